This is an optimization exercise on Yosys and OpenROAD, whose aim is small area, not a production implementation. RTL that was checked went through simulation tests only; none was proved equivalent to the original. Runs are listed by start time; runs that overlapped did not see each other's results, and the first one shown may already differ from the original design. Not every run is shown, and edits may drop behaviour that the tests do not exercise. No functional check of the RTL was part of run 4. Power and IR drop assume default switching activity.

--- design/flow/constraint.sdc ---
create_clock -name core_clock -period 10.0 [get_ports {CLK}]
set_input_delay 2.0000 -clock core_clock [delete_from_list [all_inputs] [get_ports {CLK}]]
set_output_delay 2.0000 -clock core_clock [all_outputs]
set_load 0.01 [all_outputs]
--- design/flow/run.sh ---
#!/bin/bash
# synth_recipe.tcl (not shown) runs the flow's synth.tcl, then flattens the netlist and writes it again
# the make line also repeats each setting of config.mk as NAME=value (left out here)
make -C /OpenROAD-flow-scripts/flow DESIGN_CONFIG=/design/flow/config.mk WORK_HOME=/design/flow/orfs CLKGATE_MAP_FILE= SYNTH_SCRIPT=/design/flow/synth_recipe.tcl finish
--- design/flow/config.mk ---
export PLATFORM = sky130hd
export DESIGN_NAME = all_modules
export DESIGN_NICKNAME = all_modules
export VERILOG_FILES = /design/flow/design.v
export SDC_FILE = /design/flow/constraint.sdc
export NUM_CORES = 4
export LEC_CHECK = 0
export CAP_MARGIN = 20
export CORE_MARGIN = 2
export CORE_UTILIZATION = 40
export SLEW_MARGIN = 20
--- design/flow/design.v ---
module kernel_control (
  input CLK,
  input RESET,
  input RESET_INsig,
  input DTMBsig,
  input [1:0] kernel_mode,
  input [1:0] KERNEL_MODEsig,
  output reg input_flag_kernel,
  output reg feedback_flag_kernel);
  reg [6:0] clk_counter;
  always @ (negedge CLK)
    begin
      if(RESET_INsig == 1)
        clk_counter <= 0;
      else if(RESET == 1 && DTMBsig == 0)
        clk_counter <= 0;
      else if(DTMBsig == 1)
        begin
          if(KERNEL_MODEsig == 2'b00 && clk_counter == 7'd8)
            clk_counter <= 0;
          else if(KERNEL_MODEsig == 2'b01 && clk_counter == 7'd32)
            clk_counter <= 0;
          else if(KERNEL_MODEsig == 2'b10 && clk_counter == 7'd127)
            clk_counter <= 0;
          else if(KERNEL_MODEsig == 2'b11)
            clk_counter <= 1;
          else 
            clk_counter <= clk_counter + 1;
        end
      else
        begin
          if(kernel_mode == 2'b00 && clk_counter == 7'd8)
            clk_counter <= 0;
          else if(kernel_mode == 2'b01 && clk_counter == 7'd32)
            clk_counter <= 0;
          else if(kernel_mode == 2'b10 && clk_counter == 7'd127)
            clk_counter <= 0;
          else if(kernel_mode == 2'b11)
            clk_counter <= 1;
          else 
            clk_counter <= clk_counter + 1;
        end
    end
  always @ (negedge CLK)
    begin
      if(RESET_INsig == 1)
        begin
          input_flag_kernel <= 1'b0;
          feedback_flag_kernel <= 1'b0;
        end
      else if(RESET == 1 && DTMBsig == 0)
        begin
          input_flag_kernel <= 1'b0;
          feedback_flag_kernel <= 1'b0;
        end
      else 
        begin
          if(clk_counter == 0)
            begin
              input_flag_kernel <= 1'b1;
              feedback_flag_kernel <= 1'b0;
            end
          else 
            begin
              input_flag_kernel <= 1'b0;
              feedback_flag_kernel <= 1'b1;  
            end
        end
    end
endmodule 
module frontmodule #(
  parameter COMPUTE=2'b10,  
  parameter WRITE = 2'b01,
  parameter READ = 2'b11,
  parameter SLEEP = 2'b00,
  parameter ENABLE = 2'b01,  
  parameter DISABLE = 2'b10  
)(
  input TMBsig,
  input DTMBsig,
  input [1:0] XBAR_ADDRsig,
  input [5:0] AXsig, 
  input [5:0] AYsig, 
  input CEBsig, 
  input RSTBsig, 
  input WEBsig, 
  input CMEBsig, 
  input DINsig,
  input [63:0] CM_WLsig, 
  input SIGM_INsig, 
  input ID_INsig, 
  input RESET_INsig,
  input CD_TRANSsig,
  input inputsig_CD_trans,
  input inputsig_flag_kernel,
  input feedbacksig_flag_kernel,
  input [1:0] inputsig_kernel_mode,
  input [1:0] KERNEL_MODEsig,
  input [1:0] inputsig_control,
  input [7:0] inputsig_id,
  input [11:0] inputsig_address, 
  input [63:0] inputsig_data_c,
  input [1:0] inputsig_xbar_address,
  input inputsig_data_w,
  input inputsig_flag,
  input feedbacksig_flag,
  input [63:0] feedbacksig_data,
  input [3:0] feedbacksig_row,
  input [3:0] inputsig_sigmoid_threshold,
  input CLK,
  input RESET,
  output reg [7:0] next_id,
  output reg [1:0] next_control,
  output reg next_data_w,
  output reg posxbar_data_w,
  output reg negxbar_data_w,
  output reg [3:0] next_row , 
  output reg [11:0] next_address, 
  output reg [11:0] posxbar_address, 
  output reg [11:0] negxbar_address,
  output reg [1:0] posxbar_enable,  
  output reg [1:0] negxbar_enable,
  output reg [1:0] next_xbar_address ,
  output reg [1:0] posxbar_control,  
  output reg [63:0] posxbar_data_c, 
  output reg [63:0] next_data_c,
  output reg [1:0] negxbar_control,
  output reg [63:0] negxbar_data_c,
  output reg [3:0] next_sigmoid_threshold,
  output reg next_CD_trans,
  output reg [1:0] next_kernel_mode
);
  reg compute_counter_bit;
  reg [6:0] clk_counter;
  reg [7:0] input_id;
  reg [1:0] input_control;
  reg [11:0] input_address;
  reg [63:0] input_data_c;
  reg input_data_w;
  reg [1:0] input_xbar_address;
  reg [3:0] input_sigmoid_threshold;
  reg input_flag;  
  reg input_CD_trans;
  reg input_flag_kernel;
  reg feedback_flag_kernel;
  reg [1:0]input_kernel_mode;
  reg feedback_flag;  
  reg [63:0] feedback_data;
  reg [3:0] feedback_row;
  wire FEEDBACK_FLAG;
  assign FEEDBACK_FLAG = (input_CD_trans == 1)?feedback_flag_kernel:feedback_flag;
  wire INPUT_FLAG;
  assign INPUT_FLAG = (input_CD_trans == 1)?input_flag_kernel:input_flag;
  always @ (negedge CLK)	 
    begin
      if (RESET_INsig == 1) 
        begin
          input_control <= SLEEP;
          input_address <= 0;
          input_data_c <= 0;
          input_xbar_address <= 0;
          input_data_w <= 0;
          input_flag <= 0;
          input_sigmoid_threshold <= 0;
          input_id <= 0;
          input_CD_trans <= 0;
          input_kernel_mode <= 0;
        end
      else if (clk_counter == 0)
        begin
          if (DTMBsig == 1)	
            begin
              input_control <= {WEBsig,CMEBsig};   
              input_address <= {AXsig[5:0],AYsig[5:0]};
              input_data_c <= CM_WLsig;
              input_xbar_address <= XBAR_ADDRsig;
              input_data_w <= DINsig;
              input_flag <= 1;	 
              if (SIGM_INsig ==1 )
                begin
                  input_sigmoid_threshold <= 4'b1111;	 
                end
              else
                begin
                  input_sigmoid_threshold <= 4'b0000;
                end
              input_id <= {7'b0,ID_INsig};
              input_CD_trans <=	CD_TRANSsig;
              input_kernel_mode <= KERNEL_MODEsig;
            end
          else 
            begin
              if(RESET == 1)
                begin
                  input_control <= SLEEP;
                  input_address <= 0;
                  input_data_c <= 0;
                  input_xbar_address <= 0;
                  input_data_w <= 0;
                  input_flag <= 0;
                  input_sigmoid_threshold <= 0;
                  input_id <= 0;
                  input_CD_trans <= 0;
                  input_kernel_mode <= 0;
                end
              else 
                begin
                  input_control <= inputsig_control;
                  input_address <= inputsig_address;
                  input_data_c <= inputsig_data_c;
                  input_xbar_address <= inputsig_xbar_address;
                  input_data_w <= inputsig_data_w;
                  input_flag <= inputsig_flag;
                  input_sigmoid_threshold <= inputsig_sigmoid_threshold;
                  input_id <= inputsig_id;
                  input_CD_trans <= inputsig_CD_trans;
                  input_kernel_mode <= inputsig_kernel_mode;
                end 
            end
        end
      else
        begin
          input_control <= input_control;
          input_address <= input_address;
          input_data_c <= input_data_c;
          input_xbar_address <= input_xbar_address;
          input_data_w <= input_data_w;
          input_flag <= input_flag;
          input_sigmoid_threshold <= input_sigmoid_threshold;
          input_id <= input_id;
          input_CD_trans <= input_CD_trans;
          input_kernel_mode <= input_kernel_mode;
        end
    end
  always @ (negedge CLK)	 
    begin
      if (RESET_INsig == 1) 
        begin
          clk_counter <= 0;
        end
      else 
        begin
          if(RESET == 1 && DTMBsig == 0)
            begin
              clk_counter <= 0 ;
            end
          else 
            begin 
              clk_counter <= clk_counter + 1;
            end  
        end
      end
  always @ (negedge CLK)	 
    begin
      if (RESET_INsig == 1) 
        begin
          feedback_flag <= 0;
          feedback_data <= 0;
          feedback_row <= 0;
          input_flag_kernel <= 0;
          feedback_flag_kernel <= 0; 
        end
      else
        begin
          if(RESET == 1 && DTMBsig == 0)
            begin
              feedback_flag <= 0;
              feedback_data <= 0;
              feedback_row <= 0;
              input_flag_kernel <= 0;
              feedback_flag_kernel <= 0; 
            end
          else 
            begin
              feedback_flag <= feedbacksig_flag;
              feedback_data <= feedbacksig_data;
              feedback_row <= feedbacksig_row;
              input_flag_kernel <= inputsig_flag_kernel;
              feedback_flag_kernel <= feedbacksig_flag_kernel; 
            end
        end
    end
  always @ (negedge CLK)
    begin
      if (RESET_INsig == 1) 
        begin
          compute_counter_bit <=0;
          posxbar_data_w <= 0;
          posxbar_address <= 0;
          negxbar_data_w <= 0;
          negxbar_address <= 0;
          next_id <= 0;
          posxbar_enable <= DISABLE;
          negxbar_enable <= DISABLE;
          next_control <= SLEEP;
          next_data_c <= 0;
          next_row <= 0;
          posxbar_control <= READ;
          posxbar_data_c <= 0;
          negxbar_control <= READ;
          negxbar_data_c <= 0;
        end
      else
        begin
          if (TMBsig ==1)	 
            begin
              compute_counter_bit <=0;
              next_id <=0;
              next_control <= SLEEP;
              next_data_c <= 0;
              next_row <= 0;
              if (XBAR_ADDRsig == 2'b00)
                begin
                  posxbar_data_w <= DINsig;
                  posxbar_address <= {AXsig[5:0],AYsig[5:0]};
                  posxbar_enable <= {CEBsig,RSTBsig};
                  posxbar_control <= {WEBsig,CMEBsig};
                  posxbar_data_c <= CM_WLsig;
                  negxbar_data_w <= 0;
                  negxbar_address <= 0;
                  negxbar_enable <= DISABLE;
                  negxbar_control <= READ;
                  negxbar_data_c <= 0;
                end
              else if (XBAR_ADDRsig == 2'b01)
                begin
                  posxbar_data_w <= 0;
                  posxbar_address <= 0;
                  posxbar_control <= READ;
                  posxbar_data_c <= 0;
                  posxbar_enable <= DISABLE;
                  negxbar_data_w <= DINsig;
                  negxbar_address <= {AXsig[5:0],AYsig[5:0]};
                  negxbar_enable <= {CEBsig,RSTBsig};
                  negxbar_control <= {WEBsig,CMEBsig};
                  negxbar_data_c <= CM_WLsig;
                end
              else
                begin
                  posxbar_data_w <= 0;
                  posxbar_address <= 0;
                  negxbar_data_w <= 0;
                  negxbar_address <= 0;
                  posxbar_enable <= DISABLE;
                  negxbar_enable <= DISABLE;
                  posxbar_control <= READ;
                  posxbar_data_c <= 0;
                  negxbar_control <= READ;
                  negxbar_data_c <= 0;
                end              
            end
          else
            begin
              if(RESET == 1 && DTMBsig == 0)
                begin
                  compute_counter_bit <=0;
                  posxbar_data_w <= 0;
                  posxbar_address <= 0;
                  negxbar_data_w <= 0;
                  negxbar_address <= 0;
                  next_id <= 0;
                  posxbar_enable <= DISABLE;
                  negxbar_enable <= DISABLE;
                  next_control <= SLEEP;
                  next_data_c <= 0;
                  next_row <= 0;
                  posxbar_control <= READ;
                  posxbar_data_c <= 0;
                  negxbar_control <= READ;
                  negxbar_data_c <= 0;
                end
              else
                begin
                  posxbar_data_w <= input_data_w;    
                  negxbar_data_w <= input_data_w;
                  if (FEEDBACK_FLAG == 1'b0)	 
                    begin
                      if (INPUT_FLAG == 1'b1)
                        begin
                          next_control <= input_control;
                          next_data_c <= input_data_c;
                          next_row <= 4'b0;
                          negxbar_data_c <= input_data_c;
                          posxbar_data_c <= input_data_c;
                          if (input_control == COMPUTE)
                            begin
                              posxbar_address[5:2] <= 4'b0;	
                              negxbar_address[5:2] <= 4'b0;
                              if (next_id != input_id && compute_counter_bit == 0) 
                                begin
                                  compute_counter_bit <= 1;
                                  next_id <= next_id;
                                  posxbar_enable <= DISABLE;
                                  negxbar_enable <= DISABLE;
                                  posxbar_control <= READ;
                                  negxbar_control <= READ;
                                end
                              else if (next_id != input_id && compute_counter_bit == 1)
                                begin
                                  compute_counter_bit <= 0;
                                  next_id <= input_id;
                                  posxbar_enable <= ENABLE;
                                  negxbar_enable <= ENABLE;
                                  posxbar_control <= input_control;
                                  negxbar_control <= input_control;    
                                end 
                              else
                                begin
                                  compute_counter_bit <= 0;
                                  next_id <= next_id;
                                  posxbar_enable <= posxbar_enable;
                                  negxbar_enable <= negxbar_enable;
                                  posxbar_control <= posxbar_control;
                                  negxbar_control <= negxbar_control;
                                end
                            end
                          else if (input_control == READ)
                            begin
                              posxbar_address <= input_address;
                              negxbar_address <= input_address;
                              next_id <= input_id;
                              posxbar_control <= READ;
                              negxbar_control <= READ;  
                              if (input_xbar_address == 2'b00)
                                begin
                                  posxbar_enable <= ENABLE;
                                  negxbar_enable <= DISABLE; 
                                end
                              else if (input_xbar_address == 2'b01)
                                begin
                                  posxbar_enable <= DISABLE;
                                  negxbar_enable <= ENABLE;            
                                end
                              else
                                begin
                                  posxbar_enable <= DISABLE;
                                  negxbar_enable <= DISABLE;            
                                end
                            end
                          else if (input_control == WRITE)
                            begin
                              next_id <= input_id;
                              posxbar_address <= input_address;
                              negxbar_address <= input_address;
                              if (input_xbar_address == 2'b00)
                                begin
                                  posxbar_control <= input_control; 
                                  negxbar_control <= READ; 
                                  posxbar_enable <= ENABLE;
                                  negxbar_enable <= DISABLE;
                                end
                              else if (input_xbar_address == 2'b01)
                                begin
                                  posxbar_control <= READ;
                                  negxbar_control <= input_control;  
                                  posxbar_enable <= DISABLE;
                                  negxbar_enable <= ENABLE;           
                                end
                              else
                                begin
                                  posxbar_control <= READ;
                                  negxbar_control <= READ; 
                                  posxbar_enable <= DISABLE;
                                  negxbar_enable <= DISABLE;             
                                end
                            end
                          else
                            begin
                              next_id <= next_id;
                              posxbar_control <= READ;
                              negxbar_control <= READ;
                              posxbar_enable <= DISABLE;
                              negxbar_enable <= DISABLE; 
                            end
                        end
                      else  
                        begin
                          posxbar_address <= input_address;
                          negxbar_address <= input_address;
                          next_id <= next_id;
                          next_control <= SLEEP; 
                          next_data_c <= next_data_c;
                          next_row <= 4'b0;
                          posxbar_enable <= DISABLE;
                          negxbar_enable <= DISABLE; 
                          posxbar_control <= READ;
                          posxbar_data_c <= input_data_c;
                          negxbar_control <= READ;
                          negxbar_data_c <= input_data_c;
                        end
                    end
                  else  
                    begin
                      next_id <= next_id;
                      next_control <= COMPUTE;
                      next_data_c <= feedback_data;
                      posxbar_control <= COMPUTE;
                      posxbar_address[5:2] <= feedback_row;
                      posxbar_data_c <= feedback_data;
                      negxbar_control <= COMPUTE;
                      negxbar_address[5:2] <= feedback_row;
                      negxbar_data_c <= feedback_data;
                      if (compute_counter_bit == 1)
                        begin
                          posxbar_enable <= ENABLE;
                          negxbar_enable <= ENABLE;              
                          next_row <= feedback_row;
                          compute_counter_bit <= 0;
                        end
                      else if (next_row != feedback_row) 
                        begin
                          posxbar_enable <= DISABLE;
                          negxbar_enable <= DISABLE;
                          next_row <= next_row;
                          compute_counter_bit <= 1;
                        end
                      else
                        begin
                          posxbar_enable <= ENABLE;
                          negxbar_enable <= ENABLE;
                          next_row <= next_row;
                          compute_counter_bit <= 0;
                        end                      
                    end
                end
            end
        end
    end
  always @ (negedge CLK)
    begin
      if (RESET_INsig == 1) 
        begin
          next_address <= 0;
          next_data_w <= 0;
          next_xbar_address <= 2'b00;
          next_sigmoid_threshold <= 4'b0000;
          next_CD_trans <= 0;
          next_kernel_mode <= 0;
        end
      else if (RESET == 1 && DTMBsig == 0)
        begin
          next_address <= 0;
          next_data_w <= 0;
          next_xbar_address <= 2'b00;
          next_sigmoid_threshold <= 4'b0000;
          next_CD_trans <= 0;
          next_kernel_mode <= 0;
        end
      else if (INPUT_FLAG == 1)
        begin
          next_address <= input_address;
          next_data_w <= input_data_w;
          next_xbar_address <= input_xbar_address;
          next_sigmoid_threshold <= input_sigmoid_threshold; 
          next_CD_trans <= input_CD_trans;
          next_kernel_mode <= input_kernel_mode;
        end
      else
        begin
          next_address <= next_address;
          next_data_w <= next_data_w;
          next_xbar_address <= next_xbar_address;
          next_sigmoid_threshold <= next_sigmoid_threshold;
          next_CD_trans <= next_CD_trans;
          next_kernel_mode <= next_kernel_mode;
        end
    end
endmodule
module frontmodule_second #(
  parameter COMPUTE=2'b10,  
  parameter WRITE = 2'b01,
  parameter READ = 2'b11,
  parameter SLEEP = 2'b00,
  parameter ENABLE = 2'b01,  
  parameter DISABLE = 2'b10  
)(
  input TMBsig,
  input DTMBsig,
  input [1:0] XBAR_ADDRsig,
  input [5:0] AXsig,
  input [5:0] AYsig,
  input CEBsig,
  input RSTBsig,
  input WEBsig,
  input CMEBsig,
  input DINsig,
  input [63:0] CM_WLsig,
  input SIGM_INsig,  
  input ID_INsig,
  input RESET_INsig,  
  input LAYERsig,  
  input DTWHOLEsig, 
  input [1:0] inputsig_control,
  input [11:0] inputsig_address,
  input [7:0] inputsig_id,
  input [63:0] inputsig_data_c,
  input [1:0] inputsig_xbar_address,
  input inputsig_data_w,
  input inputsig_data_r,
  input inputsig_flag, 
  input feedbacksig_flag,
  input [63:0] feedbacksig_data,
  input [3:0] feedbacksig_row,
  input [3:0] inputsig_sigmoid_threshold,
  input CLK,
  input RESET,
  output reg next_data_r,
  output reg [1:0] next_control,
  output reg next_data_w,
  output reg posxbar_data_w,
  output reg negxbar_data_w,
  output reg [3:0] next_row ,
  output reg [11:0] next_address, 
  output reg [7:0] next_id,
  output reg [11:0] posxbar_address, 
  output reg [11:0] negxbar_address,
  output reg [1:0] next_xbar_address ,
  output reg [1:0] posxbar_control,
  output reg [1:0] posxbar_enable,   
  output reg [63:0] posxbar_data_c, 
  output reg [63:0] next_data_c,
  output reg [1:0] negxbar_control,   
  output reg [1:0] negxbar_enable,
  output reg [63:0] negxbar_data_c,
  output reg [3:0] next_sigmoid_threshold
);
  reg compute_counter_bit;
  reg [6:0] clk_counter;
  reg input_data_r;
  reg [1:0] input_control;
  reg [11:0] input_address;
  reg [7:0] input_id;
  reg [63:0] input_data_c;
  reg input_data_w;
  reg [1:0] input_xbar_address;
  reg [3:0] input_sigmoid_threshold;
  reg input_flag;  
  reg feedback_flag;  
  reg [63:0] feedback_data;
  reg [3:0] feedback_row;
  always @ (negedge CLK)
    begin
      if (RESET_INsig == 1) 
        begin
          input_id <= 0;
          input_data_r <= 0;
          input_control <= SLEEP;
          input_address <= 0;
          input_data_c <= 0;
          input_xbar_address <= 0;
          input_data_w <= 0;
          input_flag <= 0;
          input_sigmoid_threshold <= 0;
        end
      else if(RESET == 1 && DTMBsig == 0)
        begin
          input_id <= 0;
          input_data_r <= 0;
          input_control <= SLEEP;
          input_address <= 0;
          input_data_c <= 0;
          input_xbar_address <= 0;
          input_data_w <= 0;
          input_flag <= 0;
          input_sigmoid_threshold <= 0;
        end
      else if (clk_counter == 0)
        begin
          if (DTMBsig == 1 && DTWHOLEsig ==0 && LAYERsig == 1)
            begin
              input_control <= {WEBsig,CMEBsig};
              input_address <= {AXsig[5:0],AYsig[5:0]};
              input_data_c <= CM_WLsig;
              input_data_r <= input_data_r;
              input_xbar_address <= XBAR_ADDRsig;
              input_data_w <= DINsig;
              input_flag <= 1;
              if (SIGM_INsig ==1 )
                input_sigmoid_threshold <= 4'b1111;
              else
                input_sigmoid_threshold <= 4'b0000;
              input_id <= {7'b0,ID_INsig};
            end
          else
            begin
              input_control <= inputsig_control;
              input_address <= inputsig_address;
              input_data_c <= inputsig_data_c;
              input_data_r <= inputsig_data_r;
              input_xbar_address <= inputsig_xbar_address;
              input_data_w <= inputsig_data_w;
              input_flag <= inputsig_flag;
              input_sigmoid_threshold <= inputsig_sigmoid_threshold;
              input_id <= inputsig_id;
            end
        end
      else
        begin
          input_id <= input_id;
          input_data_r <= input_data_r;
          input_control <= input_control;
          input_address <= input_address;
          input_data_c <= input_data_c;
          input_xbar_address <= input_xbar_address;
          input_data_w <= input_data_w;
          input_flag <= input_flag;
          input_sigmoid_threshold <= input_sigmoid_threshold;
        end
    end
    always @ (negedge CLK)
    begin
      if (RESET_INsig == 1) 
        begin
          clk_counter <= 0;
        end
      else 
        begin
          if(RESET == 1 && DTMBsig == 0)
            begin
              clk_counter <= 0;
            end
          else
            begin
              clk_counter <= clk_counter + 1;
            end
        end
      end
  always @ (negedge CLK)
    begin
      if (RESET_INsig == 1) 
        begin
          feedback_flag <= 0;
          feedback_data <= 0;
          feedback_row <= 0;
        end
      else
        begin
          if(RESET == 1 && DTMBsig == 0)
            begin
              feedback_flag <= 0;
              feedback_data <= 0;
              feedback_row <= 0;
            end
          else 
            begin
              feedback_flag <= feedbacksig_flag;
              feedback_data <= feedbacksig_data;
              feedback_row <= feedbacksig_row;
            end
        end
    end
  always @ (negedge CLK)
    begin
      if(RESET_INsig == 1) 
        begin
          compute_counter_bit <=0;
          next_id <=0;
          posxbar_data_w <= 0;
          posxbar_address <= 0;
          negxbar_data_w <= 0;
          negxbar_address <= 0;
          posxbar_enable <= DISABLE;
          negxbar_enable <= DISABLE;
          next_control <= SLEEP;
          next_data_c <= 0;
          next_row <= 0;
          posxbar_control <= READ;
          posxbar_data_c <= 0;
          negxbar_control <= READ;
          negxbar_data_c <= 0;
        end
      else
        begin
          if (TMBsig ==1)
            begin
              compute_counter_bit <=0;
              next_id <=0;
              next_control <= SLEEP;
              next_data_c <= 0;
              next_row <= 0;
              if (XBAR_ADDRsig == 2'b10)
                begin
                  posxbar_data_w <= DINsig;
                  posxbar_address <= {AXsig[5:0],AYsig[5:0]};
                  posxbar_enable <= {CEBsig,RSTBsig};
                  posxbar_control <= {WEBsig,CMEBsig};
                  posxbar_data_c <= CM_WLsig;
                  negxbar_data_w <= 0;
                  negxbar_address <= 0;
                  negxbar_enable <= DISABLE;
                  negxbar_control <= READ;
                  negxbar_data_c <= 0;
                end
              else if (XBAR_ADDRsig == 2'b11)
                begin
                  posxbar_data_w <= 0;
                  posxbar_address <= 0;
                  posxbar_control <= READ;
                  posxbar_data_c <= 0;
                  posxbar_enable <= DISABLE;
                  negxbar_data_w <= DINsig;
                  negxbar_address <= {AXsig[5:0],AYsig[5:0]};
                  negxbar_enable <= {CEBsig,RSTBsig};
                  negxbar_control <= {WEBsig,CMEBsig};
                  negxbar_data_c <= CM_WLsig;
                end
              else
                begin
                  posxbar_data_w <= 0;
                  posxbar_address <= 0;
                  negxbar_data_w <= 0;
                  negxbar_address <= 0;
                  posxbar_enable <= DISABLE;
                  negxbar_enable <= DISABLE;
                  posxbar_control <= READ;
                  posxbar_data_c <= 0;
                  negxbar_control <= READ;
                  negxbar_data_c <= 0;
                end              
            end
          else
            if(RESET == 1 && DTMBsig == 0)
              begin
                compute_counter_bit <=0;
                next_id <=0;
                posxbar_data_w <= 0;
                posxbar_address <= 0;
                negxbar_data_w <= 0;
                negxbar_address <= 0;
                posxbar_enable <= DISABLE;
                negxbar_enable <= DISABLE;
                next_control <= SLEEP;
                next_data_c <= 0;
                next_row <= 0;
                posxbar_control <= READ;
                posxbar_data_c <= 0;
                negxbar_control <= READ;
                negxbar_data_c <= 0;
              end
            else
              begin
                posxbar_data_w <= input_data_w;
                negxbar_data_w <= input_data_w;
                if (feedback_flag == 1'b0)
                  begin
                    if (input_flag == 1'b1)
                      begin
                        next_control <= input_control;
                        next_data_c <= input_data_c;
                        next_row <= 4'b0;
                        negxbar_data_c <= input_data_c;
                        posxbar_data_c <= input_data_c;
                        if (input_control == COMPUTE)
                          begin
                            negxbar_address[5:2] <= 4'b0;
                            posxbar_address[5:2] <= 4'b0;
                            if (next_id != input_id && compute_counter_bit == 0)
                              begin
                                compute_counter_bit <= 1;
                                next_id <= next_id;
                                posxbar_enable <= DISABLE;
                                negxbar_enable <= DISABLE;
                                posxbar_control <= READ;
                                negxbar_control <= READ;
                              end
                            else if (next_id != input_id && compute_counter_bit == 1)
                              begin
                                compute_counter_bit <= 0;
                                next_id <= input_id;
                                posxbar_enable <= ENABLE;
                                negxbar_enable <= ENABLE;
                                posxbar_control <= input_control;
                                negxbar_control <= input_control;    
                              end 
                            else
                              begin
                                compute_counter_bit <= 0;
                                next_id <= next_id;
                                posxbar_enable <= posxbar_enable;
                                negxbar_enable <= negxbar_enable;
                                posxbar_control <= posxbar_control;
                                negxbar_control <= negxbar_control;
                              end
                          end
                        else if (input_control == READ)
                          begin
                            posxbar_address <= input_address;
                            negxbar_address <= input_address;
                            next_id <= input_id;
                            posxbar_control <= READ;
                            negxbar_control <= READ;  
                            if (input_xbar_address == 2'b10)
                              begin
                                posxbar_enable <= ENABLE;
                                negxbar_enable <= DISABLE; 
                              end
                            else if (input_xbar_address == 2'b11)
                              begin
                                posxbar_enable <= DISABLE;
                                negxbar_enable <= ENABLE;            
                              end
                            else
                              begin
                                posxbar_enable <= DISABLE;
                                negxbar_enable <= DISABLE;            
                              end    
                          end
                        else if (input_control == WRITE)
                          begin
                            next_id <= input_id;
                            posxbar_address <= input_address;
                            negxbar_address <= input_address;
                            if (input_xbar_address == 2'b10)
                              begin
                                posxbar_control <= input_control; 
                                negxbar_control <= READ; 
                                posxbar_enable <= ENABLE;
                                negxbar_enable <= DISABLE;
                              end
                            else if (input_xbar_address == 2'b11)
                              begin
                                posxbar_control <= READ;
                                negxbar_control <= input_control;  
                                posxbar_enable <= DISABLE;
                                negxbar_enable <= ENABLE;           
                              end
                            else
                              begin
                                posxbar_control <= READ;
                                negxbar_control <= READ; 
                                posxbar_enable <= DISABLE;
                                negxbar_enable <= DISABLE;             
                              end
                          end
                        else
                          begin
                            next_id <= next_id;
                            posxbar_control <= READ;
                            negxbar_control <= READ;
                            posxbar_enable <= DISABLE;
                            negxbar_enable <= DISABLE;
                          end
                      end
                    else  
                      begin
                        posxbar_address <= input_address;
                        negxbar_address <= input_address;
                        next_id <= next_id;
                        next_control <= SLEEP; 
                        next_data_c <= next_data_c;
                        next_row <= 4'b0;
                        posxbar_enable <= DISABLE;
                        negxbar_enable <= DISABLE;
                        posxbar_control <= READ;
                        posxbar_data_c <= input_data_c;
                        negxbar_control <= READ;
                        negxbar_data_c <= input_data_c;
                      end
                  end
                else 
                  begin
                    next_id <= next_id;
                    next_control <= COMPUTE;
                    next_data_c <= feedback_data;
                    posxbar_control <= COMPUTE;
                    posxbar_address[5:2] <= feedback_row;
                    posxbar_data_c <= feedback_data;
                    negxbar_control <= COMPUTE;
                    negxbar_address[5:2] <= feedback_row;
                    negxbar_data_c <= feedback_data;
                    if (compute_counter_bit == 1)
                      begin
                        posxbar_enable <= ENABLE;
                        negxbar_enable <= ENABLE;              
                        next_row <= feedback_row;
                        compute_counter_bit <= 0;
                      end
                    else if (next_row != feedback_row) 
                      begin
                        posxbar_enable <= DISABLE;
                        negxbar_enable <= DISABLE;
                        next_row <= next_row;
                        compute_counter_bit <= 1;
                      end
                    else
                      begin
                        posxbar_enable <= ENABLE;
                        negxbar_enable <= ENABLE;
                        next_row <= next_row;
                        compute_counter_bit <= 0;
                      end
                  end 
            end 
        end 
    end 
always @ (negedge CLK)
  begin
    if (RESET_INsig == 1) 
      begin
        next_address <= 0;
        next_data_w <= 0;
        next_xbar_address <= 0;
        next_sigmoid_threshold <= 0;
        next_data_r <= 0;
      end
    else if(RESET == 1 && DTMBsig == 0)
      begin
        next_address <= 0;
        next_data_w <= 0;
        next_xbar_address <= 0;
        next_sigmoid_threshold <= 0;
        next_data_r <= 0;
      end  
    else if (input_flag ==1)
      begin
        next_address <= input_address;
        next_data_w <= input_data_w;
        next_xbar_address <= input_xbar_address;
        next_sigmoid_threshold <= input_sigmoid_threshold;
        next_data_r <= input_data_r;
      end  
    else
      begin
        next_address <= next_address;
        next_data_w <= next_data_w;
        next_xbar_address <= next_xbar_address;
        next_sigmoid_threshold <= next_sigmoid_threshold;
        next_data_r <= next_data_r;
      end
  end
endmodule
module aftermodule #(
  parameter COMPUTE=2'b10,  
  parameter WRITE = 2'b01,
  parameter READ = 2'b11,
  parameter SLEEP = 2'b00,
  parameter ENABLE = 2'b01,  
  parameter DISABLE = 2'b10  
)(
  input RESET_INsig,
  input DTMBsig,
  input [1:0] fwdsig_control,
  input [7:0] fwdsig_id,
  input [11:0] fwdsig_address,
  input [63:0] fwdsig_data_c,
  input [1:0] fwdsig_xbar_address,
  input fwdsig_data_w,
  input [3:0] posxbarsig_result_c,negxbarsig_result_c,
  input posxbarsig_result_r, negxbarsig_result_r,
  input [3:0] fwdsig_row,
  input [3:0] fwdsig_sigmoid_threshold,
  input CLK,
  input RESET,
  input fwdsig_CD_trans,
  input [1:0] fwdsig_kernel_mode,
  output reg [7:0] output_id,
  output reg [63:0] pre_data_c, output_data_c,
  output reg [3:0] pre_row,
  output reg [1:0] output_control,
  output reg [11:0] output_address,
  output reg [1:0] output_xbar_address,
  output reg output_data_w,
  output reg output_data_r,
  output reg output_flag, 
  output reg pre_flag,
  output reg [3:0] output_sigmoid_threshold
);
  reg [3:0] now_row;
  reg [3:0] sigmoid_threshold; 
  reg [1:0] fwd_control;
  reg [11:0] fwd_address;
  reg [7:0] fwd_id;
  reg [63:0] fwd_data_c;
  reg [1:0] fwd_xbar_address;
  reg fwd_data_w;
  reg [11:0] posxbar_result_c, negxbar_result_c;
  reg posxbar_result_r, negxbar_result_r;
  reg [3:0] fwd_row;
  reg fwd_CD_trans; 
  reg [7:0] reg_file_index;
  reg [255:0] reg_file;
  reg [1:0] input_count;
  reg [1:0] fwd_kernel_mode;
  integer x;
  reg input_full_flag;
  wire [3:0] subtraction_result0;
  wire [3:0] subtraction_result1;
  wire [3:0] subtraction_result2;
  wire [3:0] subtraction_result3;
  assign subtraction_result0 = {1'b0,posxbar_result_c[2:0]} - {1'b0,negxbar_result_c[2:0]};
  assign subtraction_result1 = {1'b0,posxbar_result_c[5:3]} - {1'b0,negxbar_result_c[5:3]};
  assign subtraction_result2 = {1'b0,posxbar_result_c[8:6]} - {1'b0,negxbar_result_c[8:6]};
  assign subtraction_result3 = {1'b0,posxbar_result_c[11:9]} - {1'b0,negxbar_result_c[11:9]};
  always @ (negedge CLK ) 
    begin
      if (RESET_INsig == 1) 
        begin
          fwd_control <= SLEEP;
          fwd_address <= 0;
          fwd_data_c <= 0;
          fwd_xbar_address <= 0;
          fwd_data_w <= 0;
          fwd_row <= 0;
          posxbar_result_r <= 0;
          negxbar_result_r <= 0;
          sigmoid_threshold <= 0;
          fwd_id <=0;
          fwd_CD_trans <= 0;
          fwd_kernel_mode <= 0;
        end
      else
        begin
          if(RESET == 1 && DTMBsig == 0)
            begin
              fwd_control <= SLEEP;
              fwd_address <= 0;
              fwd_data_c <= 0;
              fwd_xbar_address <= 0;
              fwd_data_w <= 0;
              fwd_row <= 0;
              posxbar_result_r <= 0;
              negxbar_result_r <= 0;
              sigmoid_threshold <= 0;
              fwd_id <=0;
              fwd_CD_trans <= 0;
              fwd_kernel_mode <= 0;
            end
          else 
            begin
              fwd_id <=fwdsig_id;
              fwd_control <= fwdsig_control;
              fwd_address <= fwdsig_address;
              fwd_data_c <= fwdsig_data_c;
              fwd_xbar_address <= fwdsig_xbar_address;
              fwd_data_w <= fwdsig_data_w;
              fwd_row <= fwdsig_row;
              fwd_CD_trans <= fwdsig_CD_trans;
              fwd_kernel_mode <= fwdsig_kernel_mode;
              posxbar_result_r <= posxbarsig_result_r;
              negxbar_result_r <= negxbarsig_result_r;
              sigmoid_threshold <= fwdsig_sigmoid_threshold;
            end  
        end
    end
  always @ (negedge CLK)
    begin
      if(RESET_INsig == 1)
        begin
          input_count <= 0;
          posxbar_result_c <= 0;
          negxbar_result_c <= 0;
        end
      else if(RESET == 1 && DTMBsig == 0)
        begin
          input_count <= 0;
          posxbar_result_c <= 0;
          negxbar_result_c <= 0;
        end
      else 
        begin
          case(input_count)
            2'b00:
              begin
                posxbar_result_c[0] <= posxbarsig_result_c[0];
                posxbar_result_c[3] <= posxbarsig_result_c[1];
                posxbar_result_c[6] <= posxbarsig_result_c[2];
                posxbar_result_c[9] <= posxbarsig_result_c[3];
                negxbar_result_c[0] <= negxbarsig_result_c[0];
                negxbar_result_c[3] <= negxbarsig_result_c[1];
                negxbar_result_c[6] <= negxbarsig_result_c[2];
                negxbar_result_c[9] <= negxbarsig_result_c[3];
                input_count <= 2'b01;
              end
            2'b01:
              begin
                posxbar_result_c[1] <= posxbarsig_result_c[0];
                posxbar_result_c[4] <= posxbarsig_result_c[1];
                posxbar_result_c[7] <= posxbarsig_result_c[2];
                posxbar_result_c[10] <= posxbarsig_result_c[3];
                negxbar_result_c[1] <= negxbarsig_result_c[0];
                negxbar_result_c[4] <= negxbarsig_result_c[1];
                negxbar_result_c[7] <= negxbarsig_result_c[2];
                negxbar_result_c[10] <= negxbarsig_result_c[3];
                input_count <= 2'b10;
              end
            2'b10:
              begin
                posxbar_result_c[2] <= posxbarsig_result_c[0];
                posxbar_result_c[5] <= posxbarsig_result_c[1];
                posxbar_result_c[8] <= posxbarsig_result_c[2];
                posxbar_result_c[11] <= posxbarsig_result_c[3];
                negxbar_result_c[2] <= negxbarsig_result_c[0];
                negxbar_result_c[5] <= negxbarsig_result_c[1];
                negxbar_result_c[8] <= negxbarsig_result_c[2];
                negxbar_result_c[11] <= negxbarsig_result_c[3];
                input_count <= 2'b00;
              end
            2'b11:
              begin
                posxbar_result_c <= posxbar_result_c;
                negxbar_result_c <= negxbar_result_c;
                input_count <= 2'b00;
              end
          endcase
        end
    end
  always @ (negedge CLK)  
    begin
      if (RESET_INsig == 1) 
        begin
          now_row <= 0;
          pre_flag <=0;
          pre_row <= 0;
          output_flag <=0;
        end
      else if(RESET == 1 && DTMBsig == 0)
        begin 
          now_row <= 0;
          pre_flag <=0;
          pre_row <= 0;
          output_flag <=0;
        end  
      else if (fwd_control == COMPUTE)
        begin
          if (output_id == fwd_id && fwd_row == 0 && output_flag == 1)  
            begin
              now_row <= 0;
              pre_flag <= 0;
              pre_row <= 0;
              output_flag <= 1'b1;
            end
          else if ((fwd_row != now_row && now_row !=4'b1111)|| output_id != fwd_id)  
            begin
              now_row <= fwd_row;
              pre_row<= fwd_row;
              pre_flag <= 1;
              output_flag <= 0;
            end
          else if (input_count == 2'b00) 
            begin
              output_flag <= 0;
              pre_flag <= 1;
              now_row <= fwd_row;
              pre_row <= fwd_row;
            end
          else if (input_count == 2'b01) 
            begin
              output_flag <= output_flag;
              pre_flag <= pre_flag;
              now_row <= now_row;
              pre_row <= pre_row;
            end
          else if (fwd_row == 4'b1111 && input_count == 2'b10)
            begin
              now_row <= fwd_row;
              output_flag <= 1'b1;
              pre_flag <= 1'b0;
              pre_row <= 4'b0;
            end
          else if (fwd_row != 4'b1111 && input_count == 2'b10)
            begin
              now_row <= fwd_row;
              output_flag <= 1'b0;
              pre_flag <= 1'b1;
              pre_row <= fwd_row+1;
            end
        end
      else
        begin 
          pre_flag <=0;
          pre_row <= 4'b0;
          if (fwd_control == READ || fwd_control == WRITE)
            begin
              output_flag <=1;
            end
          else
            begin          
              output_flag <=output_flag;
            end
        end
    end
  always @ (negedge CLK)
    begin
      if (RESET_INsig == 1)
        begin
          reg_file <= 0;
          reg_file_index <= 0;
        end
      else if (RESET == 1 && DTMBsig == 0)
        begin
          reg_file <= 0;
          reg_file_index <= 0;
        end
      else if (input_count == 2'b10)
        begin
          case ({subtraction_result0[3],sigmoid_threshold[3]})
            2'b00:
                reg_file[reg_file_index] <= (subtraction_result0[2:0]>=sigmoid_threshold[2:0]);
            2'b01:
                reg_file[reg_file_index] <= 1;
            2'b11:
                reg_file[reg_file_index] <= (subtraction_result0[2:0]<sigmoid_threshold[2:0]);
            2'b10:
                reg_file[reg_file_index] <= 0;
          endcase
          case ({subtraction_result1[3],sigmoid_threshold[3]})
            2'b00:
                reg_file[reg_file_index+1] <= (subtraction_result1[2:0]>=sigmoid_threshold[2:0]);
            2'b01:
                reg_file[reg_file_index+1] <= 1;
            2'b11:
                reg_file[reg_file_index+1] <= (subtraction_result1[2:0]<sigmoid_threshold[2:0]);
            2'b10:
                reg_file[reg_file_index+1] <= 0;
          endcase                                                                
          case ({subtraction_result2[3],sigmoid_threshold[3]})
            2'b00:
                reg_file[reg_file_index+2] <= (subtraction_result2[2:0]>=sigmoid_threshold[2:0]);
            2'b01:
                reg_file[reg_file_index+2] <= 1;
            2'b11:
                reg_file[reg_file_index+2] <= (subtraction_result2[2:0]<sigmoid_threshold[2:0]);
            2'b10:
                reg_file[reg_file_index+2] <= 0;
          endcase
          case ({subtraction_result3[3],sigmoid_threshold[3]})
            2'b00:
                reg_file[reg_file_index+3] <= (subtraction_result3[2:0]>=sigmoid_threshold[2:0]);
            2'b01:
                reg_file[reg_file_index+3] <= 1;
            2'b11:
                reg_file[reg_file_index+3] <= (subtraction_result3[2:0]<sigmoid_threshold[2:0]);
            2'b10:
                reg_file[reg_file_index+3] <= 0;
          endcase
          reg_file_index <= reg_file_index + 4;
        end
      else 
        begin
          reg_file_index <= reg_file_index;
          reg_file <= reg_file;
        end
    end
  always @ (negedge CLK)
    begin
      if (RESET_INsig == 1) 
        begin
          output_id <=0;
          output_address <= 0;
          output_data_w <= 0;
          output_xbar_address <= 0;
          output_control <= SLEEP;
          output_sigmoid_threshold <= 0;
          pre_data_c <= 0;  
          output_data_c <= 0;          
          output_data_r <= 0;
        end
      else
        begin
          if(RESET == 1 && DTMBsig == 0)
            begin
              output_id <=0;
              output_address <= 0;
              output_data_w <= 0;
              output_xbar_address <= 0;
              output_control <= SLEEP;
              output_sigmoid_threshold <= 0;
              pre_data_c <= 0;  
              output_data_c <= 0;          
              output_data_r <= 0;
            end
          else 
            begin 
              output_id <= fwd_id;
              output_address <= fwd_address;
              output_data_w <= fwd_data_w;
              output_xbar_address <= fwd_xbar_address;
              output_control <= fwd_control;
              output_sigmoid_threshold <= sigmoid_threshold;
              pre_data_c <= fwd_data_c;  
              if (fwd_control == COMPUTE)
                begin
                  if (output_id == fwd_id && fwd_row == 0 && output_flag == 1)  
                    begin
                      output_data_r <= output_data_r;
                      output_data_c <= output_data_c;             
                    end
                  else
                    begin
                      output_data_r <= output_data_r;
                      if (((fwd_row != now_row && now_row !=4'b1111) || output_id != fwd_id) && input_count == 2'b10)  
                        begin
                          if(fwd_CD_trans == 0)  
                            begin 
                              case ({subtraction_result0[3],sigmoid_threshold[3]})
                                2'b00:
                                    output_data_c[fwd_row*4] <= (subtraction_result0[2:0]>=sigmoid_threshold[2:0]);
                                2'b01:
                                    output_data_c[fwd_row*4] <= 1;
                                2'b11:
                                    output_data_c[fwd_row*4] <= (subtraction_result0[2:0]<sigmoid_threshold[2:0]);
                                2'b10:
                                    output_data_c[fwd_row*4] <= 0;
                              endcase
                              case ({subtraction_result1[3],sigmoid_threshold[3]})
                                2'b00:
                                    output_data_c[fwd_row*4+1] <= (subtraction_result1[2:0]>=sigmoid_threshold[2:0]);
                                2'b01:
                                    output_data_c[fwd_row*4+1] <= 1;
                                2'b11:
                                    output_data_c[fwd_row*4+1] <= (subtraction_result1[2:0]<sigmoid_threshold[2:0]);
                                2'b10:
                                    output_data_c[fwd_row*4+1] <= 0;
                              endcase                                                                
                              case ({subtraction_result2[3],sigmoid_threshold[3]})
                                2'b00:
                                    output_data_c[fwd_row*4+2] <= (subtraction_result2[2:0]>=sigmoid_threshold[2:0]);
                                2'b01:
                                    output_data_c[fwd_row*4+2] <= 1;
                                2'b11:
                                    output_data_c[fwd_row*4+2] <= (subtraction_result2[2:0]<sigmoid_threshold[2:0]);
                                2'b10:
                                    output_data_c[fwd_row*4+2] <= 0;
                              endcase
                              case ({subtraction_result3[3],sigmoid_threshold[3]})
                                2'b00:
                                    output_data_c[fwd_row*4+3] <= (subtraction_result3[2:0]>=sigmoid_threshold[2:0]);
                                2'b01:
                                    output_data_c[fwd_row*4+3] <= 1;
                                2'b11:
                                    output_data_c[fwd_row*4+3] <= (subtraction_result3[2:0]<sigmoid_threshold[2:0]);
                                2'b10:
                                    output_data_c[fwd_row*4+3] <= 0;
                              endcase
                            end
                          else  
                            begin
                              for(x = 0; x<=63; x = x+1)
                                begin
                                  case(fwd_kernel_mode)
                                    2'b00:
                                      begin
                                        output_data_c[x] <= (reg_file[x] || reg_file[x+4] || reg_file[x+32] || reg_file[x+36]);
                                      end
                                    2'b01:
                                      begin
                                        output_data_c[x] <= (reg_file[x] || reg_file[x+16] || reg_file[x+64] || reg_file[x+80]);  
                                      end
                                    2'b10:
                                      begin
                                        output_data_c[x] <= (reg_file[x] || reg_file[x+64] || reg_file[x+128] || reg_file[x+192]);  
                                      end
                                    2'b11:
                                      begin
                                        output_data_c[x] <= output_data_c[x];    
                                      end    
                                  endcase
                                end
                            end
                        end
                      else
                        begin
                          output_data_c <= output_data_c;       
                        end
                    end
                end              
              else if (fwd_control == WRITE)
                begin
                  output_data_r <= output_data_r;
                  output_data_c <= output_data_c;
                end
              else if (fwd_control == READ)
                begin
                  output_data_c <= output_data_c;
                  if (fwd_xbar_address == 2'b00)
                    begin
                      output_data_r <= posxbar_result_r;
                    end
                  else if (fwd_xbar_address == 2'b01)
                    begin
                      output_data_r <= negxbar_result_r;             
                    end
                  else
                    begin
                      output_data_r <= output_data_r;
                    end
                end
              else  
                begin
                  output_data_c <= output_data_c;
                  output_data_r <= output_data_r;
                end
            end    
        end
    end
endmodule
module aftermodule_second #(
  parameter COMPUTE=2'b10,  
  parameter WRITE = 2'b01,
  parameter READ = 2'b11,
  parameter SLEEP = 2'b00,
  parameter ENABLE = 2'b01,  
  parameter DISABLE = 2'b10  
)(
  input RESET_INsig,
  input DTMBsig,
  input [1:0] fwdsig_control,
  input [11:0] fwdsig_address,
  input [7:0] fwdsig_id,
  input [63:0] fwdsig_data_c,
  input [1:0] fwdsig_xbar_address,
  input fwdsig_data_w,
  input fwdsig_data_r,
  input [3:0] posxbarsig_result_c, negxbarsig_result_c,
  input posxbarsig_result_r, negxbarsig_result_r,
  input [3:0] fwdsig_row,
  input [3:0]fwdsig_sigmoid_threshold,
  input CLK,
  input RESET,
  output reg [63:0] pre_data_c, output_data_c,
  output reg [3:0] pre_row,
  output reg [1:0] output_control,
  output reg [11:0] output_address,
  output reg [7:0] output_id,
  output reg [1:0] output_xbar_address,
  output reg output_data_w,
  output reg output_data_r,
  output reg output_flag, 
  output reg pre_flag,
  output reg [3:0] output_sigmoid_threshold
);
  reg [3:0] now_row;
  reg [3:0] sigmoid_threshold;
  reg [1:0] fwd_control;
  reg [11:0] fwd_address;
  reg [7:0] fwd_id;
  reg [63:0] fwd_data_c;
  reg [1:0] fwd_xbar_address;
  reg fwd_data_w;
  reg fwd_data_r;
  reg [11:0] posxbar_result_c, negxbar_result_c;
  reg posxbar_result_r, negxbar_result_r;
  reg [3:0] fwd_row;
  reg [1:0] input_count;
  wire [3:0] subtraction_result0;
  wire [3:0] subtraction_result1;
  wire [3:0] subtraction_result2;
  wire [3:0] subtraction_result3;
  assign subtraction_result0 = {1'b0,posxbar_result_c[2:0]} - {1'b0,negxbar_result_c[2:0]};
  assign subtraction_result1 = {1'b0,posxbar_result_c[5:3]} - {1'b0,negxbar_result_c[5:3]};
  assign subtraction_result2 = {1'b0,posxbar_result_c[8:6]} - {1'b0,negxbar_result_c[8:6]};
  assign subtraction_result3 = {1'b0,posxbar_result_c[11:9]} - {1'b0,negxbar_result_c[11:9]};
  always @ (negedge CLK ) 
    begin
      if (RESET_INsig == 1) 
        begin
          fwd_id <= 0;
          fwd_control <= SLEEP;
          fwd_address <= 0;
          fwd_data_c <= 0;
          fwd_xbar_address <= 0;
          fwd_data_w <= 0;
          fwd_data_r <= 0;
          fwd_row <= 0;
          posxbar_result_r <= 0;
          negxbar_result_r <= 0;
          sigmoid_threshold <= 0;
        end
      else
        begin
          if(RESET == 1 && DTMBsig == 0)
            begin
              fwd_id <= 0;
              fwd_control <= SLEEP;
              fwd_address <= 0;
              fwd_data_c <= 0;
              fwd_xbar_address <= 0;
              fwd_data_w <= 0;
              fwd_data_r <= 0;
              fwd_row <= 0;
              posxbar_result_r <= 0;
              negxbar_result_r <= 0;
              sigmoid_threshold <= 0;
            end
          else 
            begin
              fwd_id <= fwdsig_id;
              fwd_control <= fwdsig_control;
              fwd_address <= fwdsig_address;
              fwd_data_c <= fwdsig_data_c;
              fwd_xbar_address <= fwdsig_xbar_address;
              fwd_data_w <= fwdsig_data_w;
              fwd_data_r <= fwdsig_data_r;
              fwd_row <= fwdsig_row;
              posxbar_result_r <= posxbarsig_result_r;
              negxbar_result_r <= negxbarsig_result_r;
              sigmoid_threshold <= fwdsig_sigmoid_threshold;
            end
        end
    end
  always @ (negedge CLK)
    begin
      if(RESET_INsig == 1)
        begin
          input_count <= 0;
          posxbar_result_c <= 0;
          negxbar_result_c <= 0;
        end
      else if(RESET == 1 && DTMBsig == 0)
        begin
          input_count <= 0;
          posxbar_result_c <= 0;
          negxbar_result_c <= 0;
        end
      else 
        begin
          input_count <= input_count + 1;
          case(input_count)
            2'b00:
              begin
                posxbar_result_c[0] <= posxbarsig_result_c[0];
                posxbar_result_c[3] <= posxbarsig_result_c[1];
                posxbar_result_c[6] <= posxbarsig_result_c[2];
                posxbar_result_c[9] <= posxbarsig_result_c[3];
                negxbar_result_c[0] <= negxbarsig_result_c[0];
                negxbar_result_c[3] <= negxbarsig_result_c[1];
                negxbar_result_c[6] <= negxbarsig_result_c[2];
                negxbar_result_c[9] <= negxbarsig_result_c[3];
                input_count <= 2'b01;
              end
            2'b01:
              begin
                posxbar_result_c[1] <= posxbarsig_result_c[0];
                posxbar_result_c[4] <= posxbarsig_result_c[1];
                posxbar_result_c[7] <= posxbarsig_result_c[2];
                posxbar_result_c[10] <= posxbarsig_result_c[3];
                negxbar_result_c[1] <= negxbarsig_result_c[0];
                negxbar_result_c[4] <= negxbarsig_result_c[1];
                negxbar_result_c[7] <= negxbarsig_result_c[2];
                negxbar_result_c[10] <= negxbarsig_result_c[3];
                input_count <= 2'b10;
              end
            2'b10:
              begin
                posxbar_result_c[2] <= posxbarsig_result_c[0];
                posxbar_result_c[5] <= posxbarsig_result_c[1];
                posxbar_result_c[8] <= posxbarsig_result_c[2];
                posxbar_result_c[11] <= posxbarsig_result_c[3];
                negxbar_result_c[2] <= negxbarsig_result_c[0];
                negxbar_result_c[5] <= negxbarsig_result_c[1];
                negxbar_result_c[8] <= negxbarsig_result_c[2];
                negxbar_result_c[11] <= negxbarsig_result_c[3];
                input_count <= 2'b00;
              end
            2'b11:
              begin
                posxbar_result_c <= posxbar_result_c;
                negxbar_result_c <= negxbar_result_c;
                input_count <= 2'b00;
              end
          endcase
        end
    end  
  always @ (negedge CLK)  
    begin
      if (RESET_INsig == 1) 
        begin
          now_row <= 0;
          pre_flag <=0;
          pre_row <= 4'b0;
          output_flag <=0;
        end
      else if (RESET == 1 && DTMBsig == 0)
        begin
          now_row <= 0;
          pre_flag <=0;
          pre_row <= 4'b0;
          output_flag <=0;
        end
      else if (fwd_control == COMPUTE)
        begin
          if (output_id == fwd_id && fwd_row == 0 && output_flag == 1)  
            begin
              now_row <= 0;
              pre_flag <= 1'b0;
              pre_row <= 4'b0;
              output_flag <= 1'b1;
            end
          else if ((fwd_row != now_row && now_row !=4'b1111)|| output_id != fwd_id)  
            begin
              now_row <= fwd_row;
              pre_row<= fwd_row;
              pre_flag <= 1;
              output_flag <= 0;
            end
          else if (input_count == 2'b00)
            begin
              output_flag <= 0;
              pre_flag <= 1;
              now_row <= fwd_row;
              pre_row <= fwd_row;
            end
          else if (input_count == 2'b01)
            begin
              output_flag <= output_flag;
              pre_flag <= pre_flag;
              now_row <= now_row;
              pre_row <= pre_row;
            end
          else if (fwd_row == 4'b1111 && input_count == 2'b10)
            begin
              now_row <= fwd_row;
              output_flag <= 1'b1;
              pre_flag <= 1'b0;
              pre_row <= 4'b0;
            end
          else if (fwd_row != 4'b1111 && input_count == 2'b10)
            begin
              now_row <= fwd_row;
              output_flag <= 1'b0;
              pre_flag <= 1'b1;
              pre_row <= fwd_row+1;
            end
        end
      else
        begin 
          pre_flag <=0;
          pre_row <= 4'b0;
          if (fwd_control == READ || fwd_control == WRITE)
            begin
              output_flag <=1;
            end
          else
            begin          
              output_flag <=output_flag;
            end
        end
    end
  always @ (negedge CLK)
    begin
      if (RESET_INsig == 1) 
        begin
          output_id <=0;
          output_address <= 0;
          output_data_w <= 0;
          output_xbar_address <= 0;
          output_control <= SLEEP;
          output_sigmoid_threshold <= 0;
          pre_data_c <= 0;  
          output_data_c <= 0;          
          output_data_r <= 0;
        end
      else if(RESET == 1 && DTMBsig == 0)
        begin
          output_id <=0;
          output_address <= 0;
          output_data_w <= 0;
          output_xbar_address <= 0;
          output_control <= SLEEP;
          output_sigmoid_threshold <= 0;
          pre_data_c <= 0;  
          output_data_c <= 0;          
          output_data_r <= 0;
        end
      else
        begin
          output_id <= fwd_id;
          output_address <= fwd_address;
          output_data_w <= fwd_data_w;
          output_xbar_address <= fwd_xbar_address;
          output_control <= fwd_control;
          output_sigmoid_threshold <= sigmoid_threshold;
          pre_data_c <= fwd_data_c;  
          if (fwd_control == COMPUTE)
            begin
              if (output_id == fwd_id && fwd_row == 0 && output_flag == 1)  
                begin
                  output_data_r <= output_data_r;
                  output_data_c <= output_data_c;             
                end
              else
                begin
                  output_data_r <= output_data_r;
                  if (((fwd_row != now_row && now_row !=4'b1111) || output_id != fwd_id) && input_count == 2'b10)  
                    begin
                      case ({subtraction_result0[3],sigmoid_threshold[3]})
                            2'b00:
                                output_data_c[fwd_row*4] <= (subtraction_result0[2:0]>=sigmoid_threshold[2:0]);
                            2'b01:
                                output_data_c[fwd_row*4] <= 1;
                            2'b11:
                                output_data_c[fwd_row*4] <= (subtraction_result0[2:0]<sigmoid_threshold[2:0]);
                            2'b10:
                                output_data_c[fwd_row*4] <= 0;
                          endcase
                          case ({subtraction_result1[3],sigmoid_threshold[3]})
                            2'b00:
                                output_data_c[fwd_row*4+1] <= (subtraction_result1[2:0]>=sigmoid_threshold[2:0]);
                            2'b01:
                                output_data_c[fwd_row*4+1] <= 1;
                            2'b11:
                                output_data_c[fwd_row*4+1] <= (subtraction_result1[2:0]<sigmoid_threshold[2:0]);
                            2'b10:
                                output_data_c[fwd_row*4+1] <= 0;
                          endcase                                                                
                          case ({subtraction_result2[3],sigmoid_threshold[3]})
                            2'b00:
                                output_data_c[fwd_row*4+2] <= (subtraction_result2[2:0]>=sigmoid_threshold[2:0]);
                            2'b01:
                                output_data_c[fwd_row*4+2] <= 1;
                            2'b11:
                                output_data_c[fwd_row*4+2] <= (subtraction_result2[2:0]<sigmoid_threshold[2:0]);
                            2'b10:
                                output_data_c[fwd_row*4+2] <= 0;
                          endcase
                          case ({subtraction_result3[3],sigmoid_threshold[3]})
                            2'b00:
                                output_data_c[fwd_row*4+3] <= (subtraction_result3[2:0]>=sigmoid_threshold[2:0]);
                            2'b01:
                                output_data_c[fwd_row*4+3] <= 1;
                            2'b11:
                                output_data_c[fwd_row*4+3] <= (subtraction_result3[2:0]<sigmoid_threshold[2:0]);
                            2'b10:
                                output_data_c[fwd_row*4+3] <= 0;
                          endcase
                    end
                  else
                    begin
                      output_data_c <= output_data_c; 
                    end
                  end
              end              
          else if (fwd_control == WRITE)
            begin
              output_data_r <= output_data_r;
              output_data_c <= output_data_c;
            end
          else if (fwd_control == READ)
            begin
              output_data_c <= output_data_c;
              if (fwd_xbar_address == 2'b10)
                begin
                  output_data_r <= posxbar_result_r;
                end
              else if (fwd_xbar_address == 2'b11)
                begin
                  output_data_r <= negxbar_result_r;             
                end
              else
                begin
                  output_data_r <= fwd_data_r;
                end
            end
          else  
            begin
              output_data_c <= output_data_c;
              output_data_r <= output_data_r;
            end
        end
    end
endmodule
module all_modules
  (
  input TMBsig,
  input DTMBsig,
  input LAYERsig,
  input DTWHOLEsig,
  input RESET_INsig,
  input SIGM_INsig,
  input ID_INsig,
  input [1:0] XBAR_ADDRsig,
  input [5:0] AXsig,
  input [5:0] AYsig,
  input CEBsig,
  input RSTBsig,
  input WEBsig,
  input CMEBsig,
  input DINsig,
  input [63:0] CM_WLsig,
  input CD_TRANSsig,
  input [1:0] KERNEL_MODEsig,
  input [1:0] inputsig_control,
  input [11:0] inputsig_address,
  input [7:0] inputsig_id,
  input [63:0] inputsig_data_c,
  input [1:0] inputsig_xbar_address,
  input inputsig_data_w,
  input inputsig_flag,
  input [3:0] inputsig_sigmoid_threshold,
  input [1:0] inputsig_kernel_mode, 
  input inputsig_CD_trans,
  input CLK,
  input RESET,
  input [11:0] xb0_DO_CM, xb1_DO_CM, xb2_DO_CM, xb3_DO_CM,
  input xb0_DO_R, xb1_DO_R, xb2_DO_R, xb3_DO_R,
  output xb0_DIN, xb1_DIN, xb2_DIN, xb3_DIN,
  output [5:0] xb0_AX, xb1_AX, xb2_AX, xb3_AX,
  output [5:0] xb0_AY, xb1_AY, xb2_AY, xb3_AY,
  output xb0_WEB, xb1_WEB, xb2_WEB, xb3_WEB,
  output xb0_CMEB, xb1_CMEB, xb2_CMEB, xb3_CMEB,
  output [63:0] xb0_WL_CM, xb1_WL_CM, xb2_WL_CM, xb3_WL_CM,
  output xb0_CEB, xb1_CEB, xb2_CEB, xb3_CEB,
  output xb0_RSTB, xb1_RSTB, xb2_RSTB, xb3_RSTB,
  output reg [11:0] DO_CMpo,
  output reg DO_Rpo,
  output [7:0] output_id_2,
  output [63:0] output_data_c_2,
  output [1:0] output_control_2,
  output [11:0] output_address_2,
  output [1:0] output_xbar_address_2,
  output output_data_w_2,
  output output_data_r_2,
  output output_flag_2, 
  output [3:0] output_sigmoid_threshold_2
);
  wire inputsig_flag_kernel;
  wire feedbacksig_flag_kernel;
  wire [1:0] next_control_1;
  wire next_data_w_1,posxbar_data_w_1,negxbar_data_w_1;
  wire [3:0] next_row_1 ;
  wire [11:0] next_address_1, posxbar_address_1, negxbar_address_1;
  wire [7:0] next_id_1;
  wire [1:0] next_xbar_address_1 ;
  wire [1:0] posxbar_control_1;
  wire [63:0] posxbar_data_c_1, next_data_c_1;
  wire [1:0] negxbar_control_1;
  wire [63:0] negxbar_data_c_1;
  wire [3:0] next_sigmoid_threshold_1;
  wire [1:0] posxbar_enable_1;
  wire [1:0] negxbar_enable_1;
  wire next_CD_trans_1;
  wire [1:0] next_kernel_mode_1;
  wire [11:0] xbar_result_c_pos_1;
  wire xbar_result_r_pos_1;
  wire [11:0] xbar_result_c_neg_1;
  wire xbar_result_r_neg_1;
  wire [63:0] pre_data_c_1; 
  wire [3:0] pre_row_1;
  wire pre_flag_1;
  wire [63:0] output_data_c_1;
  wire [1:0] output_control_1;
  wire [11:0] output_address_1;
  wire [7:0] output_id_1;
  wire [1:0] output_xbar_address_1;
  wire output_data_w_1;
  wire output_data_r_1;
  wire output_flag_1;  
  wire [3:0] output_sigmoid_threshold_1;
  wire next_data_r_2;
  wire [1:0] next_control_2;
  wire next_data_w_2;
  wire posxbar_data_w_2;
  wire negxbar_data_w_2;
  wire [3:0] next_row_2 ;
  wire [11:0] next_address_2;
  wire [7:0] next_id_2;
  wire [11:0] posxbar_address_2;
  wire [11:0] negxbar_address_2;
  wire [1:0] next_xbar_address_2;
  wire [1:0] posxbar_control_2;
  wire [63:0] posxbar_data_c_2;
  wire [63:0] next_data_c_2;
  wire [1:0] negxbar_control_2;
  wire [63:0] negxbar_data_c_2;
  wire [3:0] next_sigmoid_threshold_2;
  wire [1:0] posxbar_enable_2;
  wire [1:0] negxbar_enable_2;
  wire [11:0] xbar_result_c_pos_2;
  wire xbar_result_r_pos_2;
  wire [11:0] xbar_result_c_neg_2;
  wire xbar_result_r_neg_2;
  wire pre_flag_2;
  wire [3:0] pre_row_2;
  wire [63:0] pre_data_c_2;
  kernel_control
    ker_con(
      .CLK (CLK),
      .RESET (RESET),
      .RESET_INsig (RESET_INsig),
      .DTMBsig (DTMBsig),
      .kernel_mode(inputsig_kernel_mode),
      .KERNEL_MODEsig(KERNEL_MODEsig),
      .input_flag_kernel(inputsig_flag_kernel),
      .feedback_flag_kernel(feedbacksig_flag_kernel)
      );
   frontmodule 
    front1(
    .CLK        (CLK),
    .RESET      (RESET),
    .RESET_INsig (RESET_INsig),
    .SIGM_INsig (SIGM_INsig),
    .ID_INsig (ID_INsig),
    .TMBsig (TMBsig),
    .DTMBsig (DTMBsig),
    .XBAR_ADDRsig (XBAR_ADDRsig),
    .AXsig (AXsig),
    .AYsig (AYsig),
    .CEBsig (CEBsig),
    .RSTBsig (RSTBsig),
    .WEBsig (WEBsig),
    .CMEBsig (CMEBsig),
    .DINsig (DINsig),
    .CM_WLsig (CM_WLsig),
    .CD_TRANSsig(CD_TRANSsig),
    .inputsig_CD_trans(inputsig_CD_trans),
    .inputsig_flag_kernel(inputsig_flag_kernel),
    .feedbacksig_flag_kernel(feedbacksig_flag_kernel),
    .inputsig_kernel_mode(inputsig_kernel_mode),
    .KERNEL_MODEsig(KERNEL_MODEsig),
    .inputsig_id(inputsig_id),
    .inputsig_control(inputsig_control),
    .inputsig_address(inputsig_address),
    .inputsig_data_c(inputsig_data_c),
    .inputsig_xbar_address(inputsig_xbar_address),
    .inputsig_data_w(inputsig_data_w),
    .inputsig_flag(inputsig_flag),
    .inputsig_sigmoid_threshold(inputsig_sigmoid_threshold),
    .feedbacksig_flag(pre_flag_1),
    .feedbacksig_data(pre_data_c_1),
    .feedbacksig_row(pre_row_1),
    .next_control(next_control_1),
    .next_data_w(next_data_w_1),
    .posxbar_data_w(posxbar_data_w_1),
    .negxbar_data_w(negxbar_data_w_1),
    .next_row (next_row_1),
    .next_address(next_address_1), 
    .posxbar_address(posxbar_address_1), 
    .negxbar_address(negxbar_address_1),
    .next_xbar_address(next_xbar_address_1) ,
    .posxbar_control(posxbar_control_1),
    .posxbar_data_c(posxbar_data_c_1), 
    .next_data_c(next_data_c_1),
    .posxbar_enable(posxbar_enable_1),
    .negxbar_control(negxbar_control_1),
    .negxbar_data_c(negxbar_data_c_1),
    .negxbar_enable(negxbar_enable_1),
    .next_sigmoid_threshold (next_sigmoid_threshold_1),
    .next_id (next_id_1),
    .next_CD_trans (next_CD_trans_1),
    .next_kernel_mode(next_kernel_mode_1)
    );
  assign xb0_DIN = posxbar_data_w_1;
  assign xb0_AX = posxbar_address_1[11:6];
  assign xb0_AY = posxbar_address_1[5:0];
  assign xb0_WEB = posxbar_control_1[1];
  assign xb0_CMEB = posxbar_control_1[0];
  assign xb0_WL_CM = posxbar_data_c_1;
  assign xb0_CEB = posxbar_enable_1[1];
  assign xb0_RSTB = posxbar_enable_1[0];
  assign xbar_result_c_pos_1 = xb0_DO_CM;
  assign xbar_result_r_pos_1 = xb0_DO_R;
  assign xb1_DIN = negxbar_data_w_1;
  assign xb1_AX = negxbar_address_1[11:6];
  assign xb1_AY = negxbar_address_1[5:0];
  assign xb1_WEB = negxbar_control_1[1];
  assign xb1_CMEB = negxbar_control_1[0];
  assign xb1_WL_CM = negxbar_data_c_1;
  assign xb1_CEB = negxbar_enable_1[1];
  assign xb1_RSTB = negxbar_enable_1[0];
  assign xbar_result_c_neg_1 = xb1_DO_CM;
  assign xbar_result_r_neg_1 = xb1_DO_R;
    aftermodule 
    after1(
    .CLK        (CLK),
    .DTMBsig    (DTMBsig),
    .RESET      (RESET),
    .RESET_INsig (RESET_INsig),
    .fwdsig_control   (next_control_1),
    .fwdsig_address   (next_address_1),
    .fwdsig_data_c    (next_data_c_1),
    .fwdsig_xbar_address    (next_xbar_address_1),
    .fwdsig_data_w    (next_data_w_1),
    .posxbarsig_result_c    (xbar_result_c_pos_1),
    .negxbarsig_result_c    (xbar_result_c_neg_1),
    .posxbarsig_result_r    (xbar_result_r_pos_1),
    .negxbarsig_result_r    (xbar_result_r_neg_1),
    .fwdsig_row   (next_row_1),
    .fwdsig_sigmoid_threshold (next_sigmoid_threshold_1),
    .fwdsig_id (next_id_1),
    .fwdsig_CD_trans (next_CD_trans_1),
    .fwdsig_kernel_mode (next_kernel_mode_1),
    .output_id (output_id_1),
    .pre_data_c   (pre_data_c_1),
    .output_data_c    (output_data_c_1),
    .pre_row    (pre_row_1),
    .output_control   (output_control_1),
    .output_address   (output_address_1),
    .output_xbar_address    (output_xbar_address_1),
    .output_data_w    (output_data_w_1),
    .output_data_r    (output_data_r_1),
    .output_flag      (output_flag_1),
    .output_sigmoid_threshold (output_sigmoid_threshold_1),
    .pre_flag     (pre_flag_1)
    );
    frontmodule_second 
    front2nd1(
    .CLK        (CLK),
    .RESET      (RESET),
    .RESET_INsig (RESET_INsig),
    .SIGM_INsig (SIGM_INsig),
    .ID_INsig (ID_INsig),
    .TMBsig (TMBsig),
    .DTMBsig (DTMBsig),
    .XBAR_ADDRsig (XBAR_ADDRsig),
    .AXsig (AXsig),
    .AYsig (AYsig),
    .CEBsig (CEBsig),
    .RSTBsig (RSTBsig),
    .WEBsig (WEBsig),
    .CMEBsig (CMEBsig),
    .DINsig (DINsig),
    .CM_WLsig (CM_WLsig),
    .LAYERsig (LAYERsig),
    .DTWHOLEsig (DTWHOLEsig),
    .inputsig_id (output_id_1),
    .inputsig_control(output_control_1),
    .inputsig_address(output_address_1),
    .inputsig_data_c(output_data_c_1),
    .inputsig_xbar_address(output_xbar_address_1),
    .inputsig_data_w(output_data_w_1),
    .inputsig_flag(output_flag_1),
    .inputsig_sigmoid_threshold(output_sigmoid_threshold_1),
    .feedbacksig_flag(pre_flag_2),
    .feedbacksig_data(pre_data_c_2),
    .feedbacksig_row(pre_row_2),
    .inputsig_data_r(output_data_r_1),
    .next_id (next_id_2),
    .next_data_r (next_data_r_2),
    .next_control(next_control_2),
    .next_data_w(next_data_w_2),
    .posxbar_data_w(posxbar_data_w_2),
    .negxbar_data_w(negxbar_data_w_2),
    .next_row (next_row_2),
    .next_address(next_address_2), 
    .posxbar_address(posxbar_address_2), 
    .negxbar_address(negxbar_address_2),
    .next_xbar_address(next_xbar_address_2) ,
    .posxbar_control(posxbar_control_2),
    .posxbar_enable (posxbar_enable_2),
    .posxbar_data_c(posxbar_data_c_2), 
    .next_data_c(next_data_c_2),
    .negxbar_control(negxbar_control_2),
    .negxbar_enable(negxbar_enable_2),
    .negxbar_data_c(negxbar_data_c_2),
    .next_sigmoid_threshold (next_sigmoid_threshold_2)
    );
  assign xb2_DIN = posxbar_data_w_2;
  assign xb2_AX = posxbar_address_2[11:6];
  assign xb2_AY = posxbar_address_2[5:0];
  assign xb2_WEB = posxbar_control_2[1];
  assign xb2_CMEB = posxbar_control_2[0];
  assign xb2_WL_CM = posxbar_data_c_2;
  assign xb2_CEB = posxbar_enable_2[1];
  assign xb2_RSTB = posxbar_enable_2[0];
  assign xbar_result_c_pos_2 = xb2_DO_CM;
  assign xbar_result_r_pos_2 = xb2_DO_R;
  assign xb3_DIN = negxbar_data_w_2;
  assign xb3_AX = negxbar_address_2[11:6];
  assign xb3_AY = negxbar_address_2[5:0];
  assign xb3_WEB = negxbar_control_2[1];
  assign xb3_CMEB = negxbar_control_2[0];
  assign xb3_WL_CM = negxbar_data_c_2;
  assign xb3_CEB = negxbar_enable_2[1];
  assign xb3_RSTB = negxbar_enable_2[0];
  assign xbar_result_c_neg_2 = xb3_DO_CM;
  assign xbar_result_r_neg_2 = xb3_DO_R;
    aftermodule_second
    after2nd1(
    .CLK        (CLK),
    .DTMBsig    (DTMBsig),
    .RESET      (RESET),
    .RESET_INsig (RESET_INsig),
    .fwdsig_id (next_id_2),
    .fwdsig_control   (next_control_2),
    .fwdsig_address   (next_address_2),
    .fwdsig_data_c    (next_data_c_2),
    .fwdsig_xbar_address    (next_xbar_address_2),
    .fwdsig_data_w    (next_data_w_2),
    .posxbarsig_result_c    (xbar_result_c_pos_2),
    .negxbarsig_result_c    (xbar_result_c_neg_2),
    .posxbarsig_result_r    (xbar_result_r_pos_2),
    .negxbarsig_result_r    (xbar_result_r_neg_2),
    .fwdsig_row   (next_row_2),
    .fwdsig_sigmoid_threshold (next_sigmoid_threshold_2),
    .fwdsig_data_r (next_data_r_2),
    .output_id (output_id_2),
    .pre_data_c   (pre_data_c_2),
    .output_data_c    (output_data_c_2),
    .pre_row    (pre_row_2),
    .output_control   (output_control_2),
    .output_address   (output_address_2),
    .output_xbar_address    (output_xbar_address_2),
    .output_data_w    (output_data_w_2),
    .output_data_r    (output_data_r_2),
    .output_flag      (output_flag_2),
    .output_sigmoid_threshold (output_sigmoid_threshold_2),
    .pre_flag     (pre_flag_2)
    );
    always @ (negedge CLK)
  begin
    if (TMBsig == 1 )
      begin
        if (XBAR_ADDRsig == 2'b00)
          begin
            DO_Rpo <= xbar_result_r_pos_1;
            DO_CMpo <= xbar_result_c_pos_1;
          end
        else if (XBAR_ADDRsig == 2'b01)
          begin
            DO_Rpo <= xbar_result_r_neg_1;
            DO_CMpo <= xbar_result_c_neg_1;
          end
        else if (XBAR_ADDRsig == 2'b10)
          begin
            DO_Rpo <= xbar_result_r_pos_2;
            DO_CMpo <= xbar_result_c_pos_2;
          end
        else if (XBAR_ADDRsig == 2'b11)
          begin
            DO_Rpo <= xbar_result_r_neg_2;
            DO_CMpo <= xbar_result_c_neg_2;
          end
      end
    else if(DTMBsig ==1 && LAYERsig == 0 && DTWHOLEsig == 0)
      begin
        DO_Rpo <= output_data_r_1;
        DO_CMpo <= {output_id_1[0],output_data_c_1[10:0]};
      end      
    else if(DTMBsig ==1 && DTWHOLEsig == 1)
      begin
        DO_Rpo <= output_data_r_2;
        DO_CMpo <= {output_id_2[0],output_data_c_2[10:0]};
      end  
    else if(DTMBsig ==1 && LAYERsig == 1 && DTWHOLEsig == 0)
      begin
        DO_Rpo <= output_data_r_2;
        DO_CMpo <= {output_id_2[0],output_data_c_2[10:0]};
      end     
  end
endmodule
==> results of run 1 <==
## logic make-up (layout without fill, tap and decap cells)
group           count (synthesis)  count (layout)  synth area share [%]
xor+xnor                       77              77                 0.938
other cells                     0              26                     0
simple gates                 3437            3437                  22.0
buf+inv                       749            3068                  3.98
flops                        1744            1744                  48.8
compound gates               2116            2116                  19.7
mux                           194             194                  2.82
fa+ha+maj                      96              96                  1.76
## cell type report
| cell class | instances | area (um2) |
|---|---|---|
| inverters | 111 | 417 |
| clock buffers | 198 | 4950 |
| repair buffers | 850 | 8400 |
| clock inverters | 1909 | 8420 |
| diodes | 26 | 65.1 |
| well taps | 2355 | 2950 |
| flip-flops and latches | 1744 | 35000 |
| multi-input cells | 5920 | 34200 |
| fillers | 16900 | 84000 |
## worst min path at each step
| stage | start | end | depth (start not counted) |
|---|---|---|---|
| global route | front2nd1.next_control[1]$_SDFF_NP0_ | after2nd1.fwd_control[1]$_SDFF_NP0_ | 1 |
| detailed placement | after2nd1.pre_data_c[15]$_SDFF_NP0_ | front2nd1.feedback_data[15]$_SDFF_NP0_ | 1 |
| CTS | after2nd1.pre_data_c[60]$_SDFF_NP0_ | front2nd1.feedback_data[60]$_SDFF_NP0_ | 1 |
| finish | after2nd1.pre_data_c[60]$_SDFF_NP0_ | front2nd1.feedback_data[60]$_SDFF_NP0_ | 1 |
| floorplan | front1.next_control[0]$_SDFF_NP0_ | after1.fwd_control[0]$_SDFF_NP0_ | 1 |
| global placement | after1.pre_data_c[19]$_SDFF_NP0_ | front1.feedback_data[19]$_SDFF_NP0_ | 1 |
## flip-flops by register name, summed over array words and instances (netlist names), 64 cells and up
name	flops
after1.fwd_data_c	64
after1.output_data_c	64
after1.pre_data_c	64
after1.reg_file	256
after2nd1.fwd_data_c	64
after2nd1.output_data_c	64
after2nd1.pre_data_c	64
front1.feedback_data	64
front1.input_data_c	64
front1.negxbar_data_c	64
front1.next_data_c	64
front1.posxbar_data_c	64
front2nd1.feedback_data	64
front2nd1.input_data_c	64
front2nd1.negxbar_data_c	64
front2nd1.next_data_c	64
front2nd1.posxbar_data_c	64
## worst reg2reg max path: stages, from the launching register on
cell and delay [ns]:
dfxtp_1 0.33, inv_1 0.05, ha_1 0.21, fa_1 0.44, xnor2_1 0.14, ha_1 0.31
a21oi_1 0.18, o21a_1 0.23, nand3_1 0.64, a21oi_1 1.08, nor2_1 0.35, a211oi_1 0.32
## power by group through the flow
stage          logic (mW)  registers, mW  clock network [mW]
3_5_place_dp         1.67           7.40                1.05
6_report             1.72           7.31                10.5
3_3_place_gp         1.65           7.39                1.05
5_1_grt              1.80           7.31                11.5
4_1_cts              1.68           7.31                10.7
2_1_floorplan       0.832           7.38                1.05
## cell usage after synthesis, types with 12 or more instances
| cell type | number | area share (%) |
|---|---|---|
| ha_1 | 88 | 1.5 |
| nor4_1 | 27 | 0.24 |
| a211oi_1 | 187 | 2.0 |
| and2_1 | 560 | 4.9 |
| xor2_1 | 38 | 0.46 |
| buf_2 | 29 | 0.20 |
| nor2b_1 | 52 | 0.45 |
| a221oi_1 | 190 | 2.3 |
| a32o_1 | 20 | 0.28 |
| a31oi_1 | 72 | 0.63 |
| a221o_1 | 19 | 0.26 |
| o211ai_1 | 53 | 0.55 |
| nand2_1 | 1454 | 7.6 |
| a21oi_1 | 746 | 5.2 |
| nand3_1 | 177 | 1.2 |
| o31ai_1 | 34 | 0.36 |
| o221ai_1 | 36 | 0.44 |
| dfxtp_1 | 1731 | 48 |
| nor3b_1 | 23 | 0.24 |
| or3_1 | 30 | 0.26 |
| or4_1 | 66 | 0.69 |
| nand4_1 | 28 | 0.24 |
| edfxtp_1 | 13 | 0.54 |
| nand2b_1 | 44 | 0.38 |
| o41ai_1 | 72 | 0.88 |
| mux2i_1 | 125 | 1.7 |
| o32ai_1 | 22 | 0.27 |
| and3_1 | 18 | 0.16 |
| inv_1 | 109 | 0.57 |
| nor3_1 | 169 | 1.2 |
| clkbuf_1 | 543 | 2.8 |
| o21ai_0 | 293 | 2.0 |
| mux2_2 | 69 | 1.1 |
| a311oi_1 | 218 | 2.7 |
| nand3b_1 | 16 | 0.17 |
| o211a_1 | 12 | 0.17 |
| nor2_1 | 729 | 3.8 |
| buf_1 | 62 | 0.32 |
| xnor2_1 | 39 | 0.48 |
## cell usage in the layout (no fill, tap or decap), types with 51 or more instances in the layout
| cell | count |
|---|---|
| nor2b_1 | 51 |
| a221oi_1 | 190 |
| clkdlybuf4s50_1 | 672 |
| a21oi_1 | 745 |
| nor3_1 | 167 |
| and2_1 | 557 |
| a31oi_1 | 70 |
| or4_1 | 66 |
| o211ai_1 | 53 |
| nand2_1 | 1453 |
| inv_1 | 1888 |
| ha_1 | 86 |
| o21ai_0 | 291 |
| nand3_1 | 177 |
| buf_4 | 147 |
| a311oi_1 | 218 |
| a211oi_1 | 186 |
| mux2_2 | 67 |
| clkbuf_16 | 198 |
| mux2i_1 | 122 |
| nor2_1 | 717 |
| o41ai_1 | 72 |
| dfxtp_1 | 1728 |
## routing by layer
layer | part of all wire, % | global-route usage (%)
met1 | 40 | 40.1
met2 | 45 | 50.2
met3 | 8.6 | 9.36
met4 | 6.3 | 23.4
met5 | 0.032 | 0
==> results.sh, run 1 <==
export IMPL_status="finished clean"
export IMPL_grt_usage_pct=33.0
export IMPL_crit_reg2reg_launch="after1.posxbar_result_c[9]$_SDFFE_NP0P_"
export IMPL_portBuffers=675
export IMPL_avgSynthCellArea_um2=8.54
export IMPL_placeableCoreArea_um2=178000
export IMPL_design_die_area_um2=183000
export IMPL_synth_warnings=10
export IMPL_start_kind="flip-flop"
export IMPL_wirelength_um=314000
export IMPL_h_tree_depth=4
export IMPL_clkTransAtPathRegs_ns=0.04
export IMPL_r2r_end="after1.reg_file[15]$_SDFFE_NP0N_"
export IMPL_finalSetupViolCount=0
export IMPL_max_slew_margin_pct=20.3
export IMPL_dp_slack_ns=0.293
export IMPL_dpl_cell_area_um2=81000
export IMPL_cts_hold_buf=0
export IMPL_worst_pin_slew_ns=1.19
export IMPL_rr_worst_depth=11
export IMPL_min_path_type="reg -> reg"
export IMPL_synthFlopType="dfxtp_1"
export IMPL_cts_tree="yes"
export IMPL_timing_hold_violations_final=0
export IMPL_pwr_density_cell_nw_per_um2=206
export IMPL_power_internal_mw=13.2
export IMPL_route_antenna_remaining_nets=0
export IMPL_netlist_instances=8413
export IMPL_rsz0062_at_grt="no"
export IMPL_grt_max_degree=217
export IMPL_critPathRequiredTime_ns=8.00
export IMPL_finClkSkew_ns=0.0351
export IMPL_crit_path_max_fanout=1
export IMPL_dr_total_vias=75000
export IMPL_swShare_pct=32.4
export IMPL_cts_setup_buffers=0
export IMPL_cp_slowest_stage_delay_ns=0.96
export IMPL_cts_resized=0
export IMPL_finalMaxSlewViolations=0
export IMPL_arrival_ns=7.06
export IMPL_grt_pass1_vias=74100
export IMPL_critical_path_class="reg -> out"
export IMPL_slowest_stage="clkdlybuf4s50_1"
export IMPL_cp_end_kind="output port"
export IMPL_areaGrowthSynthToFinish_pct=31.5
export IMPL_clockPowerShare_pct=53.7
export IMPL_netlist_area_um2=71900
export IMPL_ff2ff_setup_slack_ns=5.63
export IMPL_crit_start="after2nd1.output_control[0]$_SDFF_NP0_"
export IMPL_cts_inserted_buffers=195
export IMPL_clk_path_buf_depth=3
export IMPL_dieHeight_um=428
export IMPL_drtPass1Iterations=7
export IMPL_fin_ws_ns=0.943
export IMPL_path_delay_family="buffers and inverters"
export IMPL_fin_hold_ws_ns=0.402
export IMPL_drt_iter0_drc=7726
export IMPL_path_cells="clkdlybuf4s50_1"
export IMPL_drc=0
export IMPL_vdd_drop_max_mv=0.173
export IMPL_drv_cap=0
export IMPL_tns_ns=0
export IMPL_antenna_found_initial=33
export IMPL_start_util_pct=40.3
export IMPL_ys_async_sr_fraction_pct=0
export IMPL_cts_sinks=1744
export IMPL_critPathBufInv=1
export IMPL_dieWidth_um=428
export IMPL_dp_hpwl_um=216000
export IMPL_endpoint="output_control_2[0]"
export IMPL_wire_per_inst_um=24.0
export IMPL_p_comb_share_pct=8.8
export IMPL_synth_edf_count=13
export IMPL_overflow=0
export IMPL_fin_util_pct=52.9
export IMPL_gp_congestion=1.00
export IMPL_synth_seq_cells=1744
export IMPL_drive_gt1_share_pct=6.15
export IMPL_std_cell_rows=155
export IMPL_synthDistinctLibCells=93
export IMPL_leakagePower_nw=41.1
export IMPL_dp_cells=11000
export IMPL_pwr_share_seq_pct=37.5
export IMPL_switchingPower_mw=6.31
export IMPL_final_area_um2=94500
export IMPL_clk_latency_ns=0.81
export IMPL_ios=676
export IMPL_cp_num_cells=1
export IMPL_nets=10900
export IMPL_viasPerCell=5.72
export IMPL_cts_root_buf="clkbuf_16"
export IMPL_final_cells=13100
export IMPL_synth_seq_area_share_pct=48.8
export IMPL_synth_nets=8753
export IMPL_grt_pass1_wl_um=460000
export IMPL_fin_total_pwr_mw=19.5
==> run 2: changes to the inputs <==
==> design/flow/design.v (replaced) <==
module all_modules
  (
  input TMBsig,
  input DTMBsig,
  input LAYERsig,
  input DTWHOLEsig,
  input RESET_INsig,
  input SIGM_INsig,
  input ID_INsig,
  input [1:0] XBAR_ADDRsig,
  input [5:0] AXsig,
  input [5:0] AYsig,
  input CEBsig,
  input RSTBsig,
  input WEBsig,
  input CMEBsig,
  input DINsig,
  input [63:0] CM_WLsig,
  input CD_TRANSsig,
  input [1:0] KERNEL_MODEsig,
  input [1:0] inputsig_control,
  input [11:0] inputsig_address,
  input [7:0] inputsig_id,
  input [63:0] inputsig_data_c,
  input [1:0] inputsig_xbar_address,
  input inputsig_data_w,
  input inputsig_flag,
  input [3:0] inputsig_sigmoid_threshold,
  input [1:0] inputsig_kernel_mode, 
  input inputsig_CD_trans,
  input CLK,
  input RESET,
  input [11:0] xb0_DO_CM, xb1_DO_CM, xb2_DO_CM, xb3_DO_CM,
  input xb0_DO_R, xb1_DO_R, xb2_DO_R, xb3_DO_R,
  output xb0_DIN, xb1_DIN, xb2_DIN, xb3_DIN,
  output [5:0] xb0_AX, xb1_AX, xb2_AX, xb3_AX,
  output [5:0] xb0_AY, xb1_AY, xb2_AY, xb3_AY,
  output xb0_WEB, xb1_WEB, xb2_WEB, xb3_WEB,
  output xb0_CMEB, xb1_CMEB, xb2_CMEB, xb3_CMEB,
  output [63:0] xb0_WL_CM, xb1_WL_CM, xb2_WL_CM, xb3_WL_CM,
  output xb0_CEB, xb1_CEB, xb2_CEB, xb3_CEB,
  output xb0_RSTB, xb1_RSTB, xb2_RSTB, xb3_RSTB,
  output reg [11:0] DO_CMpo,
  output reg DO_Rpo,
  output [7:0] output_id_2,
  output [63:0] output_data_c_2,
  output [1:0] output_control_2,
  output [11:0] output_address_2,
  output [1:0] output_xbar_address_2,
  output output_data_w_2,
  output output_data_r_2,
  output output_flag_2, 
  output [3:0] output_sigmoid_threshold_2
);
  localparam [1:0] COMPUTE = 2'b10, WRITE = 2'b01, READ = 2'b11, SLEEP = 2'b00;
  localparam [1:0] ENABLE = 2'b01, DISABLE = 2'b10;
  wire crst = RESET & ~DTMBsig;         
  wire rst  = RESET_INsig | crst;
  reg [6:0] cc;
  always @(negedge CLK)
    if (rst) cc <= 7'd0;
    else     cc <= cc + 7'd1;
  wire cc0 = (cc == 7'd0);
  reg [1:0] ic;
  always @(negedge CLK)
    if (rst) ic <= 2'd0;
    else     ic <= {ic[0], ~(ic[1] | ic[0])};
  wire ic0 = ~(ic[1] | ic[0]);
  wire ic1 = ic[0];
  wire ic2 = ic[1];
  reg [6:0] kc;
  reg kif, kff;
  wire [1:0] kms = DTMBsig ? KERNEL_MODEsig : inputsig_kernel_mode;
  always @(negedge CLK)
    if (rst) kc <= 7'd0;
    else if (kms == 2'b11) kc <= 7'd1;
    else if ((kms == 2'b00 && kc == 7'd8) || (kms == 2'b01 && kc == 7'd32) ||
             (kms == 2'b10 && kc == 7'd127)) kc <= 7'd0;
    else kc <= kc + 7'd1;
  always @(negedge CLK)
    if (rst) begin kif <= 1'b0; kff <= 1'b0; end
    else begin kif <= (kc == 7'd0); kff <= (kc != 7'd0); end
  reg [1:0]  i1_ctl;  reg [11:0] i1_addr; reg [63:0] i1_dat; reg i1_w;
  reg [1:0]  i1_xb;   reg [3:0]  i1_sig;  reg i1_flag; reg [7:0] i1_id;
  reg        i1_cd;   reg [1:0]  i1_km;
  always @(negedge CLK)
    if (RESET_INsig || (cc0 && crst)) begin
      i1_ctl <= SLEEP; i1_addr <= 12'd0; i1_dat <= 64'd0; i1_w <= 1'b0; i1_xb <= 2'd0;
      i1_sig <= 4'd0; i1_flag <= 1'b0; i1_id <= 8'd0; i1_cd <= 1'b0; i1_km <= 2'd0;
    end else if (cc0) begin
      if (DTMBsig) begin
        i1_ctl <= {WEBsig, CMEBsig}; i1_addr <= {AXsig, AYsig}; i1_dat <= CM_WLsig;
        i1_w <= DINsig; i1_xb <= XBAR_ADDRsig; i1_sig <= {4{SIGM_INsig}}; i1_flag <= 1'b1;
        i1_id <= {7'b0, ID_INsig}; i1_cd <= CD_TRANSsig; i1_km <= KERNEL_MODEsig;
      end else begin
        i1_ctl <= inputsig_control; i1_addr <= inputsig_address; i1_dat <= inputsig_data_c;
        i1_w <= inputsig_data_w; i1_xb <= inputsig_xbar_address; i1_sig <= inputsig_sigmoid_threshold;
        i1_flag <= inputsig_flag; i1_id <= inputsig_id; i1_cd <= inputsig_CD_trans;
        i1_km <= inputsig_kernel_mode;
      end
    end
  reg f1_fbf, f1_ifk, f1_ffk;
  reg [63:0] f1_B;
  reg [3:0]  f1_brow;
  wire       a1_pflag;
  wire [63:0] a1_P;
  wire [3:0] a1_prow;
  always @(negedge CLK)
    if (rst) begin f1_fbf <= 1'b0; f1_ifk <= 1'b0; f1_ffk <= 1'b0; end
    else begin f1_fbf <= a1_pflag; f1_ifk <= kif; f1_ffk <= kff; end
  always @(negedge CLK) begin f1_B <= a1_P; f1_brow <= a1_prow; end
  wire FB1 = i1_cd ? f1_ffk : f1_fbf;
  wire IN1 = i1_cd ? f1_ifk : i1_flag;
  reg f1_ccb, f1_pw, f1_nw;
  reg [7:0] f1_nid;
  reg [1:0] f1_pen, f1_nen, f1_nctl, f1_pctl, f1_xctl;
  reg [3:0] f1_nrow;
  reg [63:0] f1_N;
  always @(negedge CLK)
    if (RESET_INsig) begin
      f1_ccb <= 1'b0; f1_pw <= 1'b0; f1_nw <= 1'b0; f1_nid <= 8'd0; f1_pen <= DISABLE; f1_nen <= DISABLE;
      f1_nctl <= SLEEP; f1_nrow <= 4'd0; f1_pctl <= READ; f1_xctl <= READ;
    end else if (TMBsig) begin
      f1_ccb <= 1'b0; f1_nid <= 8'd0; f1_nctl <= SLEEP; f1_nrow <= 4'd0;
      if (XBAR_ADDRsig == 2'b00) begin
        f1_pw <= DINsig; f1_pen <= {CEBsig, RSTBsig}; f1_pctl <= {WEBsig, CMEBsig};
        f1_nw <= 1'b0;   f1_nen <= DISABLE;           f1_xctl <= READ;
      end else if (XBAR_ADDRsig == 2'b01) begin
        f1_pw <= 1'b0;   f1_pen <= DISABLE;           f1_pctl <= READ;
        f1_nw <= DINsig; f1_nen <= {CEBsig, RSTBsig}; f1_xctl <= {WEBsig, CMEBsig};
      end else begin
        f1_pw <= 1'b0;   f1_pen <= DISABLE;           f1_pctl <= READ;
        f1_nw <= 1'b0;   f1_nen <= DISABLE;           f1_xctl <= READ;
      end
    end else if (crst) begin
      f1_ccb <= 1'b0; f1_pw <= 1'b0; f1_nw <= 1'b0; f1_nid <= 8'd0; f1_pen <= DISABLE; f1_nen <= DISABLE;
      f1_nctl <= SLEEP; f1_nrow <= 4'd0; f1_pctl <= READ; f1_xctl <= READ;
    end else begin
      f1_pw <= i1_w; f1_nw <= i1_w;
      if (!FB1) begin
        f1_nrow <= 4'd0;
        if (IN1) begin
          f1_nctl <= i1_ctl;
          case (i1_ctl)
            COMPUTE:
              if (f1_nid != i1_id && !f1_ccb) begin
                f1_ccb <= 1'b1; f1_pen <= DISABLE; f1_nen <= DISABLE; f1_pctl <= READ; f1_xctl <= READ;
              end else if (f1_nid != i1_id) begin
                f1_ccb <= 1'b0; f1_nid <= i1_id; f1_pen <= ENABLE; f1_nen <= ENABLE;
                f1_pctl <= COMPUTE; f1_xctl <= COMPUTE;
              end else
                f1_ccb <= 1'b0;
            READ: begin
              f1_nid <= i1_id; f1_pctl <= READ; f1_xctl <= READ;
              f1_pen <= (i1_xb == 2'b00) ? ENABLE : DISABLE;
              f1_nen <= (i1_xb == 2'b01) ? ENABLE : DISABLE;
            end
            WRITE: begin
              f1_nid <= i1_id;
              f1_pctl <= (i1_xb == 2'b00) ? WRITE : READ;
              f1_xctl <= (i1_xb == 2'b01) ? WRITE : READ;
              f1_pen <= (i1_xb == 2'b00) ? ENABLE : DISABLE;
              f1_nen <= (i1_xb == 2'b01) ? ENABLE : DISABLE;
            end
            default: begin
              f1_pctl <= READ; f1_xctl <= READ; f1_pen <= DISABLE; f1_nen <= DISABLE;
            end
          endcase
        end else begin
          f1_nctl <= SLEEP; f1_pen <= DISABLE; f1_nen <= DISABLE; f1_pctl <= READ; f1_xctl <= READ;
        end
      end else begin
        f1_nctl <= COMPUTE; f1_pctl <= COMPUTE; f1_xctl <= COMPUTE;
        if (f1_ccb) begin
          f1_pen <= ENABLE; f1_nen <= ENABLE; f1_nrow <= f1_brow; f1_ccb <= 1'b0;
        end else if (f1_nrow != f1_brow) begin
          f1_pen <= DISABLE; f1_nen <= DISABLE; f1_ccb <= 1'b1;
        end else begin
          f1_pen <= ENABLE; f1_nen <= ENABLE; f1_ccb <= 1'b0;
        end
      end
    end
  always @(negedge CLK)
    if (RESET_INsig || TMBsig || crst) f1_N <= 64'd0;
    else if (FB1) f1_N <= f1_B;
    else if (IN1) f1_N <= i1_dat;
  reg [63:0] f1_D;
  reg f1_dzp, f1_dzn;
  always @(negedge CLK) f1_D <= TMBsig ? CM_WLsig : (FB1 ? f1_B : i1_dat);
  always @(negedge CLK)
    if (RESET_INsig) begin f1_dzp <= 1'b1; f1_dzn <= 1'b1; end
    else if (TMBsig) begin f1_dzp <= (XBAR_ADDRsig != 2'b00); f1_dzn <= (XBAR_ADDRsig != 2'b01); end
    else begin f1_dzp <= crst; f1_dzn <= crst; end
  reg [7:0] f1_Ah;    
  reg [3:0] f1_Am;    
  reg f1_zhp, f1_zhn, f1_zmp, f1_zmn;
  always @(negedge CLK)
    if (RESET_INsig) begin
      f1_zhp <= 1'b1; f1_zhn <= 1'b1; f1_zmp <= 1'b1; f1_zmn <= 1'b1;
    end else if (TMBsig) begin
      {f1_Ah[7:2], f1_Am, f1_Ah[1:0]} <= {AXsig, AYsig};
      f1_zhp <= (XBAR_ADDRsig != 2'b00); f1_zmp <= (XBAR_ADDRsig != 2'b00);
      f1_zhn <= (XBAR_ADDRsig != 2'b01); f1_zmn <= (XBAR_ADDRsig != 2'b01);
    end else if (crst) begin
      f1_zhp <= 1'b1; f1_zhn <= 1'b1; f1_zmp <= 1'b1; f1_zmn <= 1'b1;
    end else if (FB1) begin
      f1_Am <= f1_brow; f1_zmp <= 1'b0; f1_zmn <= 1'b0;
    end else if (!IN1 || i1_ctl == READ || i1_ctl == WRITE) begin
      {f1_Ah[7:2], f1_Am, f1_Ah[1:0]} <= i1_addr;
      f1_zhp <= 1'b0; f1_zhn <= 1'b0; f1_zmp <= 1'b0; f1_zmn <= 1'b0;
    end else if (i1_ctl == COMPUTE) begin
      f1_zmp <= 1'b1; f1_zmn <= 1'b1;
    end
  wire [11:0] f1_paddr = {f1_Ah[7:2] & {6{~f1_zhp}}, f1_Am & {4{~f1_zmp}}, f1_Ah[1:0] & {2{~f1_zhp}}};
  wire [11:0] f1_naddr = {f1_Ah[7:2] & {6{~f1_zhn}}, f1_Am & {4{~f1_zmn}}, f1_Ah[1:0] & {2{~f1_zhn}}};
  reg [11:0] f1_nad; reg f1_ndw; reg [1:0] f1_nxb; reg [3:0] f1_nsig; reg f1_ncd; reg [1:0] f1_nkm;
  always @(negedge CLK)
    if (rst) begin
      f1_nad <= 12'd0; f1_ndw <= 1'b0; f1_nxb <= 2'd0; f1_nsig <= 4'd0; f1_ncd <= 1'b0; f1_nkm <= 2'd0;
    end else if (IN1) begin
      f1_nad <= i1_addr; f1_ndw <= i1_w; f1_nxb <= i1_xb; f1_nsig <= i1_sig; f1_ncd <= i1_cd; f1_nkm <= i1_km;
    end
  function sigm;
    input [2:0] p, n;
    input [3:0] t;
    reg [3:0] s;
    begin
      s = {1'b0, p} - {1'b0, n};
      case ({s[3], t[3]})
        2'b00: sigm = (s[2:0] >= t[2:0]);
        2'b01: sigm = 1'b1;
        2'b11: sigm = (s[2:0] < t[2:0]);
        default: sigm = 1'b0;
      endcase
    end
  endfunction
  reg [1:0] a1_fctl; reg [63:0] a1_F; reg [1:0] a1_fxb; reg [3:0] a1_frow;
  reg a1_pr, a1_nr; reg [7:0] a1_fid; reg a1_fcd; reg [1:0] a1_fkm;
  always @(negedge CLK)
    if (rst) begin a1_fctl <= SLEEP; a1_fxb <= 2'd0; a1_fid <= 8'd0; end
    else begin a1_fctl <= f1_nctl; a1_fxb <= f1_nxb; a1_fid <= f1_nid; end
  always @(negedge CLK) begin
    a1_F <= f1_N; a1_frow <= f1_nrow; a1_fcd <= f1_ncd; a1_fkm <= f1_nkm;
    a1_pr <= xb0_DO_R; a1_nr <= xb1_DO_R;
  end
  reg [3:0] a1_q0p, a1_q0n, a1_q2p, a1_q2n;
  wire [3:0] a1_R;
  genvar g;
  generate for (g = 0; g < 4; g = g + 1) begin : a1_col
    assign a1_R[g] = sigm({a1_q2p[g], xb0_DO_CM[g], a1_q0p[g]}, {a1_q2n[g], xb1_DO_CM[g], a1_q0n[g]}, f1_nsig);
  end endgenerate
  always @(negedge CLK) begin
    a1_q0p <= ic1 ? a1_R : xb0_DO_CM[3:0];
    a1_q0n <= xb1_DO_CM[3:0];
  end
  always @(negedge CLK)
    if (rst) begin a1_q2p <= 4'd0; a1_q2n <= 4'd0; end
    else if (ic2) begin a1_q2p <= xb0_DO_CM[3:0]; a1_q2n <= xb1_DO_CM[3:0]; end
  wire [3:0] a1_res = a1_q0p;     
  reg [3:0] a1_nowrow, a1_prow_r; reg a1_pflag_r, a1_oflag;
  reg [7:0] a1_oid;
  wire a1_done = (a1_oid == a1_fid) && (a1_frow == 4'd0) && a1_oflag;
  wire a1_new  = ((a1_frow != a1_nowrow) && (a1_nowrow != 4'hF)) || (a1_oid != a1_fid);
  always @(negedge CLK)
    if (rst) begin
      a1_nowrow <= 4'd0; a1_pflag_r <= 1'b0; a1_prow_r <= 4'd0; a1_oflag <= 1'b0;
    end else if (a1_fctl == COMPUTE) begin
      if (a1_done) begin
        a1_nowrow <= 4'd0; a1_pflag_r <= 1'b0; a1_prow_r <= 4'd0; a1_oflag <= 1'b1;
      end else if (a1_new) begin
        a1_nowrow <= a1_frow; a1_prow_r <= a1_frow; a1_pflag_r <= 1'b1; a1_oflag <= 1'b0;
      end else if (ic0) begin
        a1_nowrow <= a1_frow; a1_prow_r <= a1_frow; a1_pflag_r <= 1'b1; a1_oflag <= 1'b0;
      end else if (ic2) begin
        a1_nowrow <= a1_frow;
        if (a1_frow == 4'hF) begin a1_oflag <= 1'b1; a1_pflag_r <= 1'b0; a1_prow_r <= 4'd0; end
        else begin a1_oflag <= 1'b0; a1_pflag_r <= 1'b1; a1_prow_r <= a1_frow + 4'd1; end
      end
    end else begin
      a1_pflag_r <= 1'b0; a1_prow_r <= 4'd0;
      if (a1_fctl == READ || a1_fctl == WRITE) a1_oflag <= 1'b1;
    end
  assign a1_pflag = a1_pflag_r;
  assign a1_prow  = a1_prow_r;
  reg [255:0] a1_rf;
  reg [5:0] a1_rfi;
  always @(negedge CLK)
    if (rst) a1_rfi <= 6'd0;
    else if (ic2) a1_rfi <= a1_rfi + 6'd1;
  genvar e;
  generate for (e = 0; e < 64; e = e + 1) begin : a1_rfe
    always @(negedge CLK)
      if (rst || (ic2 && a1_rfi == e)) a1_rf[4*e+3:4*e] <= a1_res & {4{~rst}};
  end endgenerate
  reg [63:0] a1_pool;
  integer x;
  always @* begin
    for (x = 0; x < 64; x = x + 1)
      case (a1_fkm)
        2'b00: a1_pool[x] = a1_rf[x] | a1_rf[x+4] | a1_rf[x+32] | a1_rf[x+36];
        2'b01: a1_pool[x] = a1_rf[x] | a1_rf[x+16] | a1_rf[x+64] | a1_rf[x+80];
        default: a1_pool[x] = a1_rf[x] | a1_rf[x+64] | a1_rf[x+128] | a1_rf[x+192];
      endcase
  end
  reg [1:0] a1_octl; reg [1:0] a1_oxb; reg a1_or;
  reg [63:0] a1_O, a1_Pr;
  wire a1_wr = (a1_fctl == COMPUTE) && !a1_done && a1_new && ic2;
  always @(negedge CLK)
    if (rst) begin
      a1_oid <= 8'd0; a1_octl <= SLEEP; a1_oxb <= 2'd0; a1_O <= 64'd0; a1_or <= 1'b0;
    end else begin
      a1_oid <= a1_fid; a1_octl <= a1_fctl; a1_oxb <= a1_fxb;
      if (a1_wr) begin
        if (!a1_fcd) a1_O[a1_frow*4 +: 4] <= a1_res;
        else if (a1_fkm != 2'b11) a1_O <= a1_pool;
      end
      if (a1_fctl == READ) begin
        if (a1_fxb == 2'b00) a1_or <= a1_pr;
        else if (a1_fxb == 2'b01) a1_or <= a1_nr;
      end
    end
  always @(negedge CLK) a1_Pr <= a1_F;
  assign a1_P = a1_Pr;
  reg [11:0] s_addr; reg s_w; reg [3:0] s_sig;
  always @(negedge CLK)
    if (rst) begin s_addr <= 12'd0; s_w <= 1'b0; s_sig <= 4'd0; end
    else if (cc == 7'd126) begin s_addr <= f1_nad; s_w <= f1_ndw; s_sig <= f1_nsig; end
  reg [1:0]  i2_ctl;  reg [11:0] i2_addr; reg [63:0] i2_dat; reg i2_w; reg i2_r;
  reg [1:0]  i2_xb;   reg [3:0]  i2_sig;  reg i2_flag; reg [7:0] i2_id;
  always @(negedge CLK)
    if (rst) begin
      i2_ctl <= SLEEP; i2_addr <= 12'd0; i2_dat <= 64'd0; i2_w <= 1'b0; i2_r <= 1'b0; i2_xb <= 2'd0;
      i2_sig <= 4'd0; i2_flag <= 1'b0; i2_id <= 8'd0;
    end else if (cc0) begin
      if (DTMBsig && !DTWHOLEsig && LAYERsig) begin
        i2_ctl <= {WEBsig, CMEBsig}; i2_addr <= {AXsig, AYsig}; i2_dat <= CM_WLsig;
        i2_w <= DINsig; i2_xb <= XBAR_ADDRsig; i2_sig <= {4{SIGM_INsig}}; i2_flag <= 1'b1;
        i2_id <= {7'b0, ID_INsig};
      end else begin
        i2_ctl <= a1_octl; i2_addr <= s_addr; i2_dat <= a1_O; i2_r <= a1_or;
        i2_w <= s_w; i2_xb <= a1_oxb; i2_sig <= s_sig; i2_flag <= a1_oflag; i2_id <= a1_oid;
      end
    end
  reg f2_fbf;
  reg [63:0] f2_B;
  reg [3:0]  f2_brow;
  wire       a2_pflag;
  wire [63:0] a2_P;
  wire [3:0] a2_prow;
  always @(negedge CLK)
    if (rst) f2_fbf <= 1'b0;
    else f2_fbf <= a2_pflag;
  always @(negedge CLK) begin f2_B <= a2_P; f2_brow <= a2_prow; end
  wire FB2 = f2_fbf;
  wire IN2 = i2_flag;
  reg f2_ccb, f2_pw, f2_nw;
  reg [7:0] f2_nid;
  reg [1:0] f2_pen, f2_nen, f2_nctl, f2_pctl, f2_xctl;
  reg [3:0] f2_nrow;
  reg [63:0] f2_N;
  always @(negedge CLK)
    if (RESET_INsig) begin
      f2_ccb <= 1'b0; f2_pw <= 1'b0; f2_nw <= 1'b0; f2_nid <= 8'd0; f2_pen <= DISABLE; f2_nen <= DISABLE;
      f2_nctl <= SLEEP; f2_nrow <= 4'd0; f2_pctl <= READ; f2_xctl <= READ;
    end else if (TMBsig) begin
      f2_ccb <= 1'b0; f2_nid <= 8'd0; f2_nctl <= SLEEP; f2_nrow <= 4'd0;
      if (XBAR_ADDRsig == 2'b10) begin
        f2_pw <= DINsig; f2_pen <= {CEBsig, RSTBsig}; f2_pctl <= {WEBsig, CMEBsig};
        f2_nw <= 1'b0;   f2_nen <= DISABLE;           f2_xctl <= READ;
      end else if (XBAR_ADDRsig == 2'b11) begin
        f2_pw <= 1'b0;   f2_pen <= DISABLE;           f2_pctl <= READ;
        f2_nw <= DINsig; f2_nen <= {CEBsig, RSTBsig}; f2_xctl <= {WEBsig, CMEBsig};
      end else begin
        f2_pw <= 1'b0;   f2_pen <= DISABLE;           f2_pctl <= READ;
        f2_nw <= 1'b0;   f2_nen <= DISABLE;           f2_xctl <= READ;
      end
    end else if (crst) begin
      f2_ccb <= 1'b0; f2_pw <= 1'b0; f2_nw <= 1'b0; f2_nid <= 8'd0; f2_pen <= DISABLE; f2_nen <= DISABLE;
      f2_nctl <= SLEEP; f2_nrow <= 4'd0; f2_pctl <= READ; f2_xctl <= READ;
    end else begin
      f2_pw <= i2_w; f2_nw <= i2_w;
      if (!FB2) begin
        f2_nrow <= 4'd0;
        if (IN2) begin
          f2_nctl <= i2_ctl;
          case (i2_ctl)
            COMPUTE:
              if (f2_nid != i2_id && !f2_ccb) begin
                f2_ccb <= 1'b1; f2_pen <= DISABLE; f2_nen <= DISABLE; f2_pctl <= READ; f2_xctl <= READ;
              end else if (f2_nid != i2_id) begin
                f2_ccb <= 1'b0; f2_nid <= i2_id; f2_pen <= ENABLE; f2_nen <= ENABLE;
                f2_pctl <= COMPUTE; f2_xctl <= COMPUTE;
              end else
                f2_ccb <= 1'b0;
            READ: begin
              f2_nid <= i2_id; f2_pctl <= READ; f2_xctl <= READ;
              f2_pen <= (i2_xb == 2'b10) ? ENABLE : DISABLE;
              f2_nen <= (i2_xb == 2'b11) ? ENABLE : DISABLE;
            end
            WRITE: begin
              f2_nid <= i2_id;
              f2_pctl <= (i2_xb == 2'b10) ? WRITE : READ;
              f2_xctl <= (i2_xb == 2'b11) ? WRITE : READ;
              f2_pen <= (i2_xb == 2'b10) ? ENABLE : DISABLE;
              f2_nen <= (i2_xb == 2'b11) ? ENABLE : DISABLE;
            end
            default: begin
              f2_pctl <= READ; f2_xctl <= READ; f2_pen <= DISABLE; f2_nen <= DISABLE;
            end
          endcase
        end else begin
          f2_nctl <= SLEEP; f2_pen <= DISABLE; f2_nen <= DISABLE; f2_pctl <= READ; f2_xctl <= READ;
        end
      end else begin
        f2_nctl <= COMPUTE; f2_pctl <= COMPUTE; f2_xctl <= COMPUTE;
        if (f2_ccb) begin
          f2_pen <= ENABLE; f2_nen <= ENABLE; f2_nrow <= f2_brow; f2_ccb <= 1'b0;
        end else if (f2_nrow != f2_brow) begin
          f2_pen <= DISABLE; f2_nen <= DISABLE; f2_ccb <= 1'b1;
        end else begin
          f2_pen <= ENABLE; f2_nen <= ENABLE; f2_ccb <= 1'b0;
        end
      end
    end
  always @(negedge CLK)
    if (RESET_INsig || TMBsig || crst) f2_N <= 64'd0;
    else if (FB2) f2_N <= f2_B;
    else if (IN2) f2_N <= i2_dat;
  reg [63:0] f2_D;
  reg f2_dzp, f2_dzn;
  always @(negedge CLK) f2_D <= TMBsig ? CM_WLsig : (FB2 ? f2_B : i2_dat);
  always @(negedge CLK)
    if (RESET_INsig) begin f2_dzp <= 1'b1; f2_dzn <= 1'b1; end
    else if (TMBsig) begin f2_dzp <= (XBAR_ADDRsig != 2'b10); f2_dzn <= (XBAR_ADDRsig != 2'b11); end
    else begin f2_dzp <= crst; f2_dzn <= crst; end
  reg [7:0] f2_Ah;
  reg [3:0] f2_Am;
  reg f2_zhp, f2_zhn, f2_zmp, f2_zmn;
  always @(negedge CLK)
    if (RESET_INsig) begin
      f2_zhp <= 1'b1; f2_zhn <= 1'b1; f2_zmp <= 1'b1; f2_zmn <= 1'b1;
    end else if (TMBsig) begin
      {f2_Ah[7:2], f2_Am, f2_Ah[1:0]} <= {AXsig, AYsig};
      f2_zhp <= (XBAR_ADDRsig != 2'b10); f2_zmp <= (XBAR_ADDRsig != 2'b10);
      f2_zhn <= (XBAR_ADDRsig != 2'b11); f2_zmn <= (XBAR_ADDRsig != 2'b11);
    end else if (crst) begin
      f2_zhp <= 1'b1; f2_zhn <= 1'b1; f2_zmp <= 1'b1; f2_zmn <= 1'b1;
    end else if (FB2) begin
      f2_Am <= f2_brow; f2_zmp <= 1'b0; f2_zmn <= 1'b0;
    end else if (!IN2 || i2_ctl == READ || i2_ctl == WRITE) begin
      {f2_Ah[7:2], f2_Am, f2_Ah[1:0]} <= i2_addr;
      f2_zhp <= 1'b0; f2_zhn <= 1'b0; f2_zmp <= 1'b0; f2_zmn <= 1'b0;
    end else if (i2_ctl == COMPUTE) begin
      f2_zmp <= 1'b1; f2_zmn <= 1'b1;
    end
  wire [11:0] f2_paddr = {f2_Ah[7:2] & {6{~f2_zhp}}, f2_Am & {4{~f2_zmp}}, f2_Ah[1:0] & {2{~f2_zhp}}};
  wire [11:0] f2_naddr = {f2_Ah[7:2] & {6{~f2_zhn}}, f2_Am & {4{~f2_zmn}}, f2_Ah[1:0] & {2{~f2_zhn}}};
  reg [11:0] f2_nad; reg f2_ndw; reg [1:0] f2_nxb; reg [3:0] f2_nsig; reg f2_ndr;
  always @(negedge CLK)
    if (rst) begin
      f2_nad <= 12'd0; f2_ndw <= 1'b0; f2_nxb <= 2'd0; f2_nsig <= 4'd0; f2_ndr <= 1'b0;
    end else if (IN2) begin
      f2_nad <= i2_addr; f2_ndw <= i2_w; f2_nxb <= i2_xb; f2_nsig <= i2_sig; f2_ndr <= i2_r;
    end
  reg [1:0] a2_fctl; reg [63:0] a2_F; reg [1:0] a2_fxb; reg [3:0] a2_frow; reg [11:0] a2_fad;
  reg a2_fw, a2_fdr, a2_pr, a2_nr; reg [7:0] a2_fid; reg [3:0] a2_thr;
  always @(negedge CLK)
    if (rst) begin
      a2_fctl <= SLEEP; a2_fxb <= 2'd0; a2_fid <= 8'd0; a2_fad <= 12'd0; a2_fw <= 1'b0;
      a2_fdr <= 1'b0; a2_thr <= 4'd0;
    end else begin
      a2_fctl <= f2_nctl; a2_fxb <= f2_nxb; a2_fid <= f2_nid; a2_fad <= f2_nad; a2_fw <= f2_ndw;
      a2_fdr <= f2_ndr; a2_thr <= f2_nsig;
    end
  always @(negedge CLK) begin
    a2_F <= f2_N; a2_frow <= f2_nrow; a2_pr <= xb2_DO_R; a2_nr <= xb3_DO_R;
  end
  reg [3:0] a2_q0p, a2_q0n, a2_q2p, a2_q2n;
  wire [3:0] a2_R;
  generate for (g = 0; g < 4; g = g + 1) begin : a2_col
    assign a2_R[g] = sigm({a2_q2p[g], xb2_DO_CM[g], a2_q0p[g]}, {a2_q2n[g], xb3_DO_CM[g], a2_q0n[g]}, f2_nsig);
  end endgenerate
  always @(negedge CLK) begin
    a2_q0p <= ic1 ? a2_R : xb2_DO_CM[3:0];
    a2_q0n <= xb3_DO_CM[3:0];
  end
  always @(negedge CLK)
    if (rst) begin a2_q2p <= 4'd0; a2_q2n <= 4'd0; end
    else if (ic2) begin a2_q2p <= xb2_DO_CM[3:0]; a2_q2n <= xb3_DO_CM[3:0]; end
  wire [3:0] a2_res = a2_q0p;
  reg [3:0] a2_nowrow, a2_prow_r; reg a2_pflag_r, a2_oflag;
  reg [7:0] a2_oid;
  wire a2_done = (a2_oid == a2_fid) && (a2_frow == 4'd0) && a2_oflag;
  wire a2_new  = ((a2_frow != a2_nowrow) && (a2_nowrow != 4'hF)) || (a2_oid != a2_fid);
  always @(negedge CLK)
    if (rst) begin
      a2_nowrow <= 4'd0; a2_pflag_r <= 1'b0; a2_prow_r <= 4'd0; a2_oflag <= 1'b0;
    end else if (a2_fctl == COMPUTE) begin
      if (a2_done) begin
        a2_nowrow <= 4'd0; a2_pflag_r <= 1'b0; a2_prow_r <= 4'd0; a2_oflag <= 1'b1;
      end else if (a2_new) begin
        a2_nowrow <= a2_frow; a2_prow_r <= a2_frow; a2_pflag_r <= 1'b1; a2_oflag <= 1'b0;
      end else if (ic0) begin
        a2_nowrow <= a2_frow; a2_prow_r <= a2_frow; a2_pflag_r <= 1'b1; a2_oflag <= 1'b0;
      end else if (ic2) begin
        a2_nowrow <= a2_frow;
        if (a2_frow == 4'hF) begin a2_oflag <= 1'b1; a2_pflag_r <= 1'b0; a2_prow_r <= 4'd0; end
        else begin a2_oflag <= 1'b0; a2_pflag_r <= 1'b1; a2_prow_r <= a2_frow + 4'd1; end
      end
    end else begin
      a2_pflag_r <= 1'b0; a2_prow_r <= 4'd0;
      if (a2_fctl == READ || a2_fctl == WRITE) a2_oflag <= 1'b1;
    end
  assign a2_pflag = a2_pflag_r;
  assign a2_prow  = a2_prow_r;
  reg [1:0] a2_octl; reg [1:0] a2_oxb; reg a2_or, a2_ow; reg [11:0] a2_oad; reg [3:0] a2_osig;
  reg [63:0] a2_O, a2_Pr;
  wire a2_wr = (a2_fctl == COMPUTE) && !a2_done && a2_new && ic2;
  always @(negedge CLK)
    if (rst) begin
      a2_oid <= 8'd0; a2_octl <= SLEEP; a2_oxb <= 2'd0; a2_O <= 64'd0; a2_or <= 1'b0;
      a2_ow <= 1'b0; a2_oad <= 12'd0; a2_osig <= 4'd0;
    end else begin
      a2_oid <= a2_fid; a2_octl <= a2_fctl; a2_oxb <= a2_fxb; a2_ow <= a2_fw; a2_oad <= a2_fad;
      a2_osig <= a2_thr;
      if (a2_wr) a2_O[a2_frow*4 +: 4] <= a2_res;
      if (a2_fctl == READ) begin
        if (a2_fxb == 2'b10) a2_or <= a2_pr;
        else if (a2_fxb == 2'b11) a2_or <= a2_nr;
        else a2_or <= a2_fdr;
      end
    end
  always @(negedge CLK) a2_Pr <= a2_F;
  assign a2_P = a2_Pr;
  always @(negedge CLK)
    if (TMBsig) begin
      case (XBAR_ADDRsig)
        2'b00: begin DO_Rpo <= xb0_DO_R; DO_CMpo <= xb0_DO_CM; end
        2'b01: begin DO_Rpo <= xb1_DO_R; DO_CMpo <= xb1_DO_CM; end
        2'b10: begin DO_Rpo <= xb2_DO_R; DO_CMpo <= xb2_DO_CM; end
        default: begin DO_Rpo <= xb3_DO_R; DO_CMpo <= xb3_DO_CM; end
      endcase
    end else if (DTMBsig) begin
      if (!LAYERsig && !DTWHOLEsig) begin
        DO_Rpo <= a1_or; DO_CMpo <= {a1_oid[0], a1_O[10:0]};
      end else begin
        DO_Rpo <= a2_or; DO_CMpo <= {a2_oid[0], a2_O[10:0]};
      end
    end
  assign xb0_DIN = f1_pw;            assign xb1_DIN = f1_nw;
  assign xb0_AX = f1_paddr[11:6];    assign xb1_AX = f1_naddr[11:6];
  assign xb0_AY = f1_paddr[5:0];     assign xb1_AY = f1_naddr[5:0];
  assign xb0_WEB = f1_pctl[1];       assign xb1_WEB = f1_xctl[1];
  assign xb0_CMEB = f1_pctl[0];      assign xb1_CMEB = f1_xctl[0];
  assign xb0_WL_CM = f1_D & {64{~f1_dzp}};
  assign xb1_WL_CM = f1_D & {64{~f1_dzn}};
  assign xb0_CEB = f1_pen[1];        assign xb1_CEB = f1_nen[1];
  assign xb0_RSTB = f1_pen[0];       assign xb1_RSTB = f1_nen[0];
  assign xb2_DIN = f2_pw;            assign xb3_DIN = f2_nw;
  assign xb2_AX = f2_paddr[11:6];    assign xb3_AX = f2_naddr[11:6];
  assign xb2_AY = f2_paddr[5:0];     assign xb3_AY = f2_naddr[5:0];
  assign xb2_WEB = f2_pctl[1];       assign xb3_WEB = f2_xctl[1];
  assign xb2_CMEB = f2_pctl[0];      assign xb3_CMEB = f2_xctl[0];
  assign xb2_WL_CM = f2_D & {64{~f2_dzp}};
  assign xb3_WL_CM = f2_D & {64{~f2_dzn}};
  assign xb2_CEB = f2_pen[1];        assign xb3_CEB = f2_nen[1];
  assign xb2_RSTB = f2_pen[0];       assign xb3_RSTB = f2_nen[0];
  assign output_id_2 = a2_oid;
  assign output_data_c_2 = a2_O;
  assign output_control_2 = a2_octl;
  assign output_address_2 = a2_oad;
  assign output_xbar_address_2 = a2_oxb;
  assign output_data_w_2 = a2_ow;
  assign output_data_r_2 = a2_or;
  assign output_flag_2 = a2_oflag;
  assign output_sigmoid_threshold_2 = a2_osig;
endmodule
==> run 2 against run 1 <==
Still clean on timing, DRC and antenna. Routed wire length shrank 33%. Area after synthesis shrank 18%. Power is 12% lower. First-iteration DRC count down 43%. Final cell count shrank 24%. Design area down 16%. Sequential power decreased by 3%.
==> results.sh, run 2 <==
export IMPL_status="finished clean"
export IMPL_antenna_found_initial=11
export IMPL_critical_path_class="reg -> out"
export IMPL_netlist_area_um2=59300
export IMPL_register_area_um2=34200
export IMPL_grt_pass1_wl_um=314000
export IMPL_largest_reg_flops=256
export IMPL_cts_root_buf="clkbuf_16"
export IMPL_placeableCoreArea_um2=147000
export IMPL_overflow=0
export IMPL_nets=8252
export IMPL_synthTopCellsByCount="dfxtp_1 (1,269), nor2_1 (698), nand2_1 (659), a21oi_1 (343), mux2i_1 (340)"
export IMPL_pwr_density_cell_nw_per_um2=217
export IMPL_synth_seq_cells=1562
export IMPL_min_path_type="reg -> reg"
export IMPL_cts_resized=0
export IMPL_dieHeight_um=389
export IMPL_clk_latency_ns=0.80
export IMPL_final_area_um2=79100
export IMPL_largest_register="a1_rf"
export IMPL_finClkSkew_ns=0.0393
export IMPL_drc=0
export IMPL_rsz0062_at_grt="no"
export IMPL_critPathRequiredTime_ns=8.00
export IMPL_cts_tree="yes"
export IMPL_grt_usage_pct=27.2
export IMPL_drive_gt1_share_pct=5.40
export IMPL_portBuffers=675
export IMPL_multiInputGateArea_um2=23200
export IMPL_synth_top_area_cell="dfxtp_1"
export IMPL_drv_cap=0
export IMPL_start_util_pct=40.2
export IMPL_layout_common_cells="inv_1 (1,700), dfxtp_1 (1,259), nor2_1 (691)"
export IMPL_finalSetupViolCount=0
export IMPL_grt_pass1_vias=54400
export IMPL_drt_iter0_drc=4400
export IMPL_h_tree_depth=4
export IMPL_grt_max_degree=159
export IMPL_dpl_cell_area_um2=67700
export IMPL_crit_path_max_fanout=64
export IMPL_ios=676
export IMPL_cp_end_kind="output port"
export IMPL_dr_total_vias=52600
export IMPL_nFillCells=13700
export IMPL_route_antenna_remaining_nets=0
export IMPL_arrival_ns=7.58
export IMPL_max_slew_margin_pct=23.2
export IMPL_synth_top_area_share_pct=42.9
export IMPL_design_die_area_um2=151000
export IMPL_synth_seq_area_share_pct=57.7
export IMPL_dp_hpwl_um=142000
export IMPL_finalMaxSlewViolations=0
export IMPL_ys_async_sr_fraction_pct=0
export IMPL_synth_edf_count=293
export IMPL_synthFlopType="dfxtp_1"
export IMPL_cts_inserted_buffers=169
export IMPL_start_kind="flip-flop"
export IMPL_wirelength_um=211000
export IMPL_leakagePower_nw=34.8
export IMPL_clk_path_buf_depth=3
export IMPL_dieWidth_um=389
export IMPL_vdd_drop_max_mv=0.133
export IMPL_clkTransAtPathRegs_ns=0.04
export IMPL_std_cell_rows=141
export IMPL_areaGrowthSynthToFinish_pct=33.4
export IMPL_drtPass1Iterations=9
export IMPL_cts_hold_buf=0
export IMPL_viasPerCell=5.27
export IMPL_synth_warnings=1
export IMPL_timing_hold_violations_final=0
export IMPL_tns_ns=0
export IMPL_cts_sinks=1562
export IMPL_avgSynthCellArea_um2=10.1
export IMPL_synth_nets=6166
export IMPL_synth_area_leaders="dfxtp_1 (43%), edfxtp_1 (15%), mux2i_1 (5.7%)"
export IMPL_wire_per_inst_um=21.2
export IMPL_worst_pin_slew_ns=1.15
export IMPL_gp_congestion=0.947
export IMPL_cts_setup_buffers=0
export IMPL_yosysMostFrequentCell="dfxtp_1"
export IMPL_mostFrequentLayoutCell="inv_1"
export IMPL_synthDistinctLibCells=89
export IMPL_netlist_instances=5843
[run 2: layout make-up]
type / count / area share [%]
Clock buffer: 171 / 5.41
Clock inverter: 1686 / 8.95
Tap cell: 1930 / 3.05
Antenna cell: 4 / 0.0127
Inverter: 98 / 0.471
Multi-Input combinational cell: 3781 / 29.3
Timing Repair Buffer: 755 / 9.55
Sequential cell: 1562 / 43.3
[run 2: per-layer routing]
metal,up-vias,part of all wire (%),global-route usage (%),routed length (um)
met5,-,0.0085,0,18
met4,4,3.1,13.8,6610
met3,395,7.6,9.01,16100
met2,2125,47,42.1,98400
met1,25300,43,33.7,90100
li1,24800,-,-,-
[run 2: worst paths after layout]
kind | startpoint | slack [ns] | end | depth (start not counted)
hold / removal | a2_Pr[3]$_DFF_N_ | 0.31 | f2_B[3]$_DFF_N_ | 0
setup / recovery | f2_dzp$_SDFF_NP1_ | 0.42 | xb2_WL_CM[12] | 2
setup reg to reg | cc[3]$_SDFF_NP0_ | 6.30 | i1_dat[27]$_SDFFE_NP0N_ | 6
hold reg to reg | a2_Pr[3]$_DFF_N_ | 0.31 | f2_B[3]$_DFF_N_ | 0
[run 2: kinds of logic (layout without fill, tap and decap cells)]
family                   Yosys count  after routing  share of synthesized area [%]
AO/OA/AOI/OAI                   1132           1132                           12.8
adder cells (fa/ha/maj)           79             79                           1.77
flip-flops                      1562           1562                           57.7
other                              0              4                              0
multiplexers                     356            356                           6.29
buffers and inverters            500           2710                           3.39
AND/OR/NAND/NOR                 2143           2143                           17.0
XOR/XNOR                          71             71                           1.05
[run 2: critical path: stages (launching register included)]
cell and delay [ns]:
dfxtp_4 0.93, nor2b_1 0.23, clkdlybuf4s50_1 0.55
[run 2: through the flow]
step / util (%) / hold slack, ns / worst slack (ns) / power (mW) / cells
3_3_place_gp: 45.9 / 0.310 / 0.727 / 9.46 / 8126
3_5_place_dp: 45.9 / 0.312 / 0.666 / 9.47 / 8127
2_1_floorplan: - / 0.310 / 0.208 / 8.73 / 5843
4_1_cts: 53.6 / 0.308 / 0.299 / 17.4 / 9983
6_report: 53.6 / 0.308 / 0.423 / 17.2 / 9987
5_1_grt: 53.6 / 0.307 / 0.310 / 18.3 / 9986
[run 2: power breakdown]
part           switching, mW  leakage (nW)  internal [mW]
combinational          0.816          10.3          0.548
clock                   4.28          11.1           4.44
sequential             0.316          13.4           6.80
==> run 3: changes to the inputs <==
--- a/design/flow/config.mk
+++ b/design/flow/config.mk
@@ -8,4 +8,5 @@
 export CAP_MARGIN = 20
 export CORE_MARGIN = 2
 export CORE_UTILIZATION = 40
+export CTS_BUF_LIST = sky130_fd_sc_hd__clkbuf_4 sky130_fd_sc_hd__clkbuf_8
 export SLEW_MARGIN = 20
==> run 3 against run 2 <==
Critical path type unchanged. Worst hold slack worse by 0.015 ns. Still clean on timing, DRC and antenna. Highest routed layer unchanged. Register-to-register slack got worse by 0.04 ns. Global-route usage is 0.15 points higher. Worst setup slack worse by 0.16 ns. Area after synthesis unchanged. First-iteration DRC count is 5.0% higher. Die area unchanged.
==> results.sh, run 3 <==
export IMPL_synth_top_area_share_pct=42.9
export IMPL_synth_top_area_cell="dfxtp_1"
export IMPL_finClkSkew_ns=0.0719
export IMPL_clk_latency_ns=0.96
export IMPL_cts_inserted_buffers=292
export IMPL_worst_pin_slew_ns=1.12
export IMPL_h_tree_depth=5
export IMPL_largest_reg_flops=256
export IMPL_cts_root_buf="clkbuf_8"
export IMPL_synth_edf_count=293
export IMPL_cts_tree="yes"
export IMPL_cp_slowest_stage_delay_ns=0.92
export IMPL_ys_async_sr_fraction_pct=0
export IMPL_rr_worst_depth=6
export IMPL_timing_hold_violations_final=0
export IMPL_clkTransAtPathRegs_ns=0.04
export IMPL_clk_path_buf_depth=4
export IMPL_tns_ns=0
export IMPL_crit_path_max_fanout=64
export IMPL_fin_hold_ws_ns=0.293
export IMPL_drtPass1Iterations=6
export IMPL_grt_max_degree=159
export IMPL_dp_hpwl_um=142000
export IMPL_rsz0062_at_grt="no"
export IMPL_ios=676
export IMPL_finalSetupViolCount=0
export IMPL_status="finished clean"
export IMPL_drt_iter0_drc=4621
export IMPL_cts_sinks=1562
export IMPL_design_die_area_um2=151000
export IMPL_synth_seq_area_share_pct=57.7
export IMPL_layout_common_cells="inv_1 (1,741), dfxtp_1 (1,259), nor2_1 (691)"
export IMPL_portBuffers=675
export IMPL_placeableCoreArea_um2=147000
export IMPL_synthTopCellsByCount="dfxtp_1 (1,269), nor2_1 (698), nand2_1 (659), a21oi_1 (343), mux2i_1 (340)"
export IMPL_drive_gt1_share_pct=6.97
export IMPL_cts_resized=0
export IMPL_start_util_pct=40.2
export IMPL_largest_register="a1_rf"
export IMPL_synth_seq_cells=1562
export IMPL_overflow=0
export IMPL_dp_slack_ns=0.666
export IMPL_dieHeight_um=389
export IMPL_cp_end_kind="output port"
export IMPL_cts_setup_buffers=0
export IMPL_synth_area_leaders="dfxtp_1 (43%), edfxtp_1 (15%), mux2i_1 (5.7%)"
export IMPL_grt_pass1_vias=55700
export IMPL_antenna_found_initial=16
export IMPL_std_cell_rows=141
export IMPL_path_cells="nor2b_1 > clkdlybuf4s50_1"
export IMPL_start_kind="flip-flop"
export IMPL_critPathRequiredTime_ns=8.00
export IMPL_viasPerCell=5.26
export IMPL_synthFlopType="dfxtp_1"
export IMPL_final_area_um2=78900
export IMPL_nets=8375
export IMPL_nFillCells=13800
export IMPL_vdd_drop_max_mv=0.0918
export IMPL_gp_congestion=0.947
export IMPL_grt_pass1_wl_um=316000
export IMPL_synthDistinctLibCells=89
export IMPL_drc=0
export IMPL_areaGrowthSynthToFinish_pct=33.2
export IMPL_synth_nets=6166
export IMPL_wire_per_inst_um=21.0
export IMPL_finalMaxSlewViolations=0
export IMPL_dieWidth_um=389
export IMPL_netlist_instances=5843
export IMPL_min_path_type="reg -> reg"
export IMPL_synth_warnings=1
export IMPL_route_antenna_remaining_nets=0
export IMPL_netlist_area_um2=59300
export IMPL_wirelength_um=213000
export IMPL_pwr_density_cell_nw_per_um2=213
export IMPL_dr_total_vias=53400
export IMPL_cts_hold_buf=0
export IMPL_max_slew_margin_pct=24.1
export IMPL_mostFrequentLayoutCell="inv_1"
export IMPL_leakagePower_nw=34.9
export IMPL_slowest_stage="dfxtp_4"
export IMPL_critical_path_class="reg -> out"
export IMPL_arrival_ns=7.74
export IMPL_yosysMostFrequentCell="dfxtp_1"
export IMPL_hold_path_cell_count=0
export IMPL_drv_cap=0
export IMPL_grt_usage_pct=27.3
export IMPL_avgSynthCellArea_um2=10.1
export IMPL_fin_ws_ns=0.261
export IMPL_dpl_cell_area_um2=67700
-- run 3: logic make-up (layout without fill, tap and decap cells) --
logic type	count (synthesis)	count (layout)	synth area share (%)
AND/OR/NAND/NOR	2143	2143	17.0
other	0	6	0
flip-flops	1562	1562	57.7
AO/OA/AOI/OAI	1132	1132	12.8
XOR/XNOR	71	71	1.05
multiplexers	356	356	6.29
adder cells (fa/ha/maj)	79	79	1.77
buffers and inverters	500	2890	3.39
-- run 3: final cells by class --
cell class	instances	area (um2)	share of cell area [%]
Antenna cell	6	15.0	0.0190
Clock buffer	297	4090	5.18
Clock inverter	1740	7120	9.02
Inverter	98	373	0.472
Multi-Input combinational cell	3781	23200	29.3
Sequential cell	1562	34200	43.4
Tap cell	1930	2410	3.06
Timing Repair Buffer	755	7550	9.57
-- run 3: routing by layer --
layer	vias up	share of wire, %	track usage [%]
met4	4	3.1	14.3
met2	2320	47	42.2
li1	25000	-	-
met3	426	8.0	9.47
met5	-	0.011	0
met1	25700	42	33.6
-- run 3: path summary, 6_finish.rpt --
kind                                  end              start  slack [ns]
hold reg to reg         a2_Pr[41]$_DFF_N_   a2_F[41]$_DFF_N_        0.29
setup / recovery            xb2_WL_CM[12]  f2_dzp$_SDFF_NP1_        0.26
setup reg to reg  i2_dat[22]$_SDFFE_NP0N_   cc[3]$_SDFF_NP0_        6.26
hold / removal          a2_Pr[41]$_DFF_N_   a2_F[41]$_DFF_N_        0.29
-- run 3: per-stage QoR --
| stage | power, mW | std cells | utilization [%] |
|---|---|---|---|
| final | 16.8 | 10200 | 53.5 |
| after global routing | 18.0 | 10200 | 53.5 |
| after CTS | 17.1 | 10200 | 53.5 |
| after detailed placement | 9.47 | 8127 | 45.9 |
| after global placement | 9.46 | 8126 | 45.9 |
| after floorplan | 8.73 | 5843 | - |
-- run 3: report_power, final --
group	internal [mW]	total (mW)	switching, mW
Sequential	6.80	7.12	0.318
Combinational	0.548	1.37	0.817
Clock	4.05	8.36	4.31
Total	11.4	16.8	5.45
-- run 3: critical path: cells and delay by family, from the launching register on --
kind,cells,cell delay (ns)
DFF,1,0.92
buffers and inverters,1,0.55
and+or+nand+nor,1,0.23
==> run 4: changes to the inputs <==
--- a/design/flow/design.v
+++ b/design/flow/design.v
@@ -184,9 +184,9 @@
     if (RESET_INsig || TMBsig || crst) f1_N <= 64'd0;
     else if (FB1) f1_N <= f1_B;
     else if (IN1) f1_N <= i1_dat;
-  reg [63:0] f1_D;
+  reg [63:0] f1_Dn;    
   reg f1_dzp, f1_dzn;
-  always @(negedge CLK) f1_D <= TMBsig ? CM_WLsig : (FB1 ? f1_B : i1_dat);
+  always @(negedge CLK) f1_Dn <= ~(TMBsig ? CM_WLsig : (FB1 ? f1_B : i1_dat));
   always @(negedge CLK)
     if (RESET_INsig) begin f1_dzp <= 1'b1; f1_dzn <= 1'b1; end
     else if (TMBsig) begin f1_dzp <= (XBAR_ADDRsig != 2'b00); f1_dzn <= (XBAR_ADDRsig != 2'b01); end
@@ -426,9 +426,9 @@
     if (RESET_INsig || TMBsig || crst) f2_N <= 64'd0;
     else if (FB2) f2_N <= f2_B;
     else if (IN2) f2_N <= i2_dat;
-  reg [63:0] f2_D;
+  reg [63:0] f2_Dn;    
   reg f2_dzp, f2_dzn;
-  always @(negedge CLK) f2_D <= TMBsig ? CM_WLsig : (FB2 ? f2_B : i2_dat);
+  always @(negedge CLK) f2_Dn <= ~(TMBsig ? CM_WLsig : (FB2 ? f2_B : i2_dat));
   always @(negedge CLK)
     if (RESET_INsig) begin f2_dzp <= 1'b1; f2_dzn <= 1'b1; end
     else if (TMBsig) begin f2_dzp <= (XBAR_ADDRsig != 2'b10); f2_dzn <= (XBAR_ADDRsig != 2'b11); end
@@ -552,8 +552,8 @@
   assign xb0_AY = f1_paddr[5:0];     assign xb1_AY = f1_naddr[5:0];
   assign xb0_WEB = f1_pctl[1];       assign xb1_WEB = f1_xctl[1];
   assign xb0_CMEB = f1_pctl[0];      assign xb1_CMEB = f1_xctl[0];
-  assign xb0_WL_CM = f1_D & {64{~f1_dzp}};
-  assign xb1_WL_CM = f1_D & {64{~f1_dzn}};
+  assign xb0_WL_CM = ~(f1_Dn | {64{f1_dzp}});
+  assign xb1_WL_CM = ~(f1_Dn | {64{f1_dzn}});
   assign xb0_CEB = f1_pen[1];        assign xb1_CEB = f1_nen[1];
   assign xb0_RSTB = f1_pen[0];       assign xb1_RSTB = f1_nen[0];
   assign xb2_DIN = f2_pw;            assign xb3_DIN = f2_nw;
@@ -561,8 +561,8 @@
   assign xb2_AY = f2_paddr[5:0];     assign xb3_AY = f2_naddr[5:0];
   assign xb2_WEB = f2_pctl[1];       assign xb3_WEB = f2_xctl[1];
   assign xb2_CMEB = f2_pctl[0];      assign xb3_CMEB = f2_xctl[0];
-  assign xb2_WL_CM = f2_D & {64{~f2_dzp}};
-  assign xb3_WL_CM = f2_D & {64{~f2_dzn}};
+  assign xb2_WL_CM = ~(f2_Dn | {64{f2_dzp}});
+  assign xb3_WL_CM = ~(f2_Dn | {64{f2_dzn}});
   assign xb2_CEB = f2_pen[1];        assign xb3_CEB = f2_nen[1];
   assign xb2_RSTB = f2_pen[0];       assign xb3_RSTB = f2_nen[0];
   assign output_id_2 = a2_oid;
--- a/design/flow/config.mk
+++ b/design/flow/config.mk
@@ -8,5 +8,6 @@
 export CAP_MARGIN = 20
 export CORE_MARGIN = 2
 export CORE_UTILIZATION = 40
-export CTS_BUF_LIST = sky130_fd_sc_hd__clkbuf_4 sky130_fd_sc_hd__clkbuf_8
+export CTS_CLUSTER_DIAMETER = 80
+export CTS_CLUSTER_SIZE = 30
 export SLEW_MARGIN = 20
==> run 4 against run 3 <==
Final cell count down 3.4%. Non-clock buffer count up 8. Global-route usage down 0.55 points. Routed wire length down 2.7%.
==> results.sh, run 4 <==
export IMPL_dr_total_vias=52000
export IMPL_tns_ns=0
export IMPL_worst_pin_slew_ns=1.25
export IMPL_start_kind="flip-flop"
export IMPL_grt_use_met3_pct=8.71
export IMPL_cts_hold_buf=0
export IMPL_std_cell_rows=140
export IMPL_cts_setup_buffers=0
export IMPL_avgSynthCellArea_um2=10.1
export IMPL_crit_path_max_fanout=46
export IMPL_vdd_drop_max_mv=0.119
export IMPL_drtPass1Iterations=6
export IMPL_synth_nets=6162
export IMPL_min_path_type="reg -> reg"
export IMPL_start_util_pct=40.4
export IMPL_largest_register="a1_rf"
export IMPL_mostFrequentLayoutCell="inv_1"
export IMPL_drive_gt1_share_pct=4.73
export IMPL_rsz0062_at_grt="no"
export IMPL_synth_area_leaders="dfxtp_1 (43%), edfxtp_1 (15%), nor2_1 (5.9%)"
export IMPL_wire_per_inst_um=21.1
export IMPL_clkTransAtPathRegs_ns=0.05
export IMPL_synth_warnings=1
export IMPL_h_tree_depth=3
export IMPL_dp_hpwl_um=140000
export IMPL_timing_hold_violations_final=0
export IMPL_route_antenna_remaining_nets=0
export IMPL_layout_common_cells="inv_1 (1,649), dfxtp_1 (1,259), nor2_1 (917)"
export IMPL_yosysMostFrequentCell="dfxtp_1"
export IMPL_grt_max_degree=188
export IMPL_finClkSkew_ns=0.0650
export IMPL_drt_iter0_drc=4751
export IMPL_netlist_area_um2=58900
export IMPL_status="finished clean"
export IMPL_max_slew_margin_pct=16.1
export IMPL_dieWidth_um=388
export IMPL_synth_seq_cells=1562
export IMPL_portBuffers=675
export IMPL_grt_pass1_vias=53300
export IMPL_critical_path_class="reg -> out"
export IMPL_grt_usage_pct=26.8
export IMPL_areaGrowthSynthToFinish_pct=29.3
export IMPL_gp_congestion=0.932
export IMPL_synthTopCellsByCount="dfxtp_1 (1,269), nor2_1 (924), nand2_1 (629), clkbuf_1 (330), mux2i_1 (327)"
export IMPL_ios=676
export IMPL_overflow=0
export IMPL_cts_inserted_buffers=76
export IMPL_arrival_ns=7.80
export IMPL_cts_root_buf="clkbuf_16"
export IMPL_wirelength_um=207000
export IMPL_drv_cap=0
export IMPL_antenna_found_initial=21
export IMPL_synth_seq_area_share_pct=58.1
export IMPL_cts_sinks=1562
export IMPL_met2_usage_pct=41.4
export IMPL_viasPerCell=5.29
export IMPL_dieHeight_um=388
export IMPL_pwr_density_cell_nw_per_um2=198
export IMPL_grt_pass1_wl_um=310000
export IMPL_design_die_area_um2=150000
export IMPL_clk_path_buf_depth=3
export IMPL_synth_top_area_cell="dfxtp_1"
export IMPL_ys_async_sr_fraction_pct=0
export IMPL_cts_resized=0
export IMPL_nets=8166
export IMPL_cts_tree="yes"
export IMPL_cp_end_kind="output port"
export IMPL_largest_reg_flops=256
export IMPL_busiest_layer="met2"
export IMPL_placeableCoreArea_um2=146000
export IMPL_synthDistinctLibCells=86
export IMPL_fin_total_pwr_mw=15.1
export IMPL_synth_top_area_share_pct=43.1
export IMPL_synthFlopType="dfxtp_1"
export IMPL_met1_usage_pct=34.0
export IMPL_clk_latency_ns=0.77
export IMPL_netlist_instances=5839
export IMPL_synth_edf_count=293
export IMPL_leakagePower_nw=34.1
export IMPL_finalMaxSlewViolations=0
export IMPL_drc=0
export IMPL_critPathRequiredTime_ns=8.00
export IMPL_finalSetupViolCount=0
## run 4: cell types whose count changed after synthesis, moves of 57 or more
cell / delta
and2_1: -87
and3_1: +81
nand2b_1: +59
nor4_1: +57
mux2_2: +67
o21ai_0: +124
nor2b_1: -241
a21oi_1: -125
nor2_1: +226
## run 4: final cells by class
type / instances / area [um2]
Fill cell: 13700 / 69800
Sequential cell: 1562 / 34200
Multi-Input combinational cell: 3791 / 22900
Clock inverter: 1611 / 6650
Inverter: 87 / 327
Antenna cell: 9 / 22.5
Tap cell: 1917 / 2400
Timing Repair Buffer: 763 / 7660
Clock buffer: 79 / 1980
## run 4: kinds of logic (layout without fill, tap and decap cells)
logic type / after synthesis / count (layout) / synth area share [%]
simple gates: 2172 / 2172 / 16.5
flops: 1562 / 1562 / 58.1
compound gates: 1059 / 1059 / 12.0
buf+inv: 486 / 2540 / 3.19
mux: 410 / 410 / 7.39
fa+ha+maj: 79 / 79 / 1.78
xor+xnor: 71 / 71 / 1.06
other cells: 0 / 9 / 0
## run 4: path summary, 6_finish.rpt
path / from / end / slack (ns) / cells after the start
max reg2reg: a1_frow[0]$_DFF_N_ / a1_O[9]$_SDFFE_NP0P_ / 6.54 / 7
max: f2_dzn$_SDFF_NP1_ / xb3_WL_CM[53] / 0.20 / 3
min: a1_F[37]$_DFF_N_ / a1_Pr[37]$_DFF_N_ / 0.30 / 0
min reg2reg: a1_F[37]$_DFF_N_ / a1_Pr[37]$_DFF_N_ / 0.30 / 0
## run 4: where the power goes
| group | leakage (nW) | switching [mW] | total, mW | internal [mW] |
|---|---|---|---|---|
| Combinational | 11.1 | 0.904 | 1.50 | 0.598 |
| Clock | 9.65 | 4.00 | 6.48 | 2.48 |
| Sequential | 13.4 | 0.307 | 7.11 | 6.81 |
## run 4: routing by layer
| metal | vias up | share of wire (%) | wire (um) |
|---|---|---|---|
| li1 | 24600 | - | - |
| met1 | 25000 | 43 | 90200 |
| met2 | 2053 | 46 | 95500 |
| met3 | 323 | 7.9 | 16400 |
| met4 | 14 | 2.5 | 5180 |
| met5 | - | 0.040 | 83 |
## run 4: critical path, stage by stage (launching register included)
cell             delay (ns)
dfxtp_2                0.66
buf_4                  0.55
nor2_1                 0.19
clkdlybuf4s50_1        0.54
## run 4: stage by stage
step / std cells / instance area, um2 / hold slack, ns / util (%) / setup slack [ns]
after floorplan: 5839 / 58900 / 0.310 / - / 0.225
after detailed placement: 8121 / 67500 / 0.312 / 46.3 / 0.578
final: 9819 / 76200 / 0.299 / 52.2 / 0.198
after global placement: 8120 / 67500 / 0.309 / 46.3 / 0.648
after global routing: 9815 / 76100 / 0.304 / 52.2 / 0.154
after CTS: 9810 / 76100 / 0.305 / 52.2 / 0.146
